This is an optimization exercise on Yosys and OpenROAD, whose aim is a short achievable clock period and few clock cycles per item, not a production implementation.
In this exercise RTL edits were held to simulation tests only and were not proved equivalent to the original.
Order is by start time. A run may have started before the one above it ended, and the first run may already hold edits.
Not every run is shown, and edits may drop behaviour that the tests do not exercise.

[flow/config.mk]
export PLATFORM = sky130hd
export DESIGN_NAME = Full_dataPath
export DESIGN_NICKNAME = Full_dataPath
export VERILOG_FILES = /design/flow/design.v
export SDC_FILE = /design/flow/constraint.sdc
export NUM_CORES = 4
export LEC_CHECK = 0
export CAP_MARGIN = 20
export CORE_MARGIN = 2
export CORE_UTILIZATION = 40
export SLEW_MARGIN = 20
[flow/constraint.sdc]
create_clock -name core_clock -period 15.0 [get_ports {clk}]
set_input_delay 3.0000 -clock core_clock [delete_from_list [all_inputs] [get_ports {clk}]]
set_output_delay 3.0000 -clock core_clock [all_outputs]
set_load 0.01 [all_outputs]
[flow/design.v]
`timescale 1ns / 1ps
module TwoXOneMUX( input A,B,S,output  C);
assign C= S? B:A;
endmodule
`timescale 1ns / 1ps
module DFlipFlop (input clk, input rst, input D, output reg Q);
always @ (posedge clk or posedge rst)
 begin
if (rst)
Q <= 1'b0;
else
Q <= D;
end
endmodule
`timescale 1ns / 1ps
module onebitReg( input  in, input S,input clk, input rst, output  Q);
wire C;
TwoXOneMUX  mux(  Q,in,S, C);
DFlipFlop flipflop( clk,  rst,  C, Q);
endmodule
`timescale 1ns / 1ps
module OneReg(input clk,input S,input [31:0] in,input rst, output [31:0] Q );
genvar i;  
generate 
for (i=0;i<=31;i=i+1)
begin
    onebitReg mod1 (   in[i],  S, clk,  rst,   Q[i]);
    end 
   endgenerate 
endmodule
`timescale 1ns / 1ps
module sixtyFour_reg #(parameter n=64)(input clk,input S,input [n-1:0] in,input rst, output [n-1:0] Q );
    genvar i;  
    generate 
    for (i=0;i<n;i=i+1)
    begin
        onebitReg mod1 (   in[i],  S, clk,  rst,   Q[i]);
        end 
       endgenerate 
    endmodule
`timescale 1ns / 1ps
module ThirtytwoMUX(input [31:0]A,input [31:0]B,input S ,output[31:0] C);
genvar i;  
generate 
for (i=0;i<=31;i=i+1)
begin
TwoXOneMUX m(A[i],B[i],S,C[i]);
 end 
  endgenerate 
endmodule
`timescale 1ns / 1ps
module FullAdder(input a,b,c, output sum1, carry_out);
wire w1,w2,w3;
assign sum1=a^b^c;
assign w1=a&b;
assign w2=a&c;
assign w3=c&b;
assign carry_out=w1|w2|w3;
endmodule
`timescale 1ns / 1ps
module ripple_carry(input [31:0] x_ripple,
input [31:0] y_ripple,
input cin,
output [31:0] sum_ripple,
output cout1_ripple
);
wire [31:0]c;
FullAdder add(x_ripple[0],y_ripple[0],cin,sum_ripple[0],c[0]);
genvar i;
generate
for(i=1;i<32;i=i+1)
begin
FullAdder add1(x_ripple[i],y_ripple[i],c[i-1],sum_ripple[i],c[i]);
end
endgenerate 
assign cout1_ripple= c[31];
endmodule
`timescale 1ns / 1ps
module shiftLeft(input [31:0]num ,output[31:0] C);
assign  C ={num[30:0],1'b0}; 
endmodule
`timescale 1ns / 1ps
module ALU (
input [31:0] in1, in2,
input [3:0] aluSel,
output reg [31:0] result, output zero );
wire c1, c2;
wire [31:0]sum;
ripple_carry plus( in1,in2, 1'b0,sum,c1);
wire [31:0]sub;
ripple_carry subt( in1,~in2+32'd1, 1'b0,sub,c2);
always @(*)
begin
case(aluSel)
4'b0010: result= sum; 
4'b0110 :result= sub ;   
4'b0000 : result= in1 & in2  ;
4'b0001 :  result= in1 | in2 ;
default:result=0;
endcase
end
  assign zero=(result==0);
endmodule
`timescale 1ns / 1ps
module ALU_Control(input [1:0]aluop, input [14:12]intr1,input  instr2 ,output reg[3:0]aluS);
always @(*)
begin
if(aluop==2'b00)
aluS=4'b0010;
else if(aluop==2'b01 )
aluS=4'b0110;
else if (aluop==2'b10 && intr1==3'b000 && instr2==1'b0)
aluS=4'b0010;
else if (aluop==2'b10&&intr1==3'b000&&instr2==1)
aluS=4'b0110;
else if (aluop==2'b10&&intr1==3'b111&&instr2==0)
aluS=4'b0000;
else if (aluop==2'b10&&intr1==3'b110&&instr2==0)
aluS=4'b0001;
else
aluS=4'b0010;
end
endmodule
`timescale 1ns / 1ps
module Control_unit(input [6:2]opcode, output reg branch,
output reg  memread,output reg  memtoreg,
output reg [1:0]aluop,output reg memwrite, output reg  alusrc,output reg regwrite );
always @(*)
begin
case(opcode) 
5'b01100 : 
begin 
 branch=0;
  memread=0;
   memtoreg=0;
 aluop=10;
  memwrite=0; 
   alusrc=0;
    regwrite=1;
end
5'b00000 :
begin 
 branch=0;
  memread=1;
   memtoreg=1;
 aluop=00;
  memwrite=0; 
   alusrc=1;
    regwrite=1;
end
5'b01000:
begin 
 branch=0;
  memread=0;
   memtoreg=1;
 aluop=00;
  memwrite=1; 
   alusrc=1;
    regwrite=0;
end
5'b11000:
begin 
 branch=1;
  memread=0;
   memtoreg=0;
 aluop=01;
  memwrite=0; 
   alusrc=0;
    regwrite=0;
end
default :
begin
 branch=0;
 memread=0;
  memtoreg=0;
aluop=2'b00;
 memwrite=0; 
  alusrc=0;
   regwrite=0;
   end
endcase
end
endmodule
`timescale 1ns / 1ps
module Forward_unit(input [4:0] Rs1, input [4:0] Rs2, input [4:0]Ex_mem_RegistarRd, input [4:0] Mem_Wb_RegistarRd,
input exmem_Regwrite, input memwb_Regwrite, output reg [1:0]f1, output reg[1:0]f2 );
always@(*)
begin
if(exmem_Regwrite==1 && Ex_mem_RegistarRd!=0 && Ex_mem_RegistarRd==Rs1 )
f1=2'b10;
else if(memwb_Regwrite==1 && Mem_Wb_RegistarRd!=0 && Mem_Wb_RegistarRd==Rs1 && 
!((exmem_Regwrite==1 && Ex_mem_RegistarRd!=0) && Ex_mem_RegistarRd==Rs1))
f1=2'b01;
else f1=2'b00;
 if(exmem_Regwrite==1 && Ex_mem_RegistarRd!=0 && Ex_mem_RegistarRd==Rs2 )
f2=2'b10;
 else 
 if(memwb_Regwrite==1 && Mem_Wb_RegistarRd!=0 && Mem_Wb_RegistarRd==Rs2 && 
!((exmem_Regwrite==1 && Ex_mem_RegistarRd!=0) && Ex_mem_RegistarRd==Rs2))
f2=2'b01;
else 
f2=2'b00;
end
endmodule
    `timescale 1ns / 1ps
    module FourMuxForward(input [31:0] read_data_ID_EX, input [31:0] write_data_mux, 
    input [31:0] ALU_result_EX_MEM, input[1:0] forward,
     output reg[31:0]RD1_output
     );
    always@(*)
    begin
    case (forward)
    2'b00 :RD1_output=read_data_ID_EX;
    2'b01 :RD1_output=write_data_mux;
    2'b10 :RD1_output=ALU_result_EX_MEM;
    default : RD1_output=0;
    endcase 
    end 
    endmodule
`timescale 1ns / 1ps
module hazard_unit( input  [4:0] RS1_IF_ID, input [4:0]RD_ID_EX,input [4:0]RS2_IF_ID,
                    input memread_ID_EX, output reg stall );
always@(*)
begin
if( RS1_IF_ID == RD_ID_EX | RS2_IF_ID == RD_ID_EX && memread_ID_EX !=0 && RD_ID_EX != 0)
    stall = 1'b1;
 else
 stall =1'b0;
end
endmodule
`timescale 1ns / 1ps
module immediate_generator(output reg [31:0] gen_out, input [31:0] inst );
always @(*)
begin
if(inst[6]==0 && inst[5]==0)  
         begin
          gen_out={{inst[31]?20'hFFFFF:20'h00000},inst[31:20]};
          end
else if(inst[6]==0 && inst[5]==1) 
        begin
           gen_out={{inst[31]?20'hFFFFF:20'h00000},inst[31:25],inst[11:7]};
        end
else   
        begin
           gen_out={{inst[31]?20'hFFFFF:20'h00000},inst[31],inst[7],inst[30:25],inst[11:8]};
         end
end 
endmodule
`timescale 1ns / 1ps
module RegisterFile(input clk, rst, 
input[4:0] readreg1, readreg2, writereg,
input[31:0] writedata,
input regwrite,
output[31:0] readdata1, readdata2  );
reg [31:0]S;
wire [31:0]dataout [0:31];
genvar i; 
assign dataout[0]=0;
generate 
for (i=1;i<32;i=i+1)
begin
OneReg regs (clk,S[i],writedata, rst,  dataout[i]);
end
endgenerate
assign readdata1 = (regwrite && writereg!=0 && writereg==readreg1) ? writedata : dataout[readreg1];
assign readdata2 = (regwrite && writereg!=0 && writereg==readreg2) ? writedata : dataout[readreg2];
always@(*)
begin
S=0;
if (regwrite)
S[writereg] =1;
end
endmodule
`timescale 1ns / 1ps
module Full_dataPath( input clk, input rst,
  output [5:0] imem_addr, input [31:0] imem_data,
  output [5:0] dmem_addr, output [31:0] dmem_wdata, output dmem_we,
  input [31:0] dmem_rdata);
wire [31:0] adder1,adder2,PCmux,PCout;
wire cout1_ripple1,cout1_ripple2;
wire [31:0]ints_out;
wire [31:0]readdata1, readdata2 ;
wire  [31:0] gen_out;  
wire branch;
 wire  memread;
  wire  memtoreg;
 wire [1:0]aluop;
  wire memwrite; 
   wire  alusrc;
    wire regwrite; 
    wire [3:0]aluS;
    wire [31:0]outmux_input_alu;
    wire [31:0]ALU_result;
    wire zero;
    wire [31:0] dataMem_out;
    wire [31:0] writingData;
    wire [31:0] shiftout;
    wire [31:0] IF_ID_PC, IF_ID_Inst;  
wire memtoreg_ID_out;
wire regwrite_ID_out;
wire memread_ID_out;
wire memwrite_ID_out; 
   wire  branch_ID_out;
   wire [1:0]aluop_ID_out;
   wire alusrc_ID_out;
   wire [31:0]IF_ID_PC_ID_out;
   wire [31:0]readdata1_ID_out;
   wire [31:0]readdata2_ID_out; 
   wire [31:0]gen_out_ID_out;
   wire [3:0]ints_out_ID_out_up;
   wire [4:0]ints_out_ID_out_down;
  wire  memtoreg_EX_out;
  wire regwrite_EX_out;
  wire memread_EX_out;
   wire memwrite_EX_out;
   wire  branch_EX_out;
     wire [31:0]adder_branch_Ex_out;
     wire zero_EX_out;
     wire [31:0]ALU_result_EX_out;
     wire [31:0]readdata2_EX_out; 
     wire [4:0]ints_out_EX_out_down;
   wire memtoreg_MEM_out;
      wire  regwrite_MEM_out;
      wire  [31:0] dataMem_out_MEM_out;
      wire [31:0]ALU_result_MEM_out;
      wire [4:0]ints_out_MEM_out_down;
     wire [31:0] RD1_output;
      wire [31:0] RD2_output;
   wire [4:0]RS1, RS2;
    wire [1:0]forwardA,forwardB;
    wire stall;
    wire stall_eff = stall & ~(branch_EX_out & zero_EX_out);
    wire [31:0]ints_out2;
OneReg  pc( clk,~stall_eff, PCmux, rst,  PCout );
ripple_carry  ripplecar0(PCout,
32'd4,
1'b0,
adder1,
cout1_ripple1
);
ripple_carry  ripplecar1(IF_ID_PC_ID_out,
shiftout,
1'b0,
adder2,
cout1_ripple2
);
ThirtytwoMUX  mux3(adder1,adder_branch_Ex_out,branch_EX_out & zero_EX_out ,PCmux);
assign imem_addr = PCout[7:2];
assign ints_out2 = imem_data;
 ThirtytwoMUX mux_ControlH (ints_out2
 ,32'b0000000_00000_00000_000_00000_0110011,branch_EX_out & zero_EX_out ,ints_out);
  sixtyFour_reg #(64) IF_ID  (clk, ~stall_eff,{PCout,ints_out},rst,{IF_ID_PC,IF_ID_Inst});
Control_unit  controlunit(IF_ID_Inst[6:2], branch,
   memread, memtoreg,
aluop, memwrite,  alusrc, regwrite );
wire [7:0]control_hazard;
 assign control_hazard = (stall|(branch_EX_out & zero_EX_out)) ? 8'b0 : {memtoreg,regwrite,memread,memwrite,
 branch,aluop,alusrc};
ALU_Control   aluControl(aluop_ID_out,  ints_out_ID_out_up[2:0],ints_out_ID_out_up[3] ,aluS);
RegisterFile regfile(clk, rst, 
IF_ID_Inst[19:15], IF_ID_Inst[24:20], ints_out_MEM_out_down,
 writingData,
 regwrite_MEM_out,
 readdata1, readdata2  );
immediate_generator   immgen( gen_out, IF_ID_Inst );
hazard_unit hazardU ( IF_ID_Inst[19:15], ints_out_ID_out_down,IF_ID_Inst[24:20],
                     memread_ID_out,  stall );
 sixtyFour_reg #(155) ID_EX (clk, 1'b1,
 {control_hazard ,  IF_ID_PC  ,  readdata1, readdata2
 ,gen_out,{IF_ID_Inst[30],IF_ID_Inst[14:12]},IF_ID_Inst[11:7]
 ,IF_ID_Inst[19:15],IF_ID_Inst[24:20]
  },rst,
{{memtoreg_ID_out,regwrite_ID_out, memread_ID_out, memwrite_ID_out, branch_ID_out,aluop_ID_out
,alusrc_ID_out},IF_ID_PC_ID_out, readdata1_ID_out,readdata2_ID_out,
  gen_out_ID_out
 ,ints_out_ID_out_up
 , ints_out_ID_out_down
 ,RS1,RS2
 });
 shiftLeft sh(gen_out_ID_out ,shiftout);
  FourMuxForward mux_one (readdata1_ID_out,writingData, ALU_result_EX_out, forwardA, RD1_output);
  FourMuxForward mux_two (readdata2_ID_out,writingData, ALU_result_EX_out, forwardB, RD2_output);
   ThirtytwoMUX mux (RD2_output,gen_out_ID_out,alusrc_ID_out ,outmux_input_alu);
   Forward_unit fowr( RS1,RS2, ints_out_EX_out_down,ints_out_MEM_out_down
 ,   regwrite_EX_out, regwrite_MEM_out,forwardA,forwardB 
     );
 ALU alu(
 RD1_output, outmux_input_alu,
 aluS,
 ALU_result,  zero );
 wire [4:0] ex_mem_controls= (branch_EX_out & zero_EX_out)?5'b00000: {memtoreg_ID_out,regwrite_ID_out, memread_ID_out, memwrite_ID_out, branch_ID_out};
  sixtyFour_reg #(107) EX_MEM (clk,1'b1 ,
 {ex_mem_controls,
  adder2,zero,ALU_result,RD2_output,ints_out_ID_out_down },rst,
{ memtoreg_EX_out,
regwrite_EX_out,
   memread_EX_out,
    memwrite_EX_out,
     branch_EX_out,
      adder_branch_Ex_out,
      zero_EX_out,
     ALU_result_EX_out,
      readdata2_EX_out,
     ints_out_EX_out_down});
 assign dmem_addr = ALU_result_EX_out[7:2];
 assign dmem_wdata = readdata2_EX_out;
 assign dmem_we = memwrite_EX_out;
 assign dataMem_out = memread_EX_out ? dmem_rdata : 32'b0;
  sixtyFour_reg #(71) MEM_WB (clk, 1'b1,
   {regwrite_EX_out,memtoreg_EX_out,
     dataMem_out,ALU_result_EX_out,ints_out_EX_out_down},rst,
  { 
       regwrite_MEM_out,
       memtoreg_MEM_out,
      dataMem_out_MEM_out,ALU_result_MEM_out,
             ints_out_MEM_out_down
 });
ThirtytwoMUX mux_writing (ALU_result_MEM_out,dataMem_out_MEM_out,memtoreg_MEM_out ,writingData);
endmodule
[flow/run.sh]
#!/bin/bash
# synth_recipe.tcl (not shown) runs the flow's synth.tcl, then flattens the netlist and writes it again
# the make line also repeats each setting of config.mk as NAME=value (left out here)
make -C /OpenROAD-flow-scripts/flow DESIGN_CONFIG=/design/flow/config.mk WORK_HOME=/design/flow/orfs CLKGATE_MAP_FILE= SYNTH_SCRIPT=/design/flow/synth_recipe.tcl finish
==> results of run 1 <==
## flip-flops by register name (all words and copies together), names as in the netlist
name / flops
EX_MEM.genblk1.mod1.flipflop.Q: 82
IF_ID.genblk1.mod1.flipflop.Q: 37
ID_EX.genblk1.mod1.flipflop.Q: 108
MEM_WB.genblk1.mod1.flipflop.Q: 71
regfile.genblk1.regs.genblk1.mod1.flipflop.Q: 992
pc.genblk1.mod1.flipflop.Q: 7
## layer usage
metal  routed length [µm]  track usage, %  up-vias
met5                  309           0.515        -
li1                     -               -    23100
met1               105000            44.8    27900
met4                21300            21.5       18
met3                44100            16.1     1474
met2               118000            50.4     4827
## synth_stat cells (83+ instances only)
cell         n  area, µm²
nand4_1    113        707
nor2_1     641       2410
a21oi_1    538       2690
nand2_1    690       2590
a22oi_1    419       3150
clkbuf_1   527       1980
nand3_1    148        741
dfrtp_1   1297      32500
o21ai_0    602       3010
inv_1       83        312
a221oi_1   239       2090
a22o_1     239       2090
## kinds of logic after synthesis
family / Yosys count
buf+inv: 716
xor+xnor: 74
simple gates: 1819
fa+ha+maj: 139
mux: 89
flops: 1297
compound gates: 2301
## cell type report
| class | instances | area, µm² |
|---|---|---|
| Fill cell | 14400 | 82600 |
| Sequential cell | 1297 | 32500 |
| Multi-Input combinational cell | 4422 | 28100 |
| Clock buffer | 196 | 4110 |
| Timing Repair Buffer | 336 | 3070 |
| Tap cell | 2044 | 2560 |
| Clock inverter | 65 | 981 |
| Inverter | 83 | 315 |
| Antenna cell | 13 | 32.5 |
## critical path: cells and delay by family, from the launching register on
kind / cells / cell delay (ns)
adders and majority gates: 33 / 11.81
AOI/OAI and AO/OA: 3 / 0.60
DFF: 1 / 0.38
buffers and inverters: 5 / 0.35
and+or+nand+nor: 8 / 1.43
## worst max-delay path by stage
stage                                       from                                  to  depth (start not counted)
2_1_floorplan                                rst   EX_MEM.genblk1[0].mod1.flipflop.Q                          1
4_1_cts        MEM_WB.genblk1[1].mod1.flipflop.Q  EX_MEM.genblk1[69].mod1.flipflop.Q                         48
5_1_grt        MEM_WB.genblk1[1].mod1.flipflop.Q  EX_MEM.genblk1[69].mod1.flipflop.Q                         48
3_5_place_dp   MEM_WB.genblk1[1].mod1.flipflop.Q  EX_MEM.genblk1[69].mod1.flipflop.Q                         49
3_3_place_gp   MEM_WB.genblk1[1].mod1.flipflop.Q  EX_MEM.genblk1[69].mod1.flipflop.Q                         49
6_report       MEM_WB.genblk1[1].mod1.flipflop.Q  EX_MEM.genblk1[69].mod1.flipflop.Q                         49
## per-stage QoR
stage	cell area, µm²	hold slack [ns]	TNS, ns	instances	utilization (%)
floorplan	62300	0.331	-7694.49	6435	-
global placement	66100	0.333	-0.852	8170	42.9
detailed placement	66200	0.343	-0.844	8172	42.9
CTS	71300	0.356	0	8433	46.2
global route	71600	0.364	0	8445	46.5
finish	71700	0.353	0	8456	46.5
## repair_timing
item | 4_1_cts | 5_1_grt
endpoints found under the setup margin | 3 | 3
resized for setup | 21 | 17
pin swaps | 2 | 1
==> flow_summary.json, run 1 <==
{
  "status": "timing/DRC/antenna clean",
  "maxCapViolations": 0,
  "timing.critical_path.mode_cell": "fa_2",
  "viasPerCell": 6.79,
  "report.final.hold_viol_count": 0,
  "report.final.slew_viol_count": 0,
  "finalWorstPathRequiredPeriod_ns": 14.64,
  "syn_area_per_cell_um2": 9.67,
  "worst_setup_hold_path_clk_slew_ns": 0.06,
  "ffs_w_async_s_r_synth_pct": 100,
  "numCtsBuffers": 142,
  "drc": 0,
  "synth-edff-count": 0,
  "worst-setup-path-type": "reg -> reg",
  "complex_gate_fraction_of_the_synthesized_area_pct": 24.4,
  "wl_per_cell_um": 34.1,
  "timing.max_slew.rel_slack_pct": 7.92,
  "detailed_route_via_count": 57400,
  "grt_max_degree": 170,
  "post-route-worst-setup-slack_ns": 0.360,
  "synth.yosys.seq_area_share_pct": 52.1,
  "htree_num_levels": 4,
  "boundaryPins": 111,
  "first_global_vias": 53900,
  "clk_root_buffer_cell": "clkbuf_16",
  "first_iter_violations": 10900,
  "worst_hold_path.endpoint": "MEM_WB.genblk1[69].mod1.flipflop.Q",
  "cp_data_required_time_ns": 15.74,
  "hold_path.class": "reg -> reg",
  "dp_hpwl_um": 160000,
  "critical-path-max-stage-delay_ns": 0.41,
  "skew_ns": 0.0409,
  "critPathCaptureType": "flip-flop",
  "drt_wl_total_um": 288000,
  "synth_simple_gate_area_share_pct": 12.7,
  "timing.rr.start": "MEM_WB.genblk1[1].mod1.flipflop.Q",
  "critPathArrivalTime_ns": 15.38,
  "timing_worst_slew_pin_value_ns": 1.37,
  "nNetsFinal": 6487,
  "detail-route-antenna-nets": 0,
  "drive_above_1_share_pct": 10.7,
  "placement.io_buffers": 108,
  "fp.dieH_um": 399,
  "gpl.final_weighted_congestion": 0.953,
  "layout_common_cells": "1294 x dfrtp_1, 684 x nand2_1, 602 x o21ai_0, 566 x nor2_1, 537 x a21oi_1",
  "cts_tree": "built",
  "worst_path_max_delay_cell": "fa_1",
  "postSynth.topFlopCell": "dfrtp_1",
  "fmaxAchievable_mhz": 68.3,
  "grt_usage_pct": 35.8,
  "worstReg2RegEnd": "EX_MEM.genblk1[69].mod1.flipflop.Q",
  "numClockSinks": 1297,
  "synth_area_um2": 62300,
  "grt_pass1_wl_um": 406000,
  "clock_insertion_delay_worst_skew_ns": 0.82,
  "crit_path_max_fanout": 7,
  "synth.distinct_cells": 80,
  "die_area_um2": 159000,
  "areaGrowthSynthToFinish_pct": 15.1,
  "timing.final.crit_share_pct": 97.6,
  "start_util_pct": 40.4,
  "synthAdderAreaFrac_pct": 3.58,
  "clock_tree.buffer_depth": 3,
  "worstSetupStartpointType": "flip-flop",
  "grt_setup_unrepaired": "false",
  "timing.reg2reg.setup_slack_ns": 0.36,
  "synth_xor_area_share_pct": 1.07,
  "pre_cts_ws_ns": -0.508,
  "grt_overflow_total": 0,
  "syn-num-nets": 6640,
  "placeableCoreArea_um2": 154000,
  "whs_path_depth": 0,
  "placement_rows": 144,
  "min_from": "EX_MEM.genblk1[106].mod1.flipflop.Q",
  "cts.repair_timing.setup_buffer_count": 0,
  "synth_top_family_by_area": "compound AO/OA/AOI/OAI gates",
  "postSynthCellCount": 6435,
  "finalSetupViolCount": 0,
  "synth-seq-cells": 1297,
  "drt-pass1-iter-count": 11,
  "synth_mux_area_share_pct": 1.46,
  "layout.cells.most_common": "dfrtp_1",
  "worstRegToRegCells": 49,
  "antenna_found_initial": 19,
  "synthesis_warning_total": 9,
  "hold_fix_buffer_count_after_cts": 0,
  "die_w_um": 399
}
Testbench counts, summed over its fixed seeds: cycles 26,065, instrs 17,427.
Power of run 1 is not shown: the default activity estimate is doubtful for this run.
==> run 2: changes to the inputs <==
--- a/flow/design.v
+++ b/flow/design.v
@@ -277,143 +277,244 @@
   output [5:0] dmem_addr, output [31:0] dmem_wdata, output dmem_we,
   input [31:0] dmem_rdata);
-wire [31:0] adder1,adder2,PCmux,PCout;
-wire cout1_ripple1,cout1_ripple2;
-wire [31:0]ints_out;
-wire [31:0]readdata1, readdata2 ;
-wire  [31:0] gen_out;  
-wire branch;
- wire  memread;
-  wire  memtoreg;
- wire [1:0]aluop;
-  wire memwrite; 
-   wire  alusrc;
-    wire regwrite; 
-    wire [3:0]aluS;
-    wire [31:0]outmux_input_alu;
-    wire [31:0]ALU_result;
-    wire zero;
-    wire [31:0] dataMem_out;
-    wire [31:0] writingData;
-    wire [31:0] shiftout;
-    wire [31:0] IF_ID_PC, IF_ID_Inst;  
-wire memtoreg_ID_out;
-wire regwrite_ID_out;
-wire memread_ID_out;
-wire memwrite_ID_out; 
-   wire  branch_ID_out;
-   wire [1:0]aluop_ID_out;
-   wire alusrc_ID_out;
-   wire [31:0]IF_ID_PC_ID_out;
-   wire [31:0]readdata1_ID_out;
-   wire [31:0]readdata2_ID_out; 
-   wire [31:0]gen_out_ID_out;
-   wire [3:0]ints_out_ID_out_up;
-   wire [4:0]ints_out_ID_out_down;
-  wire  memtoreg_EX_out;
-  wire regwrite_EX_out;
-  wire memread_EX_out;
-   wire memwrite_EX_out;
-   wire  branch_EX_out;
-     wire [31:0]adder_branch_Ex_out;
-     wire zero_EX_out;
-     wire [31:0]ALU_result_EX_out;
-     wire [31:0]readdata2_EX_out; 
-     wire [4:0]ints_out_EX_out_down;
-   wire memtoreg_MEM_out;
-      wire  regwrite_MEM_out;
-      wire  [31:0] dataMem_out_MEM_out;
-      wire [31:0]ALU_result_MEM_out;
-      wire [4:0]ints_out_MEM_out_down;
-     wire [31:0] RD1_output;
-      wire [31:0] RD2_output;
-   wire [4:0]RS1, RS2;
-    wire [1:0]forwardA,forwardB;
-    wire stall;
-    wire stall_eff = stall & ~(branch_EX_out & zero_EX_out);
-    wire [31:0]ints_out2;
-OneReg  pc( clk,~stall_eff, PCmux, rst,  PCout );
-ripple_carry  ripplecar0(PCout,
-32'd4,
-1'b0,
-adder1,
-cout1_ripple1
-);
-ripple_carry  ripplecar1(IF_ID_PC_ID_out,
-shiftout,
-1'b0,
-adder2,
-cout1_ripple2
-);
-ThirtytwoMUX  mux3(adder1,adder_branch_Ex_out,branch_EX_out & zero_EX_out ,PCmux);
-assign imem_addr = PCout[7:2];
-assign ints_out2 = imem_data;
- ThirtytwoMUX mux_ControlH (ints_out2
- ,32'b0000000_00000_00000_000_00000_0110011,branch_EX_out & zero_EX_out ,ints_out);
-  sixtyFour_reg #(64) IF_ID  (clk, ~stall_eff,{PCout,ints_out},rst,{IF_ID_PC,IF_ID_Inst});
-Control_unit  controlunit(IF_ID_Inst[6:2], branch,
-   memread, memtoreg,
-aluop, memwrite,  alusrc, regwrite );
-wire [7:0]control_hazard;
- assign control_hazard = (stall|(branch_EX_out & zero_EX_out)) ? 8'b0 : {memtoreg,regwrite,memread,memwrite,
- branch,aluop,alusrc};
-ALU_Control   aluControl(aluop_ID_out,  ints_out_ID_out_up[2:0],ints_out_ID_out_up[3] ,aluS);
-RegisterFile regfile(clk, rst, 
-IF_ID_Inst[19:15], IF_ID_Inst[24:20], ints_out_MEM_out_down,
- writingData,
- regwrite_MEM_out,
- readdata1, readdata2  );
-immediate_generator   immgen( gen_out, IF_ID_Inst );
-hazard_unit hazardU ( IF_ID_Inst[19:15], ints_out_ID_out_down,IF_ID_Inst[24:20],
-                     memread_ID_out,  stall );
- sixtyFour_reg #(155) ID_EX (clk, 1'b1,
- {control_hazard ,  IF_ID_PC  ,  readdata1, readdata2
- ,gen_out,{IF_ID_Inst[30],IF_ID_Inst[14:12]},IF_ID_Inst[11:7]
- ,IF_ID_Inst[19:15],IF_ID_Inst[24:20]
-  },rst,
-{{memtoreg_ID_out,regwrite_ID_out, memread_ID_out, memwrite_ID_out, branch_ID_out,aluop_ID_out
-,alusrc_ID_out},IF_ID_PC_ID_out, readdata1_ID_out,readdata2_ID_out,
-  gen_out_ID_out
- ,ints_out_ID_out_up
- , ints_out_ID_out_down
- ,RS1,RS2
- });
- shiftLeft sh(gen_out_ID_out ,shiftout);
-  FourMuxForward mux_one (readdata1_ID_out,writingData, ALU_result_EX_out, forwardA, RD1_output);
-  FourMuxForward mux_two (readdata2_ID_out,writingData, ALU_result_EX_out, forwardB, RD2_output);
-   ThirtytwoMUX mux (RD2_output,gen_out_ID_out,alusrc_ID_out ,outmux_input_alu);
-   Forward_unit fowr( RS1,RS2, ints_out_EX_out_down,ints_out_MEM_out_down
- ,   regwrite_EX_out, regwrite_MEM_out,forwardA,forwardB 
-     );
- ALU alu(
- RD1_output, outmux_input_alu,
- aluS,
- ALU_result,  zero );
- wire [4:0] ex_mem_controls= (branch_EX_out & zero_EX_out)?5'b00000: {memtoreg_ID_out,regwrite_ID_out, memread_ID_out, memwrite_ID_out, branch_ID_out};
-  sixtyFour_reg #(107) EX_MEM (clk,1'b1 ,
- {ex_mem_controls,
-  adder2,zero,ALU_result,RD2_output,ints_out_ID_out_down },rst,
-{ memtoreg_EX_out,
-regwrite_EX_out,
-   memread_EX_out,
-    memwrite_EX_out,
-     branch_EX_out,
-      adder_branch_Ex_out,
-      zero_EX_out,
-     ALU_result_EX_out,
-      readdata2_EX_out,
-     ints_out_EX_out_down});
- assign dmem_addr = ALU_result_EX_out[7:2];
- assign dmem_wdata = readdata2_EX_out;
- assign dmem_we = memwrite_EX_out;
- assign dataMem_out = memread_EX_out ? dmem_rdata : 32'b0;
-  sixtyFour_reg #(71) MEM_WB (clk, 1'b1,
-   {regwrite_EX_out,memtoreg_EX_out,
-     dataMem_out,ALU_result_EX_out,ints_out_EX_out_down},rst,
-  { 
-       regwrite_MEM_out,
-       memtoreg_MEM_out,
-      dataMem_out_MEM_out,ALU_result_MEM_out,
-             ints_out_MEM_out_down
- });
-ThirtytwoMUX mux_writing (ALU_result_MEM_out,dataMem_out_MEM_out,memtoreg_MEM_out ,writingData);
+reg  [5:0]  pf;                     
+reg  [20:0] ic [0:63];              
+reg  [63:0] icv;                    
+reg  [5:0]  fpc;                    
+reg  [63:0] foh;                    
+reg         fd_v0, fd_v1;
+reg  [20:0] fd_i0, fd_i1;
+reg  [5:0]  fd_pc;                  
+reg         fd_pt0, fd_pt1;         
+reg  [31:1] fd_o10, fd_o20, fd_o11, fd_o21;  
+reg         de_v0, de_v1;
+reg         de_wr0, de_wr1;         
+reg         de_lw0, de_lw1;
+reg  [4:0]  de_rd0, de_rd1;
+reg  [1:0]  de_op0, de_op1;         
+reg  [31:0] de_a0, de_b0, de_a1, de_b1;
+reg  [1:0]  de_fa0, de_fb0, de_fa1, de_fb1;  
+reg  [5:0]  de_addr;
+reg  [31:0] de_wd;
+reg         de_we;
+reg         ew_we0, ew_we1;
+reg  [4:0]  ew_rd0, ew_rd1;
+reg  [31:0] ew_res0, ew_res1;
+reg  [31:0] rf [1:31];
+reg  [31:1] rfv;
+assign imem_addr  = pf;
+assign dmem_addr  = de_addr;
+assign dmem_wdata = de_wd;
+assign dmem_we    = de_we;
+function [20:0] pack; input [31:0] i; input [5:0] a;
+  reg [1:0] c;
+  begin
+    pack[20]   = i[6] & (i[19:15] == i[24:20]);
+    c = i[6] ? 2'd3 : i[4] ? 2'd0 : i[5] ? 2'd2 : 2'd1;
+    pack[1:0]  = c;
+    pack[6:2]  = i[19:15];
+    pack[11:7] = (c == 2'd1) ? i[11:7] : i[24:20];
+    case (c)
+      2'd0: pack[19:12] = {i[11:7], i[13], i[13] ? i[12] : i[30], 1'b0};
+      2'd1: pack[19:12] = i[27:20];
+      2'd2: pack[19:12] = {i[27:25], i[11:7]};
+      default: pack[19:12] = {a + {i[27:25], i[11:9]}, 2'b00};
+    endcase
+  end
+endfunction
+function f_br;  input [20:0] w; f_br  = (w[1:0] == 2'd3); endfunction
+function f_sw;  input [20:0] w; f_sw  = (w[1:0] == 2'd2); endfunction
+function f_lw;  input [20:0] w; f_lw  = (w[1:0] == 2'd1); endfunction
+function f_mem; input [20:0] w; f_mem = w[1] ^ w[0]; endfunction
+function f_unc; input [20:0] w; f_unc = w[20]; endfunction
+function [4:0] f_rs1; input [20:0] w; f_rs1 = w[6:2]; endfunction
+function [4:0] f_rs2; input [20:0] w; f_rs2 = w[11:7]; endfunction
+function [4:0] f_rdn; input [20:0] w; f_rdn = (w[1:0] == 2'd0) ? w[19:15] : w[11:7]; endfunction
+function [5:0] f_tgt; input [20:0] w; f_tgt = w[19:14]; endfunction
+function f_wrd; input [20:0] w; f_wrd = ~w[1] & (f_rdn(w) != 5'd0); endfunction
+function f_rd; input [20:0] w; input [4:0] r;
+  f_rd = (w[6:2] == r) | (~f_lw(w) & (w[11:7] == r));
+endfunction
+function [31:0] alu; input [1:0] op; input [31:0] a, b;
+  reg [31:0] s;
+  begin
+    s = a + (op[0] ? ~b : b) + {31'b0, op[0]};
+    alu = op[1] ? (op[0] ? (a & b) : (a | b)) : s;
+  end
+endfunction
+wire [31:0] ea0 = de_fa0[1] ? ew_res1 : de_fa0[0] ? ew_res0 : de_a0;
+wire [31:0] eb0 = de_fb0[1] ? ew_res1 : de_fb0[0] ? ew_res0 : de_b0;
+wire [31:0] ea1 = de_fa1[1] ? ew_res1 : de_fa1[0] ? ew_res0 : de_a1;
+wire [31:0] eb1 = de_fb1[1] ? ew_res1 : de_fb1[0] ? ew_res0 : de_b1;
+wire [31:0] e_alu0 = alu(de_op0, ea0, eb0);
+wire [31:0] e_alu1 = alu(de_op1, ea1, eb1);
+wire [31:0] e_res0 = de_lw0 ? dmem_rdata : e_alu0;
+wire [31:0] e_res1 = de_lw1 ? dmem_rdata : e_alu1;
+function [31:0] rdreg; input [4:0] r; input [31:1] oh;
+  integer k;
+  reg [31:0] v;
+  begin
+    v = 32'b0;
+    for (k = 1; k < 32; k = k + 1)
+      v = v | ({32{oh[k] & rfv[k]}} & rf[k]);
+    rdreg = (ew_we1 && ew_rd1 == r) ? ew_res1 :
+            (ew_we0 && ew_rd0 == r) ? ew_res0 : v;
+  end
+endfunction
+function [31:1] onehot; input [4:0] r;
+  integer k;
+  for (k = 1; k < 32; k = k + 1) onehot[k] = (r == k);
+endfunction
+function [1:0] esel; input [4:0] r;
+  begin
+    esel[1] = de_v1 & de_wr1 & (de_rd1 == r);
+    esel[0] = de_v0 & de_wr0 & (de_rd0 == r) & ~esel[1];
+  end
+endfunction
+function [31:0] fwd; input [1:0] s; input [31:0] v;
+  fwd = s[1] ? e_res1 : s[0] ? e_res0 : v;
+endfunction
+wire [4:0] d_rs1_0 = f_rs1(fd_i0), d_rs2_0 = f_rs2(fd_i0), d_rd_0 = f_rdn(fd_i0);
+wire [4:0] d_rs1_1 = f_rs1(fd_i1), d_rs2_1 = f_rs2(fd_i1), d_rd_1 = f_rdn(fd_i1);
+wire [31:0] r1_0 = rdreg(d_rs1_0, fd_o10), r2_0 = rdreg(d_rs2_0, fd_o20);
+wire [31:0] r1_1 = rdreg(d_rs1_1, fd_o11), r2_1 = rdreg(d_rs2_1, fd_o21);
+wire [1:0] s1_0 = esel(d_rs1_0), s2_0 = esel(d_rs2_0);
+wire [1:0] s1_1 = esel(d_rs1_1), s2_1 = esel(d_rs2_1);
+wire [31:0] v2_0 = fwd(s2_0, r2_0), v2_1 = fwd(s2_1, r2_1);
+wire d_br0 = fd_v0 & f_br(fd_i0), d_br1 = fd_v1 & f_br(fd_i1);
+wire [5:0] d_tgt0 = f_tgt(fd_i0);
+wire [5:0] d_tgt1 = f_tgt(fd_i1);
+function sumeq; input [1:0] op; input [31:0] a, b, c;
+  reg [31:0] bb, p, g, kin;
+  begin
+    bb  = op[0] ? ~b : b;
+    p   = a ^ bb;
+    g   = a & bb;
+    kin = {g[30:0] | (p[30:0] & ~c[30:0]), op[0]};
+    if (op[1]) sumeq = ((op[0] ? (a & b) : (a | b)) == c);
+    else       sumeq = ((p ^ c) == kin);
+  end
+endfunction
+wire [31:0] e_rd = dmem_rdata;
+function eeq0; input [31:0] c; eeq0 = de_lw0 ? (e_rd == c) : sumeq(de_op0, ea0, eb0, c); endfunction
+function eeq1; input [31:0] c; eeq1 = de_lw1 ? (e_rd == c) : sumeq(de_op1, ea1, eb1, c); endfunction
+function beq_eq; input [31:0] r1, r2; input [1:0] s1, s2;
+  reg [31:0] c; reg [1:0] k;
+  begin
+    c = (s1 != 2'b00) ? r2 : r1;
+    k = (s1 != 2'b00) ? s1 : s2;
+    if (s1 != 2'b00 && s2 != 2'b00) beq_eq = 1'b1;    
+    else if (k[1]) beq_eq = eeq1(c);
+    else if (k[0]) beq_eq = eeq0(c);
+    else beq_eq = (r1 == r2);
+  end
+endfunction
+wire d_bst0 = d_br0 & ~fd_pt0 & (s1_0 != 2'b00) & (s2_0 != 2'b00) & (s1_0 != s2_0);
+wire d_bst1 = d_br1 & ~fd_pt1 & (s1_1 != 2'b00) & (s2_1 != 2'b00) & (s1_1 != s2_1);
+wire d_mis0 = d_br0 & ~fd_pt0 & ~d_bst0 & beq_eq(r1_0, r2_0, s1_0, s2_0);
+wire d_mis1 = d_br1 & ~fd_pt1 & ~d_bst1 & beq_eq(r1_1, r2_1, s1_1, s2_1);
+wire d_m1   = fd_v1 & f_mem(fd_i1);            
+wire [20:0] d_mi = d_m1 ? fd_i1 : fd_i0;
+wire d_mem  = (fd_v0 & f_mem(fd_i0)) | d_m1;
+wire d_sw   = d_mem & f_sw(d_mi);
+wire [1:0]  d_msel = d_m1 ? s1_1 : s1_0;        
+wire [31:0] d_mbase_r = d_m1 ? r1_1 : r1_0;
+wire [7:0]  d_mbase = d_msel[1] ? e_alu1[7:0] : d_msel[0] ? e_alu0[7:0] : d_mbase_r[7:0];
+wire [7:0]  d_imm  = d_mi[19:12];
+wire [7:0]  d_ea   = d_mbase + d_imm;
+wire [31:0] d_wd   = d_m1 ? v2_1 : v2_0;
+wire d_stall = (d_mem & ((d_msel[1] & de_lw1) | (d_msel[0] & de_lw0))) | d_bst0 | d_bst1;
+wire d_redir = d_mis0 | (d_mis1 & ~d_stall);
+wire [5:0] fpc1 = fpc + 6'd1;
+wire [63:0] foh1 = {foh[62:0], foh[63]};
+wire [63:0] foh2 = {foh[61:0], foh[63:62]};
+function [20:0] icread; input [63:0] oh;
+  integer k;
+  begin
+    icread = 21'b0;
+    for (k = 0; k < 64; k = k + 1)
+      icread = icread | ({21{oh[k]}} & ic[k]);
+  end
+endfunction
+function [63:0] dec64; input [5:0] a;
+  integer k;
+  for (k = 0; k < 64; k = k + 1) dec64[k] = (a == k);
+endfunction
+wire hit0 = |(foh & icv), hit1 = |(foh1 & icv);
+wire [20:0] c0 = icread(foh & icv), c1 = icread(foh1 & icv);
+wire [20:0] bus_w = pack(imem_data, pf);
+wire bus0 = ~hit0 & (pf == fpc);
+wire av0 = hit0 | bus0;
+wire [20:0] w0 = hit0 ? c0 : bus_w;
+wire [20:0] w1 = c1;
+wire unc0 = f_unc(w0), unc1 = f_unc(w1);
+wire pair = hit0 & hit1 & ~f_unc(c0) & ~(f_mem(c0) & f_mem(w1)) &
+            ~(f_wrd(c0) & f_rd(w1, f_rdn(c0)));
+wire [5:0] f_next_c = f_unc(c0) ? f_tgt(c0) :
+                      pair ? (unc1 ? f_tgt(w1) : fpc + 6'd2) : fpc1;
+wire [63:0] f_noh_c = f_unc(c0) ? dec64(f_tgt(c0)) :
+                      pair ? (unc1 ? dec64(f_tgt(w1)) : foh2) : foh1;
+wire [5:0] f_next_b = f_unc(bus_w) ? f_tgt(bus_w) : fpc1;
+wire [63:0] f_noh_b = f_unc(bus_w) ? dec64(f_tgt(bus_w)) : foh1;
+wire [5:0] f_next  = hit0 ? f_next_c : bus0 ? f_next_b : fpc;
+wire [63:0] f_noh  = hit0 ? f_noh_c : bus0 ? f_noh_b : foh;
+wire [5:0] pf_seq = pf + 6'd1;
+wire [5:0] pf_nr  = (~av0 & ~d_stall) ? fpc : pf_seq;
+wire [5:0] pf_r0  = icv[d_tgt0] ? pf_seq : d_tgt0;
+wire [5:0] pf_r1  = icv[d_tgt1] ? pf_seq : d_tgt1;
+wire d_mis1r = d_mis1 & ~d_stall;
+wire [5:0] pf_next  = d_mis0 ? pf_r0 : d_mis1r ? pf_r1 : pf_nr;
+wire [5:0] fpc_nr   = d_stall ? fpc : f_next;
+wire [5:0] fpc_next = d_mis0 ? d_tgt0 : d_mis1r ? d_tgt1 : fpc_nr;
+wire [63:0] foh_nr   = d_stall ? foh : f_noh;
+wire [63:0] foh_next = d_mis0 ? dec64(d_tgt0) : d_mis1r ? dec64(d_tgt1) : foh_nr;
+always @(posedge clk or posedge rst)
+  if (rst) begin
+    icv <= 64'b0;
+    fpc <= 6'd0;
+    foh <= 64'd1;
+    fd_v0 <= 1'b0; fd_v1 <= 1'b0;
+    de_v0 <= 1'b0; de_v1 <= 1'b0; de_wr0 <= 1'b0; de_wr1 <= 1'b0;
+    ew_we0 <= 1'b0; ew_we1 <= 1'b0;
+    rfv <= 31'b0;
+  end else begin
+    icv[pf] <= 1'b1;
+    fpc <= fpc_next;
+    foh <= foh_next;
+    if (d_redir) begin
+      fd_v0 <= 1'b0; fd_v1 <= 1'b0;
+    end else if (!d_stall) begin
+      fd_v0 <= av0; fd_v1 <= pair;
+    end
+    de_v0  <= fd_v0 & ~d_stall & ~f_br(fd_i0);
+    de_v1  <= fd_v1 & ~d_stall & ~d_mis0 & ~f_br(fd_i1);
+    de_wr0 <= fd_v0 & ~d_stall & f_wrd(fd_i0);
+    de_wr1 <= fd_v1 & ~d_stall & ~d_mis0 & f_wrd(fd_i1);
+    ew_we0 <= de_v0 & de_wr0;
+    ew_we1 <= de_v1 & de_wr1;
+    if (ew_we0) rfv[ew_rd0] <= 1'b1;
+    if (ew_we1) rfv[ew_rd1] <= 1'b1;
+  end
+always @(posedge clk) begin
+  pf    <= rst ? 6'd0 : pf_next;
+  de_we <= d_sw & ~d_stall & ~(d_m1 & d_mis0);
+  ic[pf] <= bus_w;
+  if (!d_stall) begin
+    fd_i0 <= w0; fd_i1 <= w1; fd_pc <= fpc;
+    fd_pt0 <= unc0; fd_pt1 <= unc1;
+    fd_o10 <= onehot(f_rs1(w0)); fd_o20 <= onehot(f_rs2(w0));
+    fd_o11 <= onehot(f_rs1(w1)); fd_o21 <= onehot(f_rs2(w1));
+  end
+  de_lw0 <= f_lw(fd_i0);  de_lw1 <= f_lw(fd_i1);
+  de_rd0 <= d_rd_0;       de_rd1 <= d_rd_1;
+  de_op0 <= fd_i0[14:13];
+  de_op1 <= fd_i1[14:13];
+  de_a0 <= r1_0; de_b0 <= r2_0; de_a1 <= r1_1; de_b1 <= r2_1;
+  de_fa0 <= s1_0; de_fb0 <= s2_0; de_fa1 <= s1_1; de_fb1 <= s2_1;
+  de_addr <= d_ea[7:2];
+  de_wd   <= d_wd;
+  ew_rd0 <= de_rd0; ew_rd1 <= de_rd1;
+  ew_res0 <= e_res0; ew_res1 <= e_res1;
+  if (ew_we0 && !(ew_we1 && ew_rd1 == ew_rd0)) rf[ew_rd0] <= ew_res0;
+  if (ew_we1) rf[ew_rd1] <= ew_res1;
+end
 endmodule
==> flow/flow/run.sh (new file) <==
#!/bin/bash
set -euo pipefail
MARGIN=$(cat flow/margin.txt)
bash standard.sh SETUP_SLACK_MARGIN=$MARGIN finish > make_finish.log 2>&1
==> flow/flow/margin.txt (new file) <==
10.8
==> flow/standard.sh (new file) <==
#!/bin/bash
# synth_recipe.tcl (not shown) runs the flow's synth.tcl, then flattens the netlist and writes it again
# the make line also repeats each setting of config.mk as NAME=value (left out here)
make -C /OpenROAD-flow-scripts/flow DESIGN_CONFIG=/design/flow/config.mk WORK_HOME=/design/flow/orfs CLKGATE_MAP_FILE= SYNTH_SCRIPT=/design/flow/synth_recipe.tcl "${@:-finish}"
--- a/flow/config.mk
+++ b/flow/config.mk
@@ -6,6 +6,8 @@
 export NUM_CORES = 4
 export LEC_CHECK = 0
+export ABC_CLOCK_PERIOD_IN_PS = 4000
 export CAP_MARGIN = 20
 export CORE_MARGIN = 2
 export CORE_UTILIZATION = 40
+export PLACE_DENSITY = 0.5
 export SLEW_MARGIN = 20
removed: flow/run.sh
==> run 2 against run 1 <==
  * The flow now stops in global routing (5_1_grt)
  * Synthesized cell count increased to 2.8 times the previous value
  * Area after synthesis rose to 2.9 times the previous value
==> flow_summary.json, run 2 <==
{
  "syn-num-nets": 18000,
  "synth_area_um2": 179000,
  "stop_error": "[ERROR GRT-0116] Global routing finished with congestion. Check the congestion regions in the DRC Viewer.",
  "synth.distinct_cells": 110,
  "boundaryPins": 111,
  "placement.io_buffers": 102,
  "postSynthCellCount": 17700,
  "synth.area.top_cells": "edfxtp_1 42%, nand3_1 6.9%, mux2_2 5.0%",
  "hold_fix_buffer_count_after_cts": 0,
  "synth-seq-cells": 2946,
  "grt_max_degree": 91,
  "clk_root_buffer_cell": "clkbuf_16",
  "dp_hpwl_um": 1050000,
  "ffs_w_async_s_r_synth_pct": 5.87,
  "placement_rows": 245,
  "synth-edff-count": 2502,
  "numCtsBuffers": 347,
  "yosys_top_cell_area_share_pct": 41.9,
  "first_global_vias": 203000,
  "syn_area_per_cell_um2": 10.1,
  "synth.yosys.seq_area_share_pct": 47.3,
  "grt_usage_pct": 76.0,
  "start_util_pct": 40.2,
  "yosys.cell_count.top_type": "edfxtp_1",
  "placed_area_um2": 193000,
  "synth.largest_area_cell": "edfxtp_1",
  "synthesis_warning_total": 1,
  "lastStage": "global routing (5_1_grt)",
  "postSynth.topFlopCell": "edfxtp_1",
  "grt_pass1_wl_um": 2250000,
  "die_w_um": 674,
  "status": "aborted with a tool error",
  "clock_tree.buffer_depth": 4,
  "gpl.final_weighted_congestion": 1.21,
  "place.detailed.instances": 23200,
  "numClockSinks": 2946,
  "htree_num_levels": 5,
  "grt_overflow_total": 3,
  "synth_top_cells_by_count": "2502 x edfxtp_1, 2456 x nand3_1, 1408 x clkbuf_1",
  "fp.dieH_um": 674
}
==> run 2: cell types whose count changed after synthesis, moves of 270 or more <==
cell / change
and3_1: +545
mux2_2: +783
clkbuf_1: +881
xnor2_1: +313
dfxtp_1: +271
dfrtp_1: -1125
nand4_1: +748
nand2_1: +270
nand3_1: +2308
edfxtp_1: +2502
a22oi_1: +769
==> run 2: layer usage <==
layer,global-route usage (%),GRT overflow
met5,46.7,0
met4,68.2,2
met3,64.8,0
met2,86.5,1
met1,79.7,0
==> run 2: how the worst max path moves through the flow <==
stage,startpoint,to,depth (start not counted)
after global placement,rfv[9],foh[60],22
after detailed placement,rfv[9],foh[17],21
after floorplan,rst,pf[1],3
after CTS,rfv[29],foh[17],22
==> run 2: cells by family after synthesis <==
group,count (synthesis),synth area share [%]
mux,1070,6.81
simple gates,6675,19.3
flops,2946,47.3
buf+inv,2044,4.43
xor+xnor,561,2.74
compound gates,4129,16.9
fa+ha+maj,300,2.54
==> run 2: through the flow <==
step,worst slack (ns),hold WS [ns]
4_1_cts,8.40,0.427
3_5_place_dp,5.20,0.426
3_3_place_gp,5.05,0.421
2_1_floorplan,9.05,0.346
==> run 2: timing repair <==
action / 4_1_cts
buffers inserted: 423
setup endpoints to repair: 1770
pin swaps: 252
resized for setup: 1664
gates cloned: 60
Testbench counts for the RTL of run 2, summed over its fixed seeds: cycles 13,465, instrs 17,427.
==> run 3: changes to the inputs <==
==> flow/design.v (replaced) <==
`timescale 1ns / 1ps
module TwoXOneMUX( input A,B,S,output  C);
assign C= S? B:A;
endmodule
`timescale 1ns / 1ps
module DFlipFlop (input clk, input rst, input D, output reg Q);
always @ (posedge clk or posedge rst)
 begin
if (rst)
Q <= 1'b0;
else
Q <= D;
end
endmodule
`timescale 1ns / 1ps
module onebitReg( input  in, input S,input clk, input rst, output  Q);
wire C;
TwoXOneMUX  mux(  Q,in,S, C);
DFlipFlop flipflop( clk,  rst,  C, Q);
endmodule
`timescale 1ns / 1ps
module OneReg(input clk,input S,input [31:0] in,input rst, output [31:0] Q );
genvar i;  
generate 
for (i=0;i<=31;i=i+1)
begin
    onebitReg mod1 (   in[i],  S, clk,  rst,   Q[i]);
    end 
   endgenerate 
endmodule
`timescale 1ns / 1ps
module sixtyFour_reg #(parameter n=64)(input clk,input S,input [n-1:0] in,input rst, output [n-1:0] Q );
    genvar i;  
    generate 
    for (i=0;i<n;i=i+1)
    begin
        onebitReg mod1 (   in[i],  S, clk,  rst,   Q[i]);
        end 
       endgenerate 
    endmodule
`timescale 1ns / 1ps
module ThirtytwoMUX(input [31:0]A,input [31:0]B,input S ,output[31:0] C);
genvar i;  
generate 
for (i=0;i<=31;i=i+1)
begin
TwoXOneMUX m(A[i],B[i],S,C[i]);
 end 
  endgenerate 
endmodule
`timescale 1ns / 1ps
module FullAdder(input a,b,c, output sum1, carry_out);
wire w1,w2,w3;
assign sum1=a^b^c;
assign w1=a&b;
assign w2=a&c;
assign w3=c&b;
assign carry_out=w1|w2|w3;
endmodule
`timescale 1ns / 1ps
module ripple_carry(input [31:0] x_ripple,
input [31:0] y_ripple,
input cin,
output [31:0] sum_ripple,
output cout1_ripple
);
wire [31:0]c;
FullAdder add(x_ripple[0],y_ripple[0],cin,sum_ripple[0],c[0]);
genvar i;
generate
for(i=1;i<32;i=i+1)
begin
FullAdder add1(x_ripple[i],y_ripple[i],c[i-1],sum_ripple[i],c[i]);
end
endgenerate 
assign cout1_ripple= c[31];
endmodule
`timescale 1ns / 1ps
module shiftLeft(input [31:0]num ,output[31:0] C);
assign  C ={num[30:0],1'b0}; 
endmodule
`timescale 1ns / 1ps
module ALU (
input [31:0] in1, in2,
input [3:0] aluSel,
output reg [31:0] result, output zero );
wire c1, c2;
wire [31:0]sum;
ripple_carry plus( in1,in2, 1'b0,sum,c1);
wire [31:0]sub;
ripple_carry subt( in1,~in2+32'd1, 1'b0,sub,c2);
always @(*)
begin
case(aluSel)
4'b0010: result= sum; 
4'b0110 :result= sub ;   
4'b0000 : result= in1 & in2  ;
4'b0001 :  result= in1 | in2 ;
default:result=0;
endcase
end
  assign zero=(result==0);
endmodule
`timescale 1ns / 1ps
module ALU_Control(input [1:0]aluop, input [14:12]intr1,input  instr2 ,output reg[3:0]aluS);
always @(*)
begin
if(aluop==2'b00)
aluS=4'b0010;
else if(aluop==2'b01 )
aluS=4'b0110;
else if (aluop==2'b10 && intr1==3'b000 && instr2==1'b0)
aluS=4'b0010;
else if (aluop==2'b10&&intr1==3'b000&&instr2==1)
aluS=4'b0110;
else if (aluop==2'b10&&intr1==3'b111&&instr2==0)
aluS=4'b0000;
else if (aluop==2'b10&&intr1==3'b110&&instr2==0)
aluS=4'b0001;
else
aluS=4'b0010;
end
endmodule
`timescale 1ns / 1ps
module Control_unit(input [6:2]opcode, output reg branch,
output reg  memread,output reg  memtoreg,
output reg [1:0]aluop,output reg memwrite, output reg  alusrc,output reg regwrite );
always @(*)
begin
case(opcode) 
5'b01100 : 
begin 
 branch=0;
  memread=0;
   memtoreg=0;
 aluop=10;
  memwrite=0; 
   alusrc=0;
    regwrite=1;
end
5'b00000 :
begin 
 branch=0;
  memread=1;
   memtoreg=1;
 aluop=00;
  memwrite=0; 
   alusrc=1;
    regwrite=1;
end
5'b01000:
begin 
 branch=0;
  memread=0;
   memtoreg=1;
 aluop=00;
  memwrite=1; 
   alusrc=1;
    regwrite=0;
end
5'b11000:
begin 
 branch=1;
  memread=0;
   memtoreg=0;
 aluop=01;
  memwrite=0; 
   alusrc=0;
    regwrite=0;
end
default :
begin
 branch=0;
 memread=0;
  memtoreg=0;
aluop=2'b00;
 memwrite=0; 
  alusrc=0;
   regwrite=0;
   end
endcase
end
endmodule
`timescale 1ns / 1ps
module Forward_unit(input [4:0] Rs1, input [4:0] Rs2, input [4:0]Ex_mem_RegistarRd, input [4:0] Mem_Wb_RegistarRd,
input exmem_Regwrite, input memwb_Regwrite, output reg [1:0]f1, output reg[1:0]f2 );
always@(*)
begin
if(exmem_Regwrite==1 && Ex_mem_RegistarRd!=0 && Ex_mem_RegistarRd==Rs1 )
f1=2'b10;
else if(memwb_Regwrite==1 && Mem_Wb_RegistarRd!=0 && Mem_Wb_RegistarRd==Rs1 && 
!((exmem_Regwrite==1 && Ex_mem_RegistarRd!=0) && Ex_mem_RegistarRd==Rs1))
f1=2'b01;
else f1=2'b00;
 if(exmem_Regwrite==1 && Ex_mem_RegistarRd!=0 && Ex_mem_RegistarRd==Rs2 )
f2=2'b10;
 else 
 if(memwb_Regwrite==1 && Mem_Wb_RegistarRd!=0 && Mem_Wb_RegistarRd==Rs2 && 
!((exmem_Regwrite==1 && Ex_mem_RegistarRd!=0) && Ex_mem_RegistarRd==Rs2))
f2=2'b01;
else 
f2=2'b00;
end
endmodule
    `timescale 1ns / 1ps
    module FourMuxForward(input [31:0] read_data_ID_EX, input [31:0] write_data_mux, 
    input [31:0] ALU_result_EX_MEM, input[1:0] forward,
     output reg[31:0]RD1_output
     );
    always@(*)
    begin
    case (forward)
    2'b00 :RD1_output=read_data_ID_EX;
    2'b01 :RD1_output=write_data_mux;
    2'b10 :RD1_output=ALU_result_EX_MEM;
    default : RD1_output=0;
    endcase 
    end 
    endmodule
`timescale 1ns / 1ps
module hazard_unit( input  [4:0] RS1_IF_ID, input [4:0]RD_ID_EX,input [4:0]RS2_IF_ID,
                    input memread_ID_EX, output reg stall );
always@(*)
begin
if( RS1_IF_ID == RD_ID_EX | RS2_IF_ID == RD_ID_EX && memread_ID_EX !=0 && RD_ID_EX != 0)
    stall = 1'b1;
 else
 stall =1'b0;
end
endmodule
`timescale 1ns / 1ps
module immediate_generator(output reg [31:0] gen_out, input [31:0] inst );
always @(*)
begin
if(inst[6]==0 && inst[5]==0)  
         begin
          gen_out={{inst[31]?20'hFFFFF:20'h00000},inst[31:20]};
          end
else if(inst[6]==0 && inst[5]==1) 
        begin
           gen_out={{inst[31]?20'hFFFFF:20'h00000},inst[31:25],inst[11:7]};
        end
else   
        begin
           gen_out={{inst[31]?20'hFFFFF:20'h00000},inst[31],inst[7],inst[30:25],inst[11:8]};
         end
end 
endmodule
`timescale 1ns / 1ps
module RegisterFile(input clk, rst, 
input[4:0] readreg1, readreg2, writereg,
input[31:0] writedata,
input regwrite,
output[31:0] readdata1, readdata2  );
reg [31:0]S;
wire [31:0]dataout [0:31];
genvar i; 
assign dataout[0]=0;
generate 
for (i=1;i<32;i=i+1)
begin
OneReg regs (clk,S[i],writedata, rst,  dataout[i]);
end
endgenerate
assign readdata1 = (regwrite && writereg!=0 && writereg==readreg1) ? writedata : dataout[readreg1];
assign readdata2 = (regwrite && writereg!=0 && writereg==readreg2) ? writedata : dataout[readreg2];
always@(*)
begin
S=0;
if (regwrite)
S[writereg] =1;
end
endmodule
`timescale 1ns / 1ps
module Full_dataPath( input clk, input rst,
  output [5:0] imem_addr, input [31:0] imem_data,
  output [5:0] dmem_addr, output [31:0] dmem_wdata, output dmem_we,
  input [31:0] dmem_rdata);
reg  [5:0]  pc;
reg         fd_v;
reg  [31:0] fd_inst;
reg  [5:0]  fd_pc;
reg         fd_pt;                  
reg         de_v;
reg         de_wr;                  
reg         de_lw;
reg  [4:0]  de_rd;
reg  [1:0]  de_op;                  
reg  [31:0] de_a, de_b;
reg         de_fa, de_fb;           
reg  [5:0]  de_addr;
reg  [31:0] de_wd;
reg         de_we;
reg         ew_we;
reg  [4:0]  ew_rd;
reg  [31:0] ew_res;
reg  [31:0] rf [1:31];
reg  [31:1] rfv;
assign imem_addr  = pc;
assign dmem_addr  = de_addr;
assign dmem_wdata = de_wd;
assign dmem_we    = de_we;
wire [31:0] ea = de_fa ? ew_res : de_a;
wire [31:0] eb = de_fb ? ew_res : de_b;
wire [31:0] e_sum = ea + (de_op[0] ? ~eb : eb) + {31'b0, de_op[0]};
wire [31:0] e_alu = de_op[1] ? (de_op[0] ? (ea & eb) : (ea | eb)) : e_sum;
wire [31:0] e_res = de_lw ? dmem_rdata : e_alu;
wire [6:0]  op  = fd_inst[6:0];
wire [4:0]  rs1 = fd_inst[19:15];
wire [4:0]  rs2 = fd_inst[24:20];
wire [4:0]  rd  = fd_inst[11:7];
wire d_br  = op[6];
wire d_alu = ~op[6] & op[4];
wire d_sw  = ~op[6] & op[5] & ~op[4];
wire d_lw  = ~op[6] & ~op[5] & ~op[4];
wire [1:0] d_op = fd_inst[13] ? {1'b1, fd_inst[12]} : {1'b0, fd_inst[30]};
function [31:0] rdreg(input [4:0] r);
  rdreg = (r != 5'd0 && rfv[r]) ? rf[r] : 32'b0;
endfunction
wire w_f1 = ew_we & (ew_rd == rs1);
wire w_f2 = ew_we & (ew_rd == rs2);
wire [31:0] r1 = w_f1 ? ew_res : rdreg(rs1);
wire [31:0] r2 = w_f2 ? ew_res : rdreg(rs2);
wire e_f1 = de_v & de_wr & (de_rd == rs1);
wire e_f2 = de_v & de_wr & (de_rd == rs2);
wire [31:0] v1 = e_f1 ? e_res : r1;
wire [31:0] v2 = e_f2 ? e_res : r2;
wire [7:0] d_imm = d_sw ? {fd_inst[31:25], fd_inst[11:7]} : fd_inst[27:20];
wire [7:0] d_base = e_f1 ? e_alu[7:0] : r1[7:0];
wire [7:0] d_ea = d_base + d_imm;
wire [5:0] d_tgt = fd_pc + {fd_inst[27:25], fd_inst[11:9]};
wire d_stall = fd_v & (d_lw | d_sw) & e_f1 & de_lw;
wire d_mis   = fd_v & d_br & ~fd_pt & (v1 == v2);
wire f_unc = imem_data[6] & (imem_data[19:15] == imem_data[24:20]);
wire [5:0] f_next = f_unc ? pc + {imem_data[27:25], imem_data[11:9]} : pc + 6'd1;
always @(posedge clk or posedge rst)
  if (rst) begin
    pc <= 6'd0;
    fd_v <= 1'b0;
    de_v <= 1'b0; de_wr <= 1'b0; de_we <= 1'b0;
    ew_we <= 1'b0;
    rfv <= 31'b0;
  end else begin
    if (d_mis)        pc <= d_tgt;
    else if (!d_stall) pc <= f_next;
    if (d_mis)         fd_v <= 1'b0;
    else if (!d_stall) fd_v <= 1'b1;
    de_v  <= fd_v & ~d_stall & ~d_br;
    de_wr <= fd_v & ~d_stall & (d_alu | d_lw) & (rd != 5'd0);
    de_we <= fd_v & ~d_stall & d_sw;
    ew_we <= de_v & de_wr;
    if (ew_we) rfv[ew_rd] <= 1'b1;
  end
always @(posedge clk) begin
  if (!d_stall) begin
    fd_inst <= imem_data;
    fd_pc   <= pc;
    fd_pt   <= f_unc;
  end
  de_lw   <= d_lw;
  de_rd   <= rd;
  de_op   <= d_alu ? d_op : 2'b00;
  de_a    <= r1;
  de_b    <= r2;
  de_fa   <= e_f1;
  de_fb   <= e_f2;
  de_addr <= d_ea[7:2];
  de_wd   <= v2;
  ew_rd   <= de_rd;
  ew_res  <= e_res;
  if (ew_we) rf[ew_rd] <= ew_res;
end
endmodule
--- a/flow/config.mk
+++ b/flow/config.mk
@@ -9,5 +9,5 @@
 export CAP_MARGIN = 20
 export CORE_MARGIN = 2
-export CORE_UTILIZATION = 40
+export CORE_UTILIZATION = 35
 export PLACE_DENSITY = 0.5
 export SLEW_MARGIN = 20
==> run 3 against run 2 <==
  * The run now finishes clean
  * Area after synthesis shrank 66%
  * Synthesized cell count shrank 76%
==> flow_summary.json, run 3 <==
{
  "status": "timing/DRC/antenna clean",
  "globalRoute.busiestLayer": "met2",
  "setup-tns-final_ns": 0,
  "nFillCells": 16100,
  "fmaxAchievable_mhz": 195,
  "areaGrowthSynthToFinish_pct": 18.7,
  "htree_num_levels": 4,
  "timing_worst_slew_pin_value_ns": 1.24,
  "first_global_vias": 41800,
  "maxCapViolations": 0,
  "fin_cells": 7002,
  "layout.cells.most_common": "edfxtp_1",
  "timing.max_slew.rel_slack_pct": 17.0,
  "worstSetupStartpointType": "primary input",
  "finalWorstPathRequiredPeriod_ns": 5.14,
  "placement.io_buffers": 102,
  "synthesis_warning_total": 1,
  "layout.area.seq_um2": 35100,
  "grt_overflow_total": 0,
  "placeableCoreArea_um2": 176000,
  "final_area_um2": 73400,
  "synth_area_um2": 61800,
  "timing.reg2reg.setup_slack_ns": 9.92,
  "start_util_pct": 35.2,
  "nNetsFinal": 4683,
  "numClockSinks": 1224,
  "finalSetupViolCount": 0,
  "whs_ns": 0.394,
  "hold_fix_buffer_count_after_cts": 0,
  "syn-num-nets": 4465,
  "clock_tree.buffer_depth": 3,
  "drt-pass1-iter-count": 6,
  "detailed_route_via_count": 43100,
  "grt_pass1_wl_um": 335000,
  "syn_area_per_cell_um2": 14.2,
  "wl_per_cell_um": 34.8,
  "cts_tree": "built",
  "drt_wl_total_um": 244000,
  "skew_ns": 0.0339,
  "postSynthCellCount": 4336,
  "report.final.slew_viol_count": 0,
  "crit_path_max_fanout": 5,
  "grt_max_degree": 56,
  "die_w_um": 424,
  "placement_rows": 154,
  "largest_register_ffs": 992,
  "worst_hold_path.endpoint": "ew_rd[2]",
  "antenna_found_initial": 8,
  "grt_setup_unrepaired": "true",
  "worstRegToRegCells": 14,
  "yosys.cell_count.top_type": "edfxtp_1",
  "synth.distinct_cells": 108,
  "grt_usage_pct": 26.5,
  "layout_common_cells": "1023 x edfxtp_1, 382 x mux4_2, 283 x mux2i_1, 212 x buf_4, 204 x nor2_1",
  "placed_area_um2": 65700,
  "gr-usage-met2_pct": 42.1,
  "fp.dieH_um": 424,
  "synth_top_cells_by_count": "1023 x edfxtp_1, 382 x mux4_2, 303 x mux2i_1",
  "drc": 0,
  "postSynth.topFlopCell": "edfxtp_1",
  "worst_setup_hold_path_clk_slew_ns": 0.06,
  "grt.met3_usage_pct": 4.66,
  "synth.area.top_cells": "edfxtp_1 50%, mux4_2 14%, dfxtp_1 5.2%",
  "detail-route-antenna-nets": 0,
  "footprint_of_the_multi_input_gates_um2": 26700,
  "boundaryPins": 111,
  "min_from": "de_rd[2]",
  "synth-seq-cells": 1224,
  "worstReg2RegEnd": "pc[0]",
  "synth.yosys.seq_area_share_pct": 56.6,
  "first_iter_violations": 5299,
  "report.final.hold_viol_count": 0,
  "ffs_w_async_s_r_synth_pct": 3.43,
  "critPathCaptureType": "flip-flop",
  "viasPerCell": 6.16,
  "die_area_um2": 180000,
  "register_with_the_most_flip_flops": "rf",
  "numCtsBuffers": 134,
  "synth.largest_area_cell": "edfxtp_1",
  "whs_path_depth": 0,
  "yosys_top_cell_area_share_pct": 49.7,
  "critPathArrivalTime_ns": 5.80,
  "clk_root_buffer_cell": "clkbuf_16",
  "place.detailed.instances": 6632,
  "gpl.final_weighted_congestion": 0.932,
  "worst-setup-path-type": "in -> reg",
  "hold_path.class": "reg -> reg",
  "timing.final.crit_share_pct": 34.2,
  "synth-edff-count": 1023,
  "dp_hpwl_um": 148000,
  "use_met1_pct": 34.9,
  "cp_data_required_time_ns": 15.66,
  "drive_above_1_share_pct": 28.5,
  "clock_insertion_delay_worst_skew_ns": 0.81
}
run 3: changes by cell type after synthesis, moves of 546 or more:
| cell | change |
|---|---|
| edfxtp_1 | -1479 |
| nand4_1 | -815 |
| mux2_2 | -741 |
| nand3_1 | -2379 |
| nand2_1 | -748 |
| clkbuf_1 | -1297 |
| a22oi_1 | -1082 |
| and3_1 | -546 |
run 3: critical path: stages:
cell      delay, ns
buf_6          0.10
nand2_4        0.04
o211ai_1       0.09
buf_4          0.17
xor2_1         0.13
a311o_1        0.35
a311oi_2       0.33
nand4_1        0.21
nor4_4         0.26
nand4_1        0.24
nor4_4         0.36
nand2_4        0.18
mux2_4         0.33
run 3: stage by stage:
stage / util (%) / setup WS, ns
4_1_cts: 41.1 / 10.05
5_1_grt: 41.7 / 9.89
2_1_floorplan: - / 9.75
3_3_place_gp: 37.4 / 8.23
3_5_place_dp: 37.4 / 8.25
6_report: 41.7 / 9.86
run 3: repair_timing:
action                     4_1_cts  5_1_grt
buffers inserted                79       39
setup endpoints to repair      130       62
hold endpoints to repair         0        0
cloned                           5        2
resized for setup              547      155
pin swaps                       54       51
run 3: layout make-up:
class	count	area share, %
flip-flops and latches	1224	47.8
clock buffers	168	4.87
inverters	108	0.585
repair buffers	387	5.37
well taps	2340	3.99
diodes	3	0.0102
multi-input cells	2699	36.4
clock inverters	73	1.02
run 3: routing by layer:
metal	part of all wire (%)	routed length [µm]
met5	0.0033	8
met3	8.1	19700
met1	40	96400
met4	6.1	14800
met2	46	113000
run 3: cell families after synthesis:
group           share of synthesized area [%]
fa+ha+maj                                1.52
simple gates                             6.82
mux                                      19.9
flops                                    56.6
buf+inv                                  3.15
compound gates                           9.90
xor+xnor                                 2.12
run 3: how the worst max path moves through the flow:
stage	start	endpoint	slack [ns]
6_report	dmem_rdata[0]	pc[0]	9.86
5_1_grt	de_fb	pc[0]	9.89
4_1_cts	dmem_rdata[0]	pc[0]	10.05
3_5_place_dp	de_op[0]	pc[0]	8.25
3_3_place_gp	de_op[0]	pc[0]	8.23
2_1_floorplan	dmem_rdata[0]	pc[0]	9.75
Testbench counts for the RTL of run 3, summed over its fixed seeds: cycles 18,493, instrs 17,427.
Power of run 3 is not shown: the default activity estimate is doubtful for this run.
==> run 4: changes to the inputs <==
--- a/flow/design.v
+++ b/flow/design.v
@@ -277,97 +277,278 @@
   output [5:0] dmem_addr, output [31:0] dmem_wdata, output dmem_we,
   input [31:0] dmem_rdata);
-reg  [5:0]  pc;
-reg         fd_v;
-reg  [31:0] fd_inst;
-reg  [5:0]  fd_pc;
-reg         fd_pt;                  
-reg         de_v;
-reg         de_wr;                  
-reg         de_lw;
-reg  [4:0]  de_rd;
-reg  [1:0]  de_op;                  
-reg  [31:0] de_a, de_b;
-reg         de_fa, de_fb;           
+reg  [5:0]  pf;                     
+reg  [20:0] ic [0:63];              
+reg  [63:0] icv;                    
+reg  [63:0] pairok;                 
+reg  [20:0] bw;                     
+reg  [5:0]  bwa;                    
+reg         bwv;
+reg  [20:0] lw;                     
+reg  [5:0]  la;
+reg         lv;
+reg  [5:0]  fpc;                    
+reg  [63:0] foh;                    
+reg         fd_v0, fd_v1;
+reg  [20:0] fd_i0, fd_i1;
+reg  [31:1] fd_o10, fd_o20, fd_o11, fd_o21;  
+reg         de_v0, de_v1;
+reg         de_wr0, de_wr1;         
+reg         de_lw0, de_lw1;
+reg         de_bc0, de_bc1;         
+reg  [5:0]  de_tgt0, de_tgt1;       
+reg  [4:0]  de_rd0, de_rd1;
+reg  [1:0]  de_op0, de_op1;         
+reg         de_eq0, de_eq1;         
+reg  [31:0] de_a0, de_b0, de_a1, de_b1;
+reg  [1:0]  de_fa0, de_fb0, de_fa1, de_fb1;  
 reg  [5:0]  de_addr;
 reg  [31:0] de_wd;
 reg         de_we;
-reg         ew_we;
-reg  [4:0]  ew_rd;
-reg  [31:0] ew_res;
+reg         ew_we0, ew_we1;
+reg  [4:0]  ew_rd0, ew_rd1;
+reg  [31:0] ew_res0, ew_res1;
 reg  [31:0] rf [1:31];
 reg  [31:1] rfv;
-assign imem_addr  = pc;
+assign imem_addr  = pf;
 assign dmem_addr  = de_addr;
 assign dmem_wdata = de_wd;
 assign dmem_we    = de_we;
-wire [31:0] ea = de_fa ? ew_res : de_a;
-wire [31:0] eb = de_fb ? ew_res : de_b;
-wire [31:0] e_sum = ea + (de_op[0] ? ~eb : eb) + {31'b0, de_op[0]};
-wire [31:0] e_alu = de_op[1] ? (de_op[0] ? (ea & eb) : (ea | eb)) : e_sum;
-wire [31:0] e_res = de_lw ? dmem_rdata : e_alu;
-wire [6:0]  op  = fd_inst[6:0];
-wire [4:0]  rs1 = fd_inst[19:15];
-wire [4:0]  rs2 = fd_inst[24:20];
-wire [4:0]  rd  = fd_inst[11:7];
-wire d_br  = op[6];
-wire d_alu = ~op[6] & op[4];
-wire d_sw  = ~op[6] & op[5] & ~op[4];
-wire d_lw  = ~op[6] & ~op[5] & ~op[4];
-wire [1:0] d_op = fd_inst[13] ? {1'b1, fd_inst[12]} : {1'b0, fd_inst[30]};
-function [31:0] rdreg(input [4:0] r);
-  rdreg = (r != 5'd0 && rfv[r]) ? rf[r] : 32'b0;
-endfunction
-wire w_f1 = ew_we & (ew_rd == rs1);
-wire w_f2 = ew_we & (ew_rd == rs2);
-wire [31:0] r1 = w_f1 ? ew_res : rdreg(rs1);
-wire [31:0] r2 = w_f2 ? ew_res : rdreg(rs2);
-wire e_f1 = de_v & de_wr & (de_rd == rs1);
-wire e_f2 = de_v & de_wr & (de_rd == rs2);
-wire [31:0] v1 = e_f1 ? e_res : r1;
-wire [31:0] v2 = e_f2 ? e_res : r2;
-wire [7:0] d_imm = d_sw ? {fd_inst[31:25], fd_inst[11:7]} : fd_inst[27:20];
-wire [7:0] d_base = e_f1 ? e_alu[7:0] : r1[7:0];
-wire [7:0] d_ea = d_base + d_imm;
-wire [5:0] d_tgt = fd_pc + {fd_inst[27:25], fd_inst[11:9]};
-wire d_stall = fd_v & (d_lw | d_sw) & e_f1 & de_lw;
-wire d_mis   = fd_v & d_br & ~fd_pt & (v1 == v2);
-wire f_unc = imem_data[6] & (imem_data[19:15] == imem_data[24:20]);
-wire [5:0] f_next = f_unc ? pc + {imem_data[27:25], imem_data[11:9]} : pc + 6'd1;
+function [20:0] pack; input [31:0] i; input [5:0] a;
+  reg [1:0] c;
+  begin
+    c = i[6] ? 2'd3 : i[4] ? 2'd0 : i[5] ? 2'd2 : 2'd1;
+    pack[20]   = i[6] & (i[19:15] == i[24:20]);
+    pack[1:0]  = c;
+    pack[6:2]  = i[19:15];
+    pack[11:7] = (c == 2'd1) ? i[11:7] : i[24:20];
+    case (c)
+      2'd0: pack[19:12] = {i[11:7], i[13], i[13] ? i[12] : i[30], 1'b0};
+      2'd1: pack[19:12] = i[27:20];
+      2'd2: pack[19:12] = {i[27:25], i[11:7]};
+      default: pack[19:12] = {a + {i[27:25], i[11:9]}, 2'b00};
+    endcase
+  end
+endfunction
+function f_br;  input [20:0] w; f_br  = (w[1:0] == 2'd3); endfunction
+function f_sw;  input [20:0] w; f_sw  = (w[1:0] == 2'd2); endfunction
+function f_lw;  input [20:0] w; f_lw  = (w[1:0] == 2'd1); endfunction
+function f_mem; input [20:0] w; f_mem = w[1] ^ w[0]; endfunction
+function f_unc; input [20:0] w; f_unc = w[20]; endfunction
+function [4:0] f_rs1; input [20:0] w; f_rs1 = w[6:2]; endfunction
+function [4:0] f_rs2; input [20:0] w; f_rs2 = w[11:7]; endfunction
+function [4:0] f_rdn; input [20:0] w; f_rdn = (w[1:0] == 2'd0) ? w[19:15] : w[11:7]; endfunction
+function [5:0] f_tgt; input [20:0] w; f_tgt = w[19:14]; endfunction
+function f_wrd; input [20:0] w; f_wrd = ~w[1] & (f_rdn(w) != 5'd0); endfunction
+function f_rd; input [20:0] w; input [4:0] r;
+  f_rd = (w[6:2] == r) | (~f_lw(w) & (w[11:7] == r));
+endfunction
+function [31:1] onehot; input [4:0] r;
+  integer k;
+  for (k = 1; k < 32; k = k + 1) onehot[k] = (r == k);
+endfunction
+function [63:0] dec64; input [5:0] a;
+  integer k;
+  for (k = 0; k < 64; k = k + 1) dec64[k] = (a == k);
+endfunction
+function [31:0] alu; input [1:0] op; input [31:0] a, b;
+  reg [31:0] s;
+  begin
+    s = a + (op[0] ? ~b : b) + {31'b0, op[0]};
+    alu = op[1] ? (op[0] ? (a & b) : (a | b)) : s;
+  end
+endfunction
+wire [31:0] ea0 = de_fa0[1] ? ew_res1 : de_fa0[0] ? ew_res0 : de_a0;
+wire [31:0] eb0 = de_fb0[1] ? ew_res1 : de_fb0[0] ? ew_res0 : de_b0;
+wire [31:0] ea1 = de_fa1[1] ? ew_res1 : de_fa1[0] ? ew_res0 : de_a1;
+wire [31:0] eb1 = de_fb1[1] ? ew_res1 : de_fb1[0] ? ew_res0 : de_b1;
+wire [31:0] e_alu0 = alu(de_op0, ea0, eb0);
+wire [31:0] e_alu1 = alu(de_op1, ea1, eb1);
+wire [31:0] e_res0 = de_lw0 ? dmem_rdata : e_alu0;
+wire [31:0] e_res1 = de_lw1 ? dmem_rdata : e_alu1;
+wire ew01 = (ew_res0 == ew_res1);
+function eqop; input [1:0] fa, fb; input [31:0] a, b; input deq;
+  begin
+    if (fa == 2'b00 && fb == 2'b00) eqop = deq;
+    else if (fb == 2'b00) eqop = fa[1] ? (ew_res1 == b) : (ew_res0 == b);
+    else if (fa == 2'b00) eqop = fb[1] ? (a == ew_res1) : (a == ew_res0);
+    else eqop = (fa == fb) | ew01;
+  end
+endfunction
+wire eq0 = eqop(de_fa0, de_fb0, de_a0, de_b0, de_eq0);
+wire eq1 = eqop(de_fa1, de_fb1, de_a1, de_b1, de_eq1);
+wire e_mis0 = de_v0 & de_bc0 & eq0;
+wire e_mis1 = de_v1 & de_bc1 & eq1 & ~e_mis0;
+wire e_mis  = e_mis0 | e_mis1;
+wire ez0 = ~de_lw0 & (de_op0 == 2'b01) & eq0;
+wire ez1 = ~de_lw1 & (de_op1 == 2'b01) & eq1;
+wire [31:1] rfv_n = rfv | ({31{ew_we0}} & onehot(ew_rd0)) | ({31{ew_we1}} & onehot(ew_rd1));
+function [31:0] rdreg; input [4:0] r; input [31:1] oh;
+  integer k;
+  reg [31:0] v;
+  begin
+    v = 32'b0;
+    for (k = 1; k < 32; k = k + 1)
+      v = v | ({32{oh[k]}} & rf[k]);
+    rdreg = (ew_we1 && ew_rd1 == r) ? ew_res1 :
+            (ew_we0 && ew_rd0 == r) ? ew_res0 : v;
+  end
+endfunction
+function [1:0] esel; input [4:0] r;
+  begin
+    esel[1] = de_v1 & de_wr1 & (de_rd1 == r);
+    esel[0] = de_v0 & de_wr0 & (de_rd0 == r) & ~esel[1];
+  end
+endfunction
+wire [4:0] d_rs1_0 = f_rs1(fd_i0), d_rs2_0 = f_rs2(fd_i0);
+wire [4:0] d_rs1_1 = f_rs1(fd_i1), d_rs2_1 = f_rs2(fd_i1);
+wire [31:0] r1_0 = rdreg(d_rs1_0, fd_o10), r2_0 = rdreg(d_rs2_0, fd_o20);
+wire [31:0] r1_1 = rdreg(d_rs1_1, fd_o11), r2_1 = rdreg(d_rs2_1, fd_o21);
+wire [1:0] s1_0 = esel(d_rs1_0), s2_0 = esel(d_rs2_0);
+wire [1:0] s1_1 = esel(d_rs1_1), s2_1 = esel(d_rs2_1);
+wire d_m1   = fd_v1 & f_mem(fd_i1);            
+wire [20:0] d_mi = d_m1 ? fd_i1 : fd_i0;
+wire d_mem  = d_m1 | (fd_v0 & f_mem(fd_i0));
+wire [1:0]  d_msel = d_m1 ? s1_1 : s1_0;        
+wire [31:0] d_mbase_r = d_m1 ? r1_1 : r1_0;
+wire [7:0]  d_mbase = d_msel[1] ? e_alu1[7:0] : d_msel[0] ? e_alu0[7:0] : d_mbase_r[7:0];
+wire [7:0]  d_ea   = d_mbase + d_mi[19:12];
+wire [1:0]  d_dsel = d_m1 ? s2_1 : s2_0;        
+wire [31:0] d_wd_r = d_m1 ? r2_1 : r2_0;
+wire [31:0] d_wd   = d_dsel[1] ? e_res1 : d_dsel[0] ? e_res0 : d_wd_r;
+wire d_stall = d_mem & ((d_msel[1] & de_lw1) | (d_msel[0] & de_lw0));
+function d_early; input v; input [20:0] w;
+  reg [4:0] r; reg [1:0] k;
+  begin
+    r = (f_rs2(w) == 5'd0) ? f_rs1(w) : f_rs2(w);
+    k = esel(r);
+    d_early = v & f_br(w) & ~f_unc(w) &
+              ((f_rs1(w) == 5'd0) | (f_rs2(w) == 5'd0)) &
+              ((k[1] & ez1) | (k[0] & ez0));
+  end
+endfunction
+wire d_et0 = d_early(fd_v0, fd_i0);
+wire d_et1 = d_early(fd_v1, fd_i1) & ~d_stall & ~d_et0;
+wire d_red = d_et0 | d_et1;
+wire d_go0 = ~e_mis & (~d_stall | d_et0);        
+wire d_go1 = ~e_mis & ~d_stall & ~d_et0;         
+wire [5:0] fpc1 = fpc + 6'd1;
+wire [63:0] foh1 = {foh[62:0], foh[63]};
+wire [63:0] foh2 = {foh[61:0], foh[63:62]};
+function [20:0] icread; input [63:0] oh;
+  integer k;
+  begin
+    icread = 21'b0;
+    for (k = 0; k < 64; k = k + 1)
+      icread = icread | ({21{oh[k]}} & ic[k]);
+  end
+endfunction
+function pairable; input [20:0] a, b;
+  pairable = ~f_unc(a) & ~(f_mem(a) & f_mem(b)) & ~(f_br(a) & f_sw(b)) &
+             ~(f_wrd(a) & f_rd(b, f_rdn(a)));
+endfunction
+wire hit0 = |(foh & icv), hit1 = |(foh1 & icv);
+wire [63:0] icsel = (foh | foh1) & icv;
+wire [20:0] ic_ev = icread(icsel & {32{2'b01}});
+wire [20:0] ic_od = icread(icsel & {32{2'b10}});
+wire [20:0] c0 = fpc[0] ? ic_od : ic_ev;
+wire [20:0] c1 = fpc[0] ? ic_ev : ic_od;
+wire [20:0] bus_w = pack(imem_data, pf);
+wire bwh0 = ~hit0 & bwv & (bwa == fpc);
+wire bus0 = ~hit0 & ~bwh0 & (pf == fpc);
+wire av0 = hit0 | bwh0 | bus0;
+wire [20:0] w0 = hit0 ? c0 : bwh0 ? bw : bus_w;
+wire [20:0] w1 = c1;
+wire pair = hit0 & hit1 & |(foh & pairok);
+wire [5:0] f_next_c = f_unc(c0) ? f_tgt(c0) :
+                      pair ? (f_unc(c1) ? f_tgt(c1) : fpc + 6'd2) : fpc1;
+wire [63:0] f_noh_c = f_unc(c0) ? dec64(f_tgt(c0)) :
+                      pair ? (f_unc(c1) ? dec64(f_tgt(c1)) : foh2) : foh1;
+wire [5:0] f_next_w = f_unc(bw) ? f_tgt(bw) : fpc1;
+wire [63:0] f_noh_w = f_unc(bw) ? dec64(f_tgt(bw)) : foh1;
+wire [5:0] f_next_b = f_unc(bus_w) ? f_tgt(bus_w) : fpc1;
+wire [63:0] f_noh_b = f_unc(bus_w) ? dec64(f_tgt(bus_w)) : foh1;
+wire [5:0] f_next_r = hit0 ? f_next_c : bwh0 ? f_next_w : fpc;
+wire [63:0] f_noh_r = hit0 ? f_noh_c : bwh0 ? f_noh_w : foh;
+wire [5:0] pf_seq = pf + 6'd1;
+wire [5:0] pf_nr  = (~av0 & ~d_stall) ? fpc : pf_seq;
+wire [5:0] pf_r0  = icv[de_tgt0] ? pf_seq : de_tgt0;
+wire [5:0] pf_r1  = icv[de_tgt1] ? pf_seq : de_tgt1;
+wire [5:0] d_tgt0 = f_tgt(fd_i0), d_tgt1 = f_tgt(fd_i1);
+wire [5:0] pf_d0  = icv[d_tgt0] ? pf_seq : d_tgt0;
+wire [5:0] pf_d1  = icv[d_tgt1] ? pf_seq : d_tgt1;
+wire [5:0] pf_nd  = d_et0 ? pf_d0 : d_et1 ? pf_d1 : pf_nr;
+wire [5:0] pf_next  = e_mis0 ? pf_r0 : e_mis1 ? pf_r1 : pf_nd;
+wire f_own = ~e_mis & ~d_red & ~d_stall;       
+wire [5:0] fpc_nr   = d_et0 ? d_tgt0 : d_et1 ? d_tgt1 : d_stall ? fpc : f_next_r;
+wire [5:0] fpc_o    = e_mis0 ? de_tgt0 : e_mis1 ? de_tgt1 : fpc_nr;
+wire [5:0] fpc_next = (f_own & bus0) ? f_next_b : fpc_o;
+wire [63:0] foh_nr   = d_et0 ? dec64(d_tgt0) : d_et1 ? dec64(d_tgt1) : d_stall ? foh : f_noh_r;
+wire [63:0] foh_o    = e_mis0 ? dec64(de_tgt0) : e_mis1 ? dec64(de_tgt1) : foh_nr;
+wire [63:0] foh_next = (f_own & bus0) ? f_noh_b : foh_o;
 always @(posedge clk or posedge rst)
   if (rst) begin
-    pc <= 6'd0;
-    fd_v <= 1'b0;
-    de_v <= 1'b0; de_wr <= 1'b0; de_we <= 1'b0;
-    ew_we <= 1'b0;
+    icv <= 64'b0;
+    bwv <= 1'b0; lv <= 1'b0;
+    fpc <= 6'd0;
+    foh <= 64'd1;
+    fd_v0 <= 1'b0; fd_v1 <= 1'b0;
+    de_v0 <= 1'b0; de_v1 <= 1'b0; de_wr0 <= 1'b0; de_wr1 <= 1'b0;
+    de_bc0 <= 1'b0; de_bc1 <= 1'b0;
+    ew_we0 <= 1'b0; ew_we1 <= 1'b0;
     rfv <= 31'b0;
   end else begin
-    if (d_mis)        pc <= d_tgt;
-    else if (!d_stall) pc <= f_next;
-    if (d_mis)         fd_v <= 1'b0;
-    else if (!d_stall) fd_v <= 1'b1;
-    de_v  <= fd_v & ~d_stall & ~d_br;
-    de_wr <= fd_v & ~d_stall & (d_alu | d_lw) & (rd != 5'd0);
-    de_we <= fd_v & ~d_stall & d_sw;
-    ew_we <= de_v & de_wr;
-    if (ew_we) rfv[ew_rd] <= 1'b1;
+    bwv <= 1'b1;
+    lv  <= bwv;
+    if (bwv) icv[bwa] <= 1'b1;
+    fpc <= fpc_next;
+    foh <= foh_next;
+    if (e_mis | d_red) begin
+      fd_v0 <= 1'b0; fd_v1 <= 1'b0;
+    end else if (!d_stall) begin
+      fd_v0 <= av0; fd_v1 <= pair;
+    end
+    de_v0  <= fd_v0 & d_go0;
+    de_v1  <= fd_v1 & d_go1;
+    de_wr0 <= fd_v0 & d_go0 & f_wrd(fd_i0);
+    de_wr1 <= fd_v1 & d_go1 & f_wrd(fd_i1);
+    de_bc0 <= fd_v0 & d_go0 & f_br(fd_i0) & ~f_unc(fd_i0) & ~d_et0;
+    de_bc1 <= fd_v1 & d_go1 & f_br(fd_i1) & ~f_unc(fd_i1) & ~d_et1;
+    ew_we0 <= de_v0 & de_wr0;
+    ew_we1 <= de_v1 & de_wr1 & ~e_mis0;
+    if (ew_we0) rfv[ew_rd0] <= 1'b1;
+    if (ew_we1) rfv[ew_rd1] <= 1'b1;
   end
 always @(posedge clk) begin
+  pf    <= rst ? 6'd0 : pf_next;
+  de_we <= d_mem & f_sw(d_mi) & (d_m1 ? d_go1 : d_go0);
+  bw <= bus_w; bwa <= pf;
+  lw <= bw;    la  <= bwa;
+  if (bwv) begin
+    ic[bwa] <= bw;
+    if (lv && la == bwa - 6'd1) pairok[la] <= pairable(lw, bw);
+    if (!icv[bwa]) pairok[bwa] <= 1'b0;
+  end
   if (!d_stall) begin
-    fd_inst <= imem_data;
-    fd_pc   <= pc;
-    fd_pt   <= f_unc;
-  end
-  de_lw   <= d_lw;
-  de_rd   <= rd;
-  de_op   <= d_alu ? d_op : 2'b00;
-  de_a    <= r1;
-  de_b    <= r2;
-  de_fa   <= e_f1;
-  de_fb   <= e_f2;
+    fd_i0 <= w0; fd_i1 <= w1;
+    fd_o10 <= onehot(f_rs1(w0)) & rfv_n; fd_o20 <= onehot(f_rs2(w0)) & rfv_n;
+    fd_o11 <= onehot(f_rs1(w1)) & rfv_n; fd_o21 <= onehot(f_rs2(w1)) & rfv_n;
+  end else begin
+    fd_o10 <= onehot(f_rs1(fd_i0)) & rfv_n; fd_o20 <= onehot(f_rs2(fd_i0)) & rfv_n;
+    fd_o11 <= onehot(f_rs1(fd_i1)) & rfv_n; fd_o21 <= onehot(f_rs2(fd_i1)) & rfv_n;
+  end
+  de_lw0 <= f_lw(fd_i0);  de_lw1 <= f_lw(fd_i1);
+  de_rd0 <= f_rdn(fd_i0); de_rd1 <= f_rdn(fd_i1);
+  de_op0 <= fd_i0[14:13];
+  de_op1 <= fd_i1[14:13];
+  de_tgt0 <= f_tgt(fd_i0); de_tgt1 <= f_tgt(fd_i1);
+  de_a0 <= r1_0; de_b0 <= r2_0; de_a1 <= r1_1; de_b1 <= r2_1;
+  de_eq0 <= (r1_0 == r2_0); de_eq1 <= (r1_1 == r2_1);
+  de_fa0 <= s1_0; de_fb0 <= s2_0; de_fa1 <= s1_1; de_fb1 <= s2_1;
   de_addr <= d_ea[7:2];
-  de_wd   <= v2;
-  ew_rd   <= de_rd;
-  ew_res  <= e_res;
-  if (ew_we) rf[ew_rd] <= ew_res;
+  de_wd   <= d_wd;
+  ew_rd0 <= de_rd0; ew_rd1 <= de_rd1;
+  ew_res0 <= e_res0; ew_res1 <= e_res1;
+  if (ew_we0 && !(ew_we1 && ew_rd1 == ew_rd0)) rf[ew_rd0] <= ew_res0;
+  if (ew_we1) rf[ew_rd1] <= ew_res1;
 end
 endmodule
--- a/flow/config.mk
+++ b/flow/config.mk
@@ -8,6 +8,8 @@
 export ABC_CLOCK_PERIOD_IN_PS = 4000
 export CAP_MARGIN = 20
+export CELL_PAD_IN_SITES_DETAIL_PLACEMENT = 1
+export CELL_PAD_IN_SITES_GLOBAL_PLACEMENT = 2
 export CORE_MARGIN = 2
-export CORE_UTILIZATION = 35
-export PLACE_DENSITY = 0.5
+export CORE_UTILIZATION = 22
+export PLACE_DENSITY = 0.35
 export SLEW_MARGIN = 20
==> run 4 against run 3 <==
  * Wire length grew to 6.2 times the previous value
  * Synthesized cell count grew to 3.4 times the previous value
  * Flip-flop and latch count grew 1848
  * Sequential share of layout area shrank 7.4 points
  * Final area grew to 3.0 times the previous value
  * Critical path depth grew 2
  * Worst hold slack gained 0.092 ns
  * Via count grew to 3.9 times the previous value
  * Clock skew grew 0.078 ns
  * Area after synthesis grew to 2.7 times the previous value
==> flow_summary.json, run 4 <==
{
  "cp_cell_sequence": "buf_12 > buf_16 > mux2i_4 > xor2_2 > nand4_1 > or4_4 > or4_4 > o31ai_4 > o211ai_1 > buf_4 > nand2_8 > nor4b_4 > buf_6 > a222oi_1 > nand2_1",
  "drive_above_1_share_pct": 31.3,
  "numClockSinks": 3072,
  "timing.final.crit_share_pct": 31.8,
  "whs_path_depth": 1,
  "yosys.cell_count.top_type": "edfxtp_1",
  "synth_top_cells_by_count": "2442 x edfxtp_1, 1226 x clkbuf_1, 1221 x a22oi_1",
  "worst-setup-path-type": "reg -> reg",
  "numCtsBuffers": 410,
  "clock_tree.buffer_depth": 4,
  "layout_common_cells": "2442 x edfxtp_1, 1195 x a22oi_1, 1081 x buf_4, 1034 x mux2_2, 637 x nor2_1",
  "critical-path-max-stage-delay_ns": 0.59,
  "layout_top_registers": "ic: 1344 flops, rf: 992 flops",
  "dp_hpwl_um": 956000,
  "worst_setup_hold_path_clk_slew_ns": 0.06,
  "post-route-util_pct": 28.4,
  "antenna_found_initial": 196,
  "drt-pass1-iter-count": 10,
  "start_util_pct": 22.1,
  "detail-route-antenna-nets": 0,
  "syn_area_per_cell_um2": 11.4,
  "cp_data_required_time_ns": 15.93,
  "timing_worst_slew_pin_value_ns": 1.29,
  "fp.dieH_um": 880,
  "crit_path_max_fanout": 28,
  "boundaryPins": 111,
  "synth.yosys.seq_area_share_pct": 51.4,
  "placement_rows": 321,
  "report.final.hold_viol_count": 0,
  "areaGrowthSynthToFinish_pct": 28.3,
  "worst_hold_path.endpoint": "de_bc0",
  "clk_root_buffer_cell": "clkbuf_16",
  "largest_register_ffs": 1344,
  "grt_overflow_total": 0,
  "gpl.final_weighted_congestion": 0.954,
  "place.detailed.instances": 24500,
  "grt_usage_pct": 37.3,
  "grt_max_degree": 69,
  "drt_wl_total_um": 1510000,
  "synth-seq-cells": 3072,
  "viasPerCell": 6.41,
  "layout.cells.most_common": "edfxtp_1",
  "critPathArrivalTime_ns": 5.70,
  "detailed_route_via_count": 167000,
  "grt_pass1_wl_um": 1880000,
  "worstRegToRegCells": 15,
  "die_area_um2": 775000,
  "critical-path-top-delay-family": "simple AND/OR/NAND/NOR gates",
  "syn-num-nets": 15000,
  "synth-edff-count": 2442,
  "synthesis_warning_total": 1,
  "first_iter_violations": 26600,
  "grt_setup_unrepaired": "true",
  "timing.rr.start": "de_fa1[1]",
  "finalWorstPathRequiredPeriod_ns": 4.76,
  "htree_num_levels": 5,
  "timing.max_slew.rel_slack_pct": 14.3,
  "worst_path_max_delay_cell": "or4_4",
  "yosys_top_cell_area_share_pct": 43.4,
  "fmaxAchievable_mhz": 210,
  "wl_per_cell_um": 58.1,
  "critPathCaptureType": "flip-flop",
  "register_with_the_most_flip_flops": "ic",
  "status": "timing/DRC/antenna clean",
  "synth.distinct_cells": 110,
  "nFillCells": 82600,
  "fin_cells": 26100,
  "cp_num_buf_inv": 4,
  "cts_tree": "built",
  "first_global_vias": 160000,
  "worstSetupStartpointType": "flip-flop",
  "min_from": "fd_i0[20]",
  "die_w_um": 880,
  "clock_insertion_delay_worst_skew_ns": 1.14,
  "setup-tns-final_ns": 0,
  "synth.largest_area_cell": "edfxtp_1",
  "synth.area.top_cells": "edfxtp_1 43%, mux2_2 7.1%, a22oi_1 5.4%",
  "finalSetupViolCount": 0,
  "pre_cts_ws_ns": 7.66,
  "worstReg2RegEnd": "foh[9]",
  "post-route-worst-setup-slack_ns": 10.24,
  "placement.io_buffers": 102,
  "hold_path.class": "reg -> reg",
  "timing.reg2reg.setup_slack_ns": 10.24,
  "placeableCoreArea_um2": 765000,
  "ffs_w_async_s_r_synth_pct": 5.76,
  "skew_ns": 0.112,
  "postSynth.topFlopCell": "edfxtp_1",
  "synth_area_um2": 169000,
  "maxCapViolations": 0,
  "drc": 0,
  "postSynthCellCount": 14800,
  "nNetsFinal": 15600,
  "timing.critical_path.mode_cell": "or4_4",
  "report.final.slew_viol_count": 0
}
-- run 4: cell types whose count changed after synthesis, moves of 281 or more --
cell      change
edfxtp_1   +1419
a22oi_1    +1115
clkbuf_1   +1115
mux2_2     +1003
a221oi_1    +625
a22o_1      +593
nor2_1      +550
nand4_1     +441
o211ai_1    +392
nand2_1     +321
mux4_2      -301
nor3_1      +301
dfxtp_1     +294
xnor2_1     +281
-- run 4: logic make-up after synthesis --
logic type / count (synthesis) / share of synthesized area (%)
AO/OA/AOI/OAI: 4757 / 21.5
XOR/XNOR: 515 / 2.67
adder cells (fa/ha/maj): 171 / 1.20
buffers and inverters: 1784 / 4.08
flip-flops: 3072 / 51.4
multiplexers: 1501 / 10.3
other: 1 / 0.00222
AND/OR/NAND/NOR: 3001 / 8.83
-- run 4: worst max-delay path by stage --
stage | startpoint | end | cells after the start
finish | de_fa1[1] | foh[9] | 15
global route | imem_data[10] | foh[26] | 16
CTS | pf[0] | imem_addr[0] | 2
detailed placement | de_fa1[1] | foh[19] | 18
global placement | imem_data[18] | foh[13] | 11
floorplan | rst | pf[0] | 3
-- run 4: repair_timing --
item	CTS	global route
buffers inserted	371	228
gates resized for setup	1505	736
gates cloned	32	24
pin swaps	249	296
hold buffers	0	0
endpoints found under the setup margin	1119	440
-- run 4: cell type report --
class                      instances  area (µm²)  share of cell area [%]
antenna                          132         330                   0.152
sequential                      3072       87600                    40.4
timing repair buffer            1720       17900                    8.24
tap                            10200       12700                    5.87
clock inverter                   225        2210                    1.02
inverter                         243         963                   0.444
clock buffer                     538       11100                    5.13
multi-input combinational       9957       84000                    38.7
-- run 4: stage by stage --
stage	hold slack, ns	cell area, µm²
floorplan	0.326	170000
global placement	0.486	187000
detailed placement	0.484	187000
CTS	0.484	210000
global route	0.516	217000
finish	0.485	217000
-- run 4: per-layer routing --
layer / share of wire (%) / vias up / GRT usage (%)
met2: 44 / 12500 / 58.5
met4: 8.1 / 32 / 24.1
met1: 39 / 89200 / 45.4
met5: 0.026 / - / 0.228
met3: 8.6 / 4035 / 9.57
li1: - / 61200 / -
Testbench counts for the RTL of run 4, summed over its fixed seeds: cycles 13,717, instrs 17,427.
Power of run 4 is not shown: the default activity estimate is doubtful for this run.
==> run 5: changes to the inputs <==
--- a/flow/config.mk
+++ b/flow/config.mk
@@ -11,5 +11,5 @@
 export CELL_PAD_IN_SITES_GLOBAL_PLACEMENT = 2
 export CORE_MARGIN = 2
-export CORE_UTILIZATION = 22
-export PLACE_DENSITY = 0.35
+export CORE_UTILIZATION = 18
+export PLACE_DENSITY = 0.3
 export SLEW_MARGIN = 20
==> run 5 against run 4 <==
  * Worst setup slack better by 0.031 ns
  * Cell count up 10%
  * Worst hold slack worse by 0.027 ns
  * Core utilization fell by 4.2 points
  * Wire length is 8.9% higher
  * Sequential share of layout area down 1.5 points
  * Clock-buffer cell count is 26 higher
  * Critical path type unchanged
  * Critical endpoint is now foh[49]
==> flow_summary.json, run 5 <==
{
  "status": "timing/DRC/antenna clean",
  "numCtsBuffers": 426,
  "min_from": "fd_i1[20]",
  "timing.rr.start": "de_fa1[1]",
  "syn_area_per_cell_um2": 11.4,
  "post-route-util_pct": 24.1,
  "die_w_um": 973,
  "maxCapViolations": 0,
  "timing.final.crit_share_pct": 31.6,
  "placement.io_buffers": 102,
  "worstRegToRegCells": 20,
  "drive_above_1_share_pct": 33.5,
  "whs_path_depth": 1,
  "finalWorstPathRequiredPeriod_ns": 4.73,
  "gpl.final_weighted_congestion": 0.921,
  "report.final.hold_viol_count": 0,
  "hold_path.class": "reg -> reg",
  "htree_num_levels": 5,
  "drc": 0,
  "grt_usage_pct": 33.5,
  "setup-tns-final_ns": 0,
  "critical-path-max-stage-delay_ns": 0.58,
  "drt-pass1-iter-count": 10,
  "clock_insertion_delay_worst_skew_ns": 1.08,
  "synth_simple_gate_area_share_pct": 8.83,
  "first_iter_violations": 24800,
  "synth.area.top_cells": "edfxtp_1 43%, mux2_2 7.1%, a22oi_1 5.4%",
  "grt_setup_unrepaired": "true",
  "timing.critical_path.mode_cell": "buf_12",
  "worst-setup-path-type": "reg -> reg",
  "worst_path_max_delay_cell": "or4_4",
  "synth.yosys.seq_area_share_pct": 51.4,
  "register_with_the_most_flip_flops": "ic",
  "nFillCells": 102000,
  "synth-edff-count": 2442,
  "synth_area_um2": 169000,
  "synthesis_warning_total": 1,
  "boundaryPins": 111,
  "timing.reg2reg.setup_slack_ns": 10.27,
  "layout.cells.most_common": "edfxtp_1",
  "cts_tree": "built",
  "yosys.cell_count.top_type": "edfxtp_1",
  "postSynthCellCount": 14800,
  "grt_max_degree": 70,
  "report.final.slew_viol_count": 0,
  "postSynth.topFlopCell": "edfxtp_1",
  "skew_ns": 0.0937,
  "layout_common_cells": "2442 x edfxtp_1, 1239 x buf_4, 1198 x a22oi_1, 1035 x mux2_2, 633 x nor2_1",
  "areaGrowthSynthToFinish_pct": 33.4,
  "worst_setup_hold_path_clk_slew_ns": 0.06,
  "grt_pass1_wl_um": 2040000,
  "dp_hpwl_um": 1050000,
  "detailed_route_via_count": 168000,
  "synth_top_cells_by_count": "2442 x edfxtp_1, 1226 x clkbuf_1, 1221 x a22oi_1",
  "clock_tree.buffer_depth": 4,
  "layout_top_registers": "ic: 1344 flops, rf: 992 flops",
  "fp.dieH_um": 973,
  "synth_mux_area_share_pct": 10.3,
  "cp_cell_sequence": "buf_12 > buf_16 > buf_12 > mux2i_4 > o22ai_2 > a2111oi_4 > nand4_1 > buf_6 > buf_6 > or4_4 > o31ai_4 > o21a_4 > o21ai_4 > or3_4 > buf_12 > buf_12 > buf_4 > o21ai_2 > o221ai_4 > nand2_1",
  "synth_xor_area_share_pct": 2.67,
  "yosys_top_cell_area_share_pct": 43.4,
  "finalSetupViolCount": 0,
  "worst_hold_path.endpoint": "de_bc1",
  "wl_per_cell_um": 57.3,
  "die_area_um2": 946000,
  "timing.critical_path.from": "de_fa1[1]",
  "synth_top_family_by_area": "compound AO/OA/AOI/OAI gates",
  "drt_wl_total_um": 1650000,
  "nNetsFinal": 16000,
  "largest_register_ffs": 1344,
  "clk_root_buffer_cell": "clkbuf_16",
  "grt_overflow_total": 0,
  "antenna_found_initial": 235,
  "worstReg2RegEnd": "foh[49]",
  "timing_worst_slew_pin_value_ns": 1.36,
  "critPathCaptureType": "flip-flop",
  "ffs_w_async_s_r_synth_pct": 5.76,
  "start_util_pct": 18.1,
  "synth-seq-cells": 3072,
  "fmaxAchievable_mhz": 211,
  "worstSetupStartpointType": "flip-flop",
  "synth.largest_area_cell": "edfxtp_1",
  "complex_gate_fraction_of_the_synthesized_area_pct": 21.5,
  "synthAdderAreaFrac_pct": 1.20,
  "first_global_vias": 164000,
  "placement_rows": 355,
  "numClockSinks": 3072,
  "placeableCoreArea_um2": 935000,
  "cp_data_required_time_ns": 15.97,
  "viasPerCell": 5.84,
  "critPathArrivalTime_ns": 5.70,
  "timing.max_slew.rel_slack_pct": 8.79,
  "detail-route-antenna-nets": 0,
  "crit_path_max_fanout": 6,
  "synth.distinct_cells": 110,
  "syn-num-nets": 15000
}
run 5: kinds of logic after synthesis:
| family | after synthesis |
|---|---|
| other | 1 |
| AND/OR/NAND/NOR | 3001 |
| adder cells (fa/ha/maj) | 171 |
| multiplexers | 1501 |
| XOR/XNOR | 515 |
| flip-flops | 3072 |
| AO/OA/AOI/OAI | 4757 |
| buffers and inverters | 1784 |
run 5: how the worst max path moves through the flow:
stage	cells past startpoint	slack [ns]	end
detailed placement	13	7.51	foh[20]
finish	20	10.27	foh[49]
CTS	2	10.31	imem_addr[0]
floorplan	3	8.82	pf[0]
global route	20	10.17	de_wd[31]
global placement	13	7.09	foh[20]
run 5: critical path, delay by kind of cell (launching register included):
| family | cells | cell delay, ns |
|---|---|---|
| buffers and inverters | 8 | 1.10 |
| DFF | 1 | 0.44 |
| AOI/OAI and AO/OA | 7 | 1.50 |
| muxes | 1 | 0.28 |
| and+or+nand+nor | 4 | 1.27 |
run 5: stage by stage:
step           hold slack [ns]  instances  area [µm²]  setup slack [ns]
2_1_floorplan            0.326      14800      170000              8.82
3_3_place_gp             0.453      26900      191000              7.09
3_5_place_dp             0.457      26900      191000              7.51
4_1_cts                  0.435      28300      220000             10.31
5_1_grt                  0.457      28700      225000             10.17
6_report                 0.458      28800      225000             10.27
run 5: per-layer routing:
metal	up-vias	share of wire [%]	global-route usage, %
met5	-	0.030	0
met4	54	8.3	22.0
met3	3915	7.0	7.07
met2	11300	45	53.2
met1	91000	40	41.0
li1	62100	-	-
run 5: repair_timing:
item	in CTS	in global routing
cloned	59	9
pin swaps	392	269
gates resized for setup	2191	531
endpoints found under the setup margin	1147	665
hold buffers	0	0
endpoints found under the hold margin	0	0
setup buffers	612	250
run 5: final cells by class:
cell class | instances | area (µm²) | share of cell area [%]
sequential | 3072 | 87700 | 38.9
timing repair inverter | 1 | 5.00 | 0.00222
multi-input combinational | 9959 | 84800 | 37.6
inverter | 243 | 962 | 0.427
clock buffer | 564 | 11600 | 5.13
timing repair buffer | 2063 | 22500 | 9.98
clock inverter | 205 | 1820 | 0.809
tap | 12500 | 15600 | 6.94
antenna | 192 | 480 | 0.213
Power of run 5 is not shown: the default activity estimate is doubtful for this run.
==> run 6: changes to the inputs <==
--- a/flow/config.mk
+++ b/flow/config.mk
@@ -11,5 +11,6 @@
 export CELL_PAD_IN_SITES_GLOBAL_PLACEMENT = 2
 export CORE_MARGIN = 2
-export CORE_UTILIZATION = 18
-export PLACE_DENSITY = 0.3
+export CORE_UTILIZATION = 24
+export GPL_TIMING_DRIVEN = 1
+export PLACE_DENSITY = 0.38
 export SLEW_MARGIN = 20
==> run 6 against run 5 <==
  * Still clean on timing, DRC and antenna
  * Final area decreased by 3.6%
  * Global-route usage increased by 6.8 points
  * Clock-buffer cell count decreased by 60
  * Register-to-register slack improved by 0.05 ns
  * Largest cell class unchanged
==> flow_summary.json, run 6 <==
{
  "drc": 0,
  "use_met1_pct": 48.0,
  "hold_path.class": "reg -> reg",
  "synth.area.top_cells": "edfxtp_1 43%, mux2_2 7.1%, a22oi_1 5.4%",
  "synth.largest_area_cell": "edfxtp_1",
  "layout.area.seq_um2": 87600,
  "layout_common_cells": "2442 x edfxtp_1, 1194 x a22oi_1, 1126 x buf_4, 1038 x mux2_2, 650 x nor2_1",
  "footprint_of_the_multi_input_gates_um2": 83800,
  "drt_wl_total_um": 1500000,
  "placeableCoreArea_um2": 703000,
  "critPathArrivalTime_ns": 5.71,
  "timing.max_slew.rel_slack_pct": 10.0,
  "timing.critical_path.from": "fd_o21[12]",
  "synth.yosys.seq_area_share_pct": 51.4,
  "syn-num-nets": 15000,
  "grt_overflow_total": 0,
  "cp_data_required_time_ns": 16.02,
  "detailed_route_via_count": 171000,
  "fp.dieH_um": 843,
  "grt_max_degree": 74,
  "gr-usage-met2_pct": 60.9,
  "grt_setup_unrepaired": "true",
  "synth_top_cells_by_count": "2442 x edfxtp_1, 1226 x clkbuf_1, 1221 x a22oi_1",
  "antenna_found_initial": 212,
  "grt_usage_pct": 40.3,
  "die_w_um": 843,
  "whs_path_depth": 0,
  "clock_tree.buffer_depth": 4,
  "timing_worst_slew_pin_value_ns": 1.34,
  "maxCapViolations": 0,
  "skew_ns": 0.106,
  "drt-pass1-iter-count": 14,
  "yosys.cell_count.top_type": "edfxtp_1",
  "syn_area_per_cell_um2": 11.4,
  "htree_num_levels": 5,
  "dp_hpwl_um": 926000,
  "timing.final.crit_share_pct": 31.2,
  "die_area_um2": 711000,
  "postSynthCellCount": 14800,
  "status": "timing/DRC/antenna clean",
  "placement_rows": 308,
  "timing.reg2reg.setup_slack_ns": 10.32,
  "first_iter_violations": 28500,
  "timing.rr.start": "fd_o21[12]",
  "worst-setup-path-type": "reg -> reg",
  "synth-edff-count": 2442,
  "report.final.slew_viol_count": 0,
  "synth-seq-cells": 3072,
  "worstReg2RegEnd": "de_wd[30]",
  "placement.io_buffers": 102,
  "layout.cells.most_common": "edfxtp_1",
  "clock_insertion_delay_worst_skew_ns": 1.18,
  "fmaxAchievable_mhz": 213,
  "place.detailed.instances": 23600,
  "synthesis_warning_total": 1,
  "finalSetupViolCount": 0,
  "numClockSinks": 3072,
  "finalWorstPathRequiredPeriod_ns": 4.68,
  "wl_per_cell_um": 59.3,
  "worstRegToRegCells": 11,
  "ffs_w_async_s_r_synth_pct": 5.76,
  "nNetsFinal": 15700,
  "grt.met3_usage_pct": 12.1,
  "gpl.final_weighted_congestion": 0.980,
  "fin_cells": 25300,
  "register_with_the_most_flip_flops": "ic",
  "clk_root_buffer_cell": "clkbuf_16",
  "boundaryPins": 111,
  "postSynth.topFlopCell": "edfxtp_1",
  "critPathCaptureType": "flip-flop",
  "min_from": "fd_i0[13]",
  "first_global_vias": 162000,
  "largest_register_ffs": 1344,
  "start_util_pct": 24.0,
  "areaGrowthSynthToFinish_pct": 28.6,
  "cts_tree": "built",
  "numCtsBuffers": 403,
  "drive_above_1_share_pct": 31.7,
  "setup-tns-final_ns": 0,
  "synth_area_um2": 169000,
  "worst_hold_path.endpoint": "de_op0[0]",
  "layout_top_registers": "ic: 1344 flops, rf: 992 flops",
  "grt_pass1_wl_um": 1870000,
  "globalRoute.busiestLayer": "met2",
  "yosys_top_cell_area_share_pct": 43.4,
  "detail-route-antenna-nets": 0,
  "hold_fix_buffer_count_after_cts": 0,
  "viasPerCell": 6.75,
  "worst_setup_hold_path_clk_slew_ns": 0.06,
  "nFillCells": 75000,
  "crit_path_max_fanout": 18,
  "report.final.hold_viol_count": 0,
  "synth.distinct_cells": 110,
  "worstSetupStartpointType": "flip-flop"
}
run 6: cell counts after synthesis:
No cell type changed its count.
run 6: per-stage QoR:
step,setup WS [ns],instance area [µm²],util [%],hold WS (ns)
finish,10.32,217000,30.9,0.412
detailed placement,7.66,186000,26.5,0.409
global placement,7.54,186000,26.5,0.402
CTS,10.29,211000,30.0,0.423
floorplan,8.82,170000,-,0.326
global route,10.28,217000,30.9,0.435
run 6: worst max path at each step:
| stage | end | slack, ns | depth (start not counted) |
|---|---|---|---|
| after floorplan | pf[0] | 8.82 | 3 |
| after CTS | imem_addr[0] | 10.29 | 2 |
| after global placement | foh[12] | 7.54 | 15 |
| final | de_wd[30] | 10.32 | 11 |
| after detailed placement | foh[13] | 7.66 | 11 |
| after global routing | de_addr[5] | 10.28 | 18 |
run 6: cell families (layout without fill, tap and decap cells):
kind of cell / Yosys count / count (layout) / synth area share (%)
multiplexers: 1501 / 1501 / 10.3
flip-flops: 3072 / 3072 / 51.4
AO/OA/AOI/OAI: 4757 / 4758 / 21.5
adder cells (fa/ha/maj): 171 / 171 / 1.20
other: 1 / 175 / 0.00222
AND/OR/NAND/NOR: 3001 / 3013 / 8.83
buffers and inverters: 1784 / 2811 / 4.08
XOR/XNOR: 515 / 515 / 2.67
run 6: layout make-up:
| cell class | instances | area share [%] |
|---|---|---|
| multi-input cells | 9959 | 38.6 |
| inverters | 243 | 0.450 |
| well taps | 9300 | 5.36 |
| flip-flops and latches | 3072 | 40.3 |
| diodes | 174 | 0.200 |
| clock inverters | 239 | 1.18 |
| clock buffers | 504 | 5.01 |
| repair buffers | 1825 | 8.90 |
run 6: worst max-delay path, cell delays in order, from the launching register on:
cell	delay (ns)
dfxtp_4	0.91
buf_4	0.83
a221oi_1	0.22
nand4_1	0.18
nor3_1	0.11
a211oi_4	0.68
a21oi_1	0.26
inv_1	0.18
nor2_1	0.06
a211oi_1	0.73
a211o_1	0.23
o21a_4	0.19
run 6: routing by layer:
metal  vias up  wire length, µm
met5         -              935
met1     90700           567000
met2     14000           653000
li1      61400                -
met4        56           140000
met3      4815           140000
run 6: repair_timing:
item	CTS	global route
cloned	45	20
buffers inserted	446	241
endpoints found under the setup margin	862	395
gates resized for setup	1703	672
pin swaps	253	285
Power of run 6 is not shown: the default activity estimate is doubtful for this run.

[afterwards: timing with drivers on the ports]
How much do the figures lean on ideal ports? The routed layouts below were timed once more, with nothing changed but the port constraints. Step 1 (the two cells are an assumption about what drives the block):
set clk [get_ports {clk}]
set_driving_cell -lib_cell sky130_fd_sc_hd__clkbuf_16 $clk
set_driving_cell -lib_cell sky130_fd_sc_hd__buf_2 [delete_from_list [all_inputs] $clk]
Step 2 adds t to the input delays and takes it off the output delays; t is the mean of the earliest and latest rising clock arrival at the registers after step 1. Input paths then give back, and output paths get back, about the clock's delay inside the block. Slacks: no drivers / after step 1 / after step 2; pairs: no drivers / after step 1.
run | t, ns | setup slack, ns | worst setup path at the end | latest minus earliest clock arrival (ns) | worst data-port slew with drivers (ns)
run 1 | 0.889 | 0.360 / 0.360 / 0.360 | register to register | 0.048 / 0.047 | 0.05
run 3 | 0.875 | 9.863 / 9.915 / 9.039 | input to register | 0.037 / 0.037 | 0.08
run 4 | 1.244 | 10.236 / 10.187 / 9.213 | input to register | 0.111 / 0.111 | 0.17
run 5 | 1.177 | 10.267 / 10.260 / 9.248 | input to register | 0.094 / 0.094 | 0.15
run 6 | 1.238 | 10.316 / 10.214 / 9.341 | input to register | 0.105 / 0.106 | 0.13
After both steps setup and hold are still met in every run listed. The setup slack of run 4, which loses most, moves by -0.049 ns with the drivers and by -1.023 ns with both steps.
